Background: an optimization exercise with open tools, aiming at small area. Do not read the settings as production practice. Only simulation tests tie the RTL to the original design; equivalence was not proved. Order is by start time. A run may have started before the one above it ended, and the first run may already hold edits. Not every run is shown, and edits may drop behaviour that the tests do not exercise. Power figures rest on the tool's default switching activity, not on a simulated workload.

==> flow/config.mk <==
export PLATFORM = sky130hd
export DESIGN_NAME = cardinal_router_four_way
export DESIGN_NICKNAME = cardinal_router_four_way
export VERILOG_FILES = /design/flow/design.v
export SDC_FILE = /design/flow/constraint.sdc
export NUM_CORES = 4
export LEC_CHECK = 0
export CAP_MARGIN = 20
export CORE_MARGIN = 2
export CORE_UTILIZATION = 30
export PLACE_DENSITY = 0.45
export SLEW_MARGIN = 20
==> flow/constraint.sdc <==
create_clock -name core_clock -period 6.0 [get_ports {clk}]
set_input_delay 1.2000 -clock core_clock [delete_from_list [all_inputs] [get_ports {clk}]]
set_output_delay 1.2000 -clock core_clock [all_outputs]
set_load 0.01 [all_outputs]
==> flow/design.v <==
`timescale 1ns/1ps
module input_ctrl (
	input  wire        clk,
	input  wire        reset,  
	input  wire        polarity,  
	input  wire        send_in,  
	output reg         ready_in,  
	input  wire [63:0] data_in,  
	input  wire        clear_even,
	input  wire        clear_odd,
	output reg         valid_even,
	output reg         valid_odd,
	output reg  [63:0] data_even,
	output reg  [63:0] data_odd
);
    wire ext_even =  polarity;   
    wire ext_odd  = ~polarity;   
    wire can_accept_even = ext_even && !valid_even;
    wire can_accept_odd  = ext_odd  && !valid_odd;
    always @(*) begin
        ready_in = ext_even ? ~valid_even : ~valid_odd;
    end
	always @(posedge clk) begin
		if (reset) begin
			valid_even <= 1'b0;
			valid_odd  <= 1'b0;
			data_even  <= 64'b0;
			data_odd   <= 64'b0;
		end
		else begin
            if (send_in && can_accept_even) begin
                data_even  <= data_in;
                valid_even <= 1'b1;
            end
            if (send_in && can_accept_odd) begin
                data_odd   <= data_in;
                valid_odd  <= 1'b1;
            end
			if (clear_even) valid_even <= 1'b0;
			if (clear_odd)  valid_odd  <= 1'b0;			
		end
	end
endmodule
`timescale 1ns/1ps
module output_ctrl (
	input  wire        clk,
	input  wire        reset,  
	input  wire        polarity,  
	input  wire        ready_out,  
	output reg         send_out,  
	output reg [63:0] data_out,  
	input  wire [63:0] data_even,
	input  wire        en_even,
	input  wire [63:0] data_odd,
	input  wire        en_odd,
	output reg         empty_even,
	output reg         empty_odd
);
	reg [63:0] output_buffer_data_even,  output_buffer_data_odd;
    reg        output_buffer_valid_even, output_buffer_valid_odd;
	always @(*) begin
		data_out = polarity ? output_buffer_data_even : output_buffer_data_odd;
		send_out = polarity ? (output_buffer_valid_even & ready_out) : (output_buffer_valid_odd & ready_out);
		empty_even = !output_buffer_valid_even;
		empty_odd  = !output_buffer_valid_odd;
	end
	always @(posedge clk) begin
		if (reset) begin
			output_buffer_data_even <= 64'b0;
			output_buffer_data_odd  <= 64'b0;
			output_buffer_valid_even <= 1'b0;
			output_buffer_valid_odd  <= 1'b0;
		end
		else begin
			if (polarity) begin
				if (en_odd && !output_buffer_valid_odd) begin
					output_buffer_data_odd <= data_odd;
					output_buffer_valid_odd <= en_odd;
				end
			end
			else begin
				if (en_even && !output_buffer_valid_even) begin
					output_buffer_data_even  <= data_even;
					output_buffer_valid_even <= en_even;
				end
			end
			if (!polarity && output_buffer_valid_odd  && ready_out) output_buffer_valid_odd  <= 1'b0;
            if (polarity  && output_buffer_valid_even && ready_out) output_buffer_valid_even <= 1'b0;
		end
	end
endmodule
`timescale 1ns/1ps
module round_robin_arbitrator5 (
	input  wire clk,
	input  wire reset,  
	input  wire en,  
	input  wire output_empty,
	input  wire [4:0] req,  
	output reg  [4:0] gnt  
);
	reg [4:0] prio;
	always @(posedge clk) begin
		if (reset) prio <= 5'b00001;
		else if (en && output_empty && (gnt != 5'b00000)) prio <= {gnt[3:0], gnt[4]};
	end
	always @(*) begin
		gnt = 5'b00000;
		if (output_empty && en) begin
			case (prio)
				5'b00001: begin
					if      (req[0]) gnt = 5'b00001;
					else if (req[1]) gnt = 5'b00010;
					else if (req[2]) gnt = 5'b00100;
					else if (req[3]) gnt = 5'b01000;
					else if (req[4]) gnt = 5'b10000;
				end
				5'b00010: begin
					if      (req[1]) gnt = 5'b00010;
					else if (req[2]) gnt = 5'b00100;
					else if (req[3]) gnt = 5'b01000;
					else if (req[4]) gnt = 5'b10000;
					else if (req[0]) gnt = 5'b00001;
				end
				5'b00100: begin
					if      (req[2]) gnt = 5'b00100;
					else if (req[3]) gnt = 5'b01000;
					else if (req[4]) gnt = 5'b10000;
					else if (req[0]) gnt = 5'b00001;
					else if (req[1]) gnt = 5'b00010;
				end
				5'b01000: begin
					if      (req[3]) gnt = 5'b01000;
					else if (req[4]) gnt = 5'b10000;
					else if (req[0]) gnt = 5'b00001;
					else if (req[1]) gnt = 5'b00010;
					else if (req[2]) gnt = 5'b00100;
				end
				5'b10000: begin
					if      (req[4]) gnt = 5'b10000;
					else if (req[0]) gnt = 5'b00001;
					else if (req[1]) gnt = 5'b00010;
					else if (req[2]) gnt = 5'b00100;
					else if (req[3]) gnt = 5'b01000;
				end
			endcase
		end
	end
endmodule
`timescale 1ns/1ps
module switch_arbiter_four_way (
	input  wire        clk,
	input  wire        reset,  
	input  wire        en,  
	input  wire        up_in_valid,
	input  wire        down_in_valid,
	input  wire        left_in_valid,
	input  wire        right_in_valid,
	input  wire        pe_in_valid,
	input  wire [63:0] up_in_data,
	input  wire [63:0] down_in_data,
	input  wire [63:0] left_in_data,
	input  wire [63:0] right_in_data,
	input  wire [63:0] pe_in_data,
	input  wire        up_out_empty,
	input  wire        down_out_empty,
	input  wire        left_out_empty,
	input  wire        right_out_empty,
	input  wire        pe_out_empty,
	output reg         up_in_clear,
	output reg         down_in_clear,
	output reg         left_in_clear,
	output reg         right_in_clear,
	output reg         pe_in_clear,
	output reg         up_out_enable,
	output reg         down_out_enable,
	output reg         left_out_enable,
	output reg         right_out_enable,
	output reg         pe_out_enable,
	output reg  [63:0] up_out_data,
	output reg  [63:0] down_out_data,
	output reg  [63:0] left_out_data,
	output reg  [63:0] right_out_data,
	output reg  [63:0] pe_out_data
);
	localparam VC_BIT     = 63;
    localparam DIR_X_BIT  = 62;
	localparam DIR_Y_BIT  = 61;
    localparam HOP_X_HI   = 55;  
	localparam HOP_X_LO   = 52;
	localparam HOP_Y_HI   = 51;  
    localparam HOP_Y_LO   = 48;
	wire        valid_in [0:4]; 
	wire [63:0] data_in  [0:4];
	assign data_in [0] = up_in_data;
	assign data_in [1] = down_in_data;
	assign data_in [2] = left_in_data;
	assign data_in [3] = right_in_data;
	assign data_in [4] = pe_in_data;
	assign valid_in [0] = up_in_valid;
	assign valid_in [1] = down_in_valid;
	assign valid_in [2] = left_in_valid;
	assign valid_in [3] = right_in_valid;
	assign valid_in [4] = pe_in_valid;
	reg        valid [0:4]; 
	reg [63:0] data  [0:4];
	integer i;
	localparam GOING_UP      = 5'b00001;
	localparam GOING_DOWN    = 5'b00010;
	localparam GOING_LEFT    = 5'b00100;
	localparam GOING_RIGHT   = 5'b01000;
	localparam GOING_PE      = 5'b10000;
	localparam GOING_NOWHERE = 5'b00000;
	reg [4:0] target [0:4];
	reg [3:0] x_offset, y_offset;
	reg       x_dir,    y_dir;
    always @(*) begin
        for (i = 0; i < 5; i = i + 1) begin
            valid[i] = valid_in[i];
            data[i] = data_in[i];
            target[i] = GOING_NOWHERE;
            x_dir = 1'b0;
            y_dir = 1'b0;
            x_offset = 4'd0;
            y_offset = 4'd0;
            if (valid[i]) begin
				x_dir = data[i][DIR_X_BIT];
				y_dir = data[i][DIR_Y_BIT];
                x_offset = data[i][HOP_X_HI:HOP_X_LO];
                y_offset = data[i][HOP_Y_HI:HOP_Y_LO];
                if     (x_offset != 0) begin
                    data[i][HOP_X_HI:HOP_X_LO] = x_offset - 4'd1;
                    target[i] = (x_dir ? GOING_LEFT : GOING_RIGHT);
                end
                else if (y_offset != 0) begin
                    data[i][HOP_Y_HI:HOP_Y_LO] = y_offset - 4'd1;
                    target[i] = (y_dir ? GOING_UP : GOING_DOWN);
                end
				else begin
                    target[i] = GOING_PE;  
                end
            end
        end
    end
	wire [4:0] req_up;
	wire [4:0] req_down;
	wire [4:0] req_left;
	wire [4:0] req_right;
	wire [4:0] req_pe;
	assign req_up = {
		((target[4] == GOING_UP)   & valid[4]),  
		((target[3] == GOING_UP)   & valid[3]),
		((target[2] == GOING_UP)   & valid[2]),
		((target[1] == GOING_UP)   & valid[1]),
		1'b0
	};
	assign req_down = {
		((target[4] == GOING_DOWN) & valid[4]),
		((target[3] == GOING_DOWN) & valid[3]),
		((target[2] == GOING_DOWN) & valid[2]),
		1'b0,
		((target[0] == GOING_DOWN) & valid[0])
	};
	assign req_left = {
		((target[4] == GOING_LEFT) & valid[4]),
		((target[3] == GOING_LEFT) & valid[3]),
		1'b0,
		((target[1] == GOING_LEFT) & valid[1]),
		((target[0] == GOING_LEFT) & valid[0])
	};
	assign req_right = {
		((target[4] == GOING_RIGHT) & valid[4]),
		1'b0,
		((target[2] == GOING_RIGHT) & valid[2]),
		((target[1] == GOING_RIGHT) & valid[1]),
		((target[0] == GOING_RIGHT) & valid[0])
	};
	assign req_pe = {
		((target[4] == GOING_PE) & valid[4]),
		((target[3] == GOING_PE) & valid[3]),
		((target[2] == GOING_PE) & valid[2]),
		((target[1] == GOING_PE) & valid[1]),
		((target[0] == GOING_PE) & valid[0])
	};
	wire [4:0] gnt_up;
	wire [4:0] gnt_down;
	wire [4:0] gnt_left;
	wire [4:0] gnt_right;
	wire [4:0] gnt_pe;
	round_robin_arbitrator5 RRARB_UP(
		.clk(clk), .reset(reset), .en(en),
		.output_empty(up_out_empty),
		.req(req_up),
		.gnt(gnt_up)
	);
	round_robin_arbitrator5 RRARB_DOWN(
		.clk(clk), .reset(reset), .en(en),
		.output_empty(down_out_empty),
		.req(req_down),
		.gnt(gnt_down)
	);
	round_robin_arbitrator5 RRARB_LEFT(
		.clk(clk), .reset(reset), .en(en),
		.output_empty(left_out_empty),
		.req(req_left),
		.gnt(gnt_left)
	);
	round_robin_arbitrator5 RRARB_RIGHT(
		.clk(clk), .reset(reset), .en(en),
		.output_empty(right_out_empty),
		.req(req_right),
		.gnt(gnt_right)
	);
	round_robin_arbitrator5 RRARB_PE(
		.clk(clk), .reset(reset), .en(en),
		.output_empty(pe_out_empty),
		.req(req_pe),
		.gnt(gnt_pe)
	);
	localparam UP_GRANTED      = 5'b00001;
	localparam DOWN_GRANTED    = 5'b00010;
	localparam LEFT_GRANTED    = 5'b00100;
	localparam RIGHT_GRANTED   = 5'b01000;
	localparam PE_GRANTED      = 5'b10000;
	localparam NONE_GRANTED    = 5'b00000;
	always @(*) begin
		up_in_clear    = 1'b0;
		down_in_clear  = 1'b0;
		left_in_clear  = 1'b0;
		right_in_clear = 1'b0;
		pe_in_clear    = 1'b0;
		up_out_enable    = 1'b0;
		down_out_enable  = 1'b0;
		left_out_enable  = 1'b0;
		right_out_enable = 1'b0;
		pe_out_enable    = 1'b0;
		up_out_data    = 64'b0;
		down_out_data  = 64'b0;
		left_out_data  = 64'b0;
		right_out_data = 64'b0;
		pe_out_data    = 64'b0;
		if (en) begin
			case (gnt_up)
				UP_GRANTED: begin
					up_out_data   = data[0];
					up_out_enable = 1'b1;
					up_in_clear   = 1'b1;
				end
				DOWN_GRANTED: begin
					up_out_data   = data[1];
					up_out_enable = 1'b1;
					down_in_clear   = 1'b1;
				end
				LEFT_GRANTED: begin
					up_out_data   = data[2];
					up_out_enable = 1'b1;
					left_in_clear   = 1'b1;
				end
				RIGHT_GRANTED: begin
					up_out_data   = data[3];
					up_out_enable = 1'b1;
					right_in_clear   = 1'b1;
				end
				PE_GRANTED: begin
					up_out_data   = data[4];
					up_out_enable = 1'b1;
					pe_in_clear   = 1'b1;
				end
				default: ;
			endcase
			case (gnt_down)
				UP_GRANTED: begin
					down_out_data   = data[0];
					down_out_enable = 1'b1;
					up_in_clear   = 1'b1;
				end
				DOWN_GRANTED: begin
					down_out_data   = data[1];
					down_out_enable = 1'b1;
					down_in_clear   = 1'b1;
				end
				LEFT_GRANTED: begin
					down_out_data   = data[2];
					down_out_enable = 1'b1;
					left_in_clear   = 1'b1;
				end
				RIGHT_GRANTED: begin
					down_out_data   = data[3];
					down_out_enable = 1'b1;
					right_in_clear   = 1'b1;
				end
				PE_GRANTED: begin
					down_out_data   = data[4];
					down_out_enable = 1'b1;
					pe_in_clear   = 1'b1;
				end
				default: ;
			endcase
			case (gnt_left)
				UP_GRANTED: begin
					left_out_data   = data[0];
					left_out_enable = 1'b1;
					up_in_clear   = 1'b1;
				end
				DOWN_GRANTED: begin
					left_out_data   = data[1];
					left_out_enable = 1'b1;
					down_in_clear   = 1'b1;
				end
				LEFT_GRANTED: begin
					left_out_data   = data[2];
					left_out_enable = 1'b1;
					left_in_clear   = 1'b1;
				end
				RIGHT_GRANTED: begin
					left_out_data   = data[3];
					left_out_enable = 1'b1;
					right_in_clear   = 1'b1;
				end
				PE_GRANTED: begin
					left_out_data   = data[4];
					left_out_enable = 1'b1;
					pe_in_clear   = 1'b1;
				end
				default: ;
			endcase
			case (gnt_right)
				UP_GRANTED: begin
					right_out_data   = data[0];
					right_out_enable = 1'b1;
					up_in_clear   = 1'b1;
				end
				DOWN_GRANTED: begin
					right_out_data   = data[1];
					right_out_enable = 1'b1;
					down_in_clear   = 1'b1;
				end
				LEFT_GRANTED: begin
					right_out_data   = data[2];
					right_out_enable = 1'b1;
					left_in_clear   = 1'b1;
				end
				RIGHT_GRANTED: begin
					right_out_data   = data[3];
					right_out_enable = 1'b1;
					right_in_clear   = 1'b1;
				end
				PE_GRANTED: begin
					right_out_data   = data[4];
					right_out_enable = 1'b1;
					pe_in_clear   = 1'b1;
				end
				default: ;
			endcase
			case (gnt_pe)
				UP_GRANTED: begin
					pe_out_data   = data[0];
					pe_out_enable = 1'b1;
					up_in_clear   = 1'b1;
				end
				DOWN_GRANTED: begin
					pe_out_data   = data[1];
					pe_out_enable = 1'b1;
					down_in_clear   = 1'b1;
				end
				LEFT_GRANTED: begin
					pe_out_data   = data[2];
					pe_out_enable = 1'b1;
					left_in_clear   = 1'b1;
				end
				RIGHT_GRANTED: begin
					pe_out_data   = data[3];
					pe_out_enable = 1'b1;
					right_in_clear   = 1'b1;
				end
				PE_GRANTED: begin
					pe_out_data   = data[4];
					pe_out_enable = 1'b1;
					pe_in_clear   = 1'b1;
				end
				default: ;
			endcase
		end
	end
endmodule
`timescale 1ns/1ps
module cardinal_router_four_way (
	input  wire        clk,
	input  wire        reset,  
	output reg         polarity,  
	input  wire        upsi,  
	output wire        upri,  
	input  wire [63:0] updi,  
	input  wire        downsi,  
	output wire        downri,  
	input  wire [63:0] downdi,  
	input  wire        leftsi,  
	output wire        leftri,  
	input  wire [63:0] leftdi,  
	input  wire        rightsi,  
	output wire        rightri,  
	input  wire [63:0] rightdi,  
	input  wire        pesi,  
	output wire        peri,  
	input  wire [63:0] pedi,  
	output wire        upso,  
	input  wire        upro,  
	output wire [63:0] updo,  
	output wire        downso,  
	input  wire        downro,  
	output wire [63:0] downdo,  
	output wire        leftso,  
	input  wire        leftro,  
	output wire [63:0] leftdo,  
	output wire        rightso,  
	input  wire        rightro,  
	output wire [63:0] rightdo,  
	output wire        peso,  
	input  wire        pero,  
	output wire [63:0] pedo   
);
	always @(posedge clk) begin
		if (reset) polarity <= 1'b0;
		else       polarity <= ~polarity;
	end
	wire        up_in_clear_even,  up_in_clear_odd;
	wire        up_in_valid_even,  up_in_valid_odd;
	wire [63:0] up_in_data_even,   up_in_data_odd;
	input_ctrl UP_INPUT_CTRL (
		.clk(clk), .reset(reset), .polarity(polarity),
		.send_in    (upsi),
		.ready_in   (upri),
		.data_in    (updi),
		.clear_even (up_in_clear_even),
		.clear_odd  (up_in_clear_odd),
		.valid_even (up_in_valid_even),
		.valid_odd  (up_in_valid_odd),
		.data_even  (up_in_data_even),
		.data_odd   (up_in_data_odd)
	);
	wire        down_in_clear_even,  down_in_clear_odd;
	wire        down_in_valid_even,  down_in_valid_odd;
	wire [63:0] down_in_data_even,   down_in_data_odd;
	input_ctrl DOWN_INPUT_CTRL (
		.clk(clk), .reset(reset), .polarity(polarity),
		.send_in    (downsi),
		.ready_in   (downri),
		.data_in    (downdi),
		.clear_even (down_in_clear_even),
		.clear_odd  (down_in_clear_odd),
		.valid_even (down_in_valid_even),
		.valid_odd  (down_in_valid_odd),
		.data_even  (down_in_data_even),
		.data_odd   (down_in_data_odd)
	);
	wire        left_in_clear_even,  left_in_clear_odd;
	wire        left_in_valid_even,  left_in_valid_odd;
	wire [63:0] left_in_data_even,   left_in_data_odd;
	input_ctrl LEFT_INPUT_CTRL (
		.clk(clk), .reset(reset), .polarity(polarity),
		.send_in    (leftsi),
		.ready_in   (leftri),
		.data_in    (leftdi),
		.clear_even (left_in_clear_even),
		.clear_odd  (left_in_clear_odd),
		.valid_even (left_in_valid_even),
		.valid_odd  (left_in_valid_odd),
		.data_even  (left_in_data_even),
		.data_odd   (left_in_data_odd)
	);
	wire        right_in_clear_even,  right_in_clear_odd;
	wire        right_in_valid_even,  right_in_valid_odd;
	wire [63:0] right_in_data_even,   right_in_data_odd;
	input_ctrl RIGHT_INPUT_CTRL (
		.clk(clk), .reset(reset), .polarity(polarity),
		.send_in    (rightsi),
		.ready_in   (rightri),
		.data_in    (rightdi),
		.clear_even (right_in_clear_even),
		.clear_odd  (right_in_clear_odd),
		.valid_even (right_in_valid_even),
		.valid_odd  (right_in_valid_odd),
		.data_even  (right_in_data_even),
		.data_odd   (right_in_data_odd)
	);
	wire        pe_in_clear_even,  pe_in_clear_odd;
	wire        pe_in_valid_even,  pe_in_valid_odd;
	wire [63:0] pe_in_data_even,   pe_in_data_odd;
	input_ctrl PE_INPUT_CTRL (
		.clk(clk), .reset(reset), .polarity(polarity),
		.send_in    (pesi),
		.ready_in   (peri),
		.data_in    (pedi),
		.clear_even (pe_in_clear_even),
		.clear_odd  (pe_in_clear_odd),
		.valid_even (pe_in_valid_even),
		.valid_odd  (pe_in_valid_odd),
		.data_even  (pe_in_data_even),
		.data_odd   (pe_in_data_odd)
	);
	wire        up_out_empty_even,  up_out_empty_odd;
	wire        up_out_en_even,  up_out_en_odd;
	wire [63:0] up_out_data_even,   up_out_data_odd;
	output_ctrl UP_OUTPUT_CTRL (
		.clk(clk), .reset(reset), .polarity(polarity),
		.ready_out  (upro),
		.send_out   (upso),
		.data_out   (updo),
		.empty_even (up_out_empty_even),
		.empty_odd  (up_out_empty_odd),
		.en_even    (up_out_en_even),
		.en_odd     (up_out_en_odd),
		.data_even  (up_out_data_even),
		.data_odd   (up_out_data_odd)
	);
	wire        down_out_empty_even,  down_out_empty_odd;
	wire        down_out_en_even,  down_out_en_odd;
	wire [63:0] down_out_data_even,   down_out_data_odd;
	output_ctrl DOWN_OUTPUT_CTRL (
		.clk(clk), .reset(reset), .polarity(polarity),
		.ready_out  (downro),
		.send_out   (downso),
		.data_out   (downdo),
		.empty_even (down_out_empty_even),
		.empty_odd  (down_out_empty_odd),
		.en_even    (down_out_en_even),
		.en_odd     (down_out_en_odd),
		.data_even  (down_out_data_even),
		.data_odd   (down_out_data_odd)
	);
	wire        left_out_empty_even,  left_out_empty_odd;
	wire        left_out_en_even,  left_out_en_odd;
	wire [63:0] left_out_data_even,   left_out_data_odd;
	output_ctrl LEFT_OUTPUT_CTRL (
		.clk(clk), .reset(reset), .polarity(polarity),
		.ready_out  (leftro),
		.send_out   (leftso),
		.data_out   (leftdo),
		.empty_even (left_out_empty_even),
		.empty_odd  (left_out_empty_odd),
		.en_even    (left_out_en_even),
		.en_odd     (left_out_en_odd),
		.data_even  (left_out_data_even),
		.data_odd   (left_out_data_odd)
	);
	wire        right_out_empty_even,  right_out_empty_odd;
	wire        right_out_en_even,  right_out_en_odd;
	wire [63:0] right_out_data_even,   right_out_data_odd;
	output_ctrl RIGHT_OUTPUT_CTRL (
		.clk(clk), .reset(reset), .polarity(polarity),
		.ready_out  (rightro),
		.send_out   (rightso),
		.data_out   (rightdo),
		.empty_even (right_out_empty_even),
		.empty_odd  (right_out_empty_odd),
		.en_even    (right_out_en_even),
		.en_odd     (right_out_en_odd),
		.data_even  (right_out_data_even),
		.data_odd   (right_out_data_odd)
	);
	wire        pe_out_empty_even,  pe_out_empty_odd;
	wire        pe_out_en_even,  pe_out_en_odd;
	wire [63:0] pe_out_data_even,   pe_out_data_odd;
	output_ctrl PE_OUTPUT_CTRL (
		.clk(clk), .reset(reset), .polarity(polarity),
		.ready_out  (pero),
		.send_out   (peso),
		.data_out   (pedo),
		.empty_even (pe_out_empty_even),
		.empty_odd  (pe_out_empty_odd),
		.en_even    (pe_out_en_even),
		.en_odd     (pe_out_en_odd),
		.data_even  (pe_out_data_even),
		.data_odd   (pe_out_data_odd)
	);
	switch_arbiter_four_way ARB_EVEN (
        .clk(clk), .reset(reset), .en(!polarity),
		.up_in_valid    (up_in_valid_even),
		.down_in_valid  (down_in_valid_even),
		.left_in_valid  (left_in_valid_even),
		.right_in_valid (right_in_valid_even),
		.pe_in_valid    (pe_in_valid_even),
		.up_in_data    (up_in_data_even),
		.down_in_data  (down_in_data_even),
		.left_in_data  (left_in_data_even),
		.right_in_data (right_in_data_even),
		.pe_in_data    (pe_in_data_even),
        .up_out_empty    (up_out_empty_even),
		.down_out_empty  (down_out_empty_even),
		.left_out_empty  (left_out_empty_even),
		.right_out_empty (right_out_empty_even),
        .pe_out_empty    (pe_out_empty_even),
		.up_in_clear    (up_in_clear_even),
		.down_in_clear  (down_in_clear_even),
		.left_in_clear  (left_in_clear_even),
		.right_in_clear (right_in_clear_even),
		.pe_in_clear    (pe_in_clear_even),
		.up_out_enable    (up_out_en_even),
		.down_out_enable  (down_out_en_even),
		.left_out_enable  (left_out_en_even),
		.right_out_enable (right_out_en_even),
		.pe_out_enable    (pe_out_en_even),
		.up_out_data    (up_out_data_even),
		.down_out_data  (down_out_data_even),
		.left_out_data  (left_out_data_even),
		.right_out_data (right_out_data_even),
		.pe_out_data     (pe_out_data_even)
    );
	switch_arbiter_four_way ARB_ODD (
        .clk(clk), .reset(reset), .en(polarity),
		.up_in_valid    (up_in_valid_odd),
		.down_in_valid  (down_in_valid_odd),
		.left_in_valid  (left_in_valid_odd),
		.right_in_valid (right_in_valid_odd),
		.pe_in_valid    (pe_in_valid_odd),
		.up_in_data    (up_in_data_odd),
		.down_in_data  (down_in_data_odd),
		.left_in_data  (left_in_data_odd),
		.right_in_data (right_in_data_odd),
		.pe_in_data    (pe_in_data_odd),
        .up_out_empty    (up_out_empty_odd),
		.down_out_empty  (down_out_empty_odd),
		.left_out_empty  (left_out_empty_odd),
		.right_out_empty (right_out_empty_odd),
        .pe_out_empty    (pe_out_empty_odd),
		.up_in_clear    (up_in_clear_odd),
		.down_in_clear  (down_in_clear_odd),
		.left_in_clear  (left_in_clear_odd),
		.right_in_clear (right_in_clear_odd),
		.pe_in_clear    (pe_in_clear_odd),
		.up_out_enable    (up_out_en_odd),
		.down_out_enable  (down_out_en_odd),
		.left_out_enable  (left_out_en_odd),
		.right_out_enable (right_out_en_odd),
		.pe_out_enable    (pe_out_en_odd),
		.up_out_data    (up_out_data_odd),
		.down_out_data  (down_out_data_odd),
		.left_out_data  (left_out_data_odd),
		.right_out_data (right_out_data_odd),
		.pe_out_data     (pe_out_data_odd)
    );
endmodule
==> flow/run.sh <==
#!/bin/bash
# synth_recipe.tcl (not shown) runs the flow's synth.tcl, then flattens the netlist and writes it again
# the make line also repeats each setting of config.mk as NAME=value (left out here)
make -C /OpenROAD-flow-scripts/flow DESIGN_CONFIG=/design/flow/config.mk WORK_HOME=/design/flow/orfs CLKGATE_MAP_FILE= SYNTH_SCRIPT=/design/flow/synth_recipe.tcl finish
==> results of run 1 <==
-- kinds of logic (layout without fill, tap and decap cells) --
logic type / after synthesis / after routing / synth area share, %
compound gates: 2934 / 2934 / 30.4
simple gates: 2619 / 2619 / 17.2
flops: 1343 / 1343 / 40.6
buf+inv: 898 / 1237 / 5.35
mux: 331 / 331 / 5.61
xor+xnor: 37 / 37 / 0.490
fa+ha+maj: 21 / 21 / 0.393
other cells: 0 / 15 / 0
-- layout make-up --
class | instances | share of cell area, %
Multi-Input combinational cell | 5942 | 45.0
Inverter | 91 | 0.431
Sequential cell | 1343 | 33.2
Timing Repair Buffer | 849 | 10.3
Antenna cell | 15 | 0.0464
Tap cell | 2871 | 4.44
Clock buffer | 248 | 6.04
Clock inverter | 49 | 0.541
-- sequential cells by signal, summed over array words and instances (netlist names), 5 cells and up --
register                                   flops
UP_OUTPUT_CTRL.output_buffer_data_odd         64
DOWN_INPUT_CTRL.data_even                     64
RIGHT_INPUT_CTRL.data_even                    64
UP_OUTPUT_CTRL.output_buffer_data_even        64
UP_INPUT_CTRL.data_odd                        64
RIGHT_INPUT_CTRL.data_odd                     64
DOWN_OUTPUT_CTRL.output_buffer_data_even      64
LEFT_OUTPUT_CTRL.output_buffer_data_even      64
RIGHT_OUTPUT_CTRL.output_buffer_data_even     64
LEFT_INPUT_CTRL.data_odd                      64
DOWN_INPUT_CTRL.data_odd                      64
ARB_ODD.RRARB_PE.prio                          5
LEFT_OUTPUT_CTRL.output_buffer_data_odd       64
PE_OUTPUT_CTRL.output_buffer_data_odd         64
LEFT_INPUT_CTRL.data_even                     64
PE_INPUT_CTRL.data_odd                        64
PE_INPUT_CTRL.data_even                       64
UP_INPUT_CTRL.data_even                       64
PE_OUTPUT_CTRL.output_buffer_data_even        64
ARB_EVEN.RRARB_PE.prio                         5
DOWN_OUTPUT_CTRL.output_buffer_data_odd       64
RIGHT_OUTPUT_CTRL.output_buffer_data_odd      64
-- stage by stage --
stage | total power (uW) | setup slack, ns | hold WS [ns]
floorplan | 12100 | 2.51 | 0.433
global placement | 14600 | 1.03 | 0.446
detailed placement | 14600 | 1.35 | 0.449
CTS | 24600 | 0.773 | 0.457
global route | 25300 | 0.715 | 0.485
finish | 24900 | 0.727 | 0.456
-- layout by cell type, fill, tap and decap left out, types with 102 or more instances in the layout --
cell type / instances
a211oi_1: 102
clkdlybuf4s50_1: 661
a21oi_1: 1021
a222oi_1: 433
mux2_2: 320
o31ai_1: 130
a22oi_1: 167
o21ai_0: 273
a31oi_1: 332
buf_4: 162
dfxtp_1: 1342
nand2_1: 1816
nor2_1: 241
clkbuf_16: 170
-- worst paths after layout --
check	endpoint	depth (start not counted)
setup / recovery	pedo[10]	4
hold / removal	DOWN_INPUT_CTRL.data_odd[52]	2
setup reg to reg	PE_OUTPUT_CTRL.output_buffer_data_odd[37]	9
hold reg to reg	DOWN_INPUT_CTRL.data_odd[52]	2
-- metal layers --
metal | share of wire, % | GRT usage (%) | vias to the layer above
li1 | - | - | 31000
met1 | 39 | 50.0 | 37300
met2 | 41 | 55.0 | 6418
met3 | 13 | 11.3 | 1389
met4 | 7.0 | 22.4 | 20
met5 | 0.038 | 0.173 | -
-- cells in the mapped netlist (all sizes together) (18+ instances only) --
master / count
a211oi: 108
a21oi: 1026
a221oi: 89
a222oi: 433
a22o: 34
a22oi: 167
a31oi: 332
and2: 38
and3: 59
buf: 129
clkbuf: 678
dfxtp: 1343
ha: 20
inv: 91
mux2: 320
nand2: 1824
nand2b: 30
nand3: 81
nand4: 49
nor2: 253
nor2b: 18
nor3: 86
nor3b: 30
o211a: 98
o211ai: 84
o21ai: 281
o31ai: 130
or3: 36
or3b: 20
xnor2: 29
-- report_power, final --
part           switching [uW]  internal, uW
Clock                    4420          5830
Sequential                687          9490
Combinational            3020          1430
-- worst max-delay path, delay by kind of cell (launching register included) --
kind                   cells  cell delay (ns)
flip-flops                 1             0.87
multiplexers               1             0.49
buffers and inverters      3             1.74
==> run notes, run 1 <==
During synthesis, Yosys emitted a total of 8 warnings. Averaged over all synthesized cells, the footprint is 8.08 um2. The count of antenna-violating nets left after detailed routing is 0. The post-detailed-placement cell area is 75,600 um2. Setup violations remaining at the end of the flow were counted as 0.

For this run, asynchronously set or reset flops after synthesis account for 0%. In this run, CTS created clock tree buffers numbering 166. In the final design database the tool counted 8,745 nets.

Traced cell by cell, the critical path runs through buf_4 -> buf_4 -> mux2_2 -> clkdlybuf4s50_1. The wire length per cell is 39.5 um. The number of levels in the clock H-tree is 4. The core outline area came out at 220,000 um2. Routability-driven placement finished with a final weighted congestion of 0.986. The number of antenna violations at the first check in global routing came out at 37.

The library cell occupying the most area in the post-synthesis netlist is dfxtp_1. In this run the critical register-to-register path is launched from LEFT_INPUT_CTRL.data_odd[52]. The register-to-register path setup slack came out at 1.11 ns. Sorting the synthesized cells by area gives the leading types as dfxtp_1 41%, nand2_1 10%, a21oi_1 7.7%.

Cells fill 36.9% of the core in the end. The horizontal extent of the die is 474 um. In this run the deepest clock path goes through 3 buffers. The layout has 22,600 filler cells.

In the final layout, the share of cells above drive strength 1 is 10.6%. The HPWL after detailed placement came out at 287 mm. In the routed design, unresolved DRC markers number 0. The count of TritonRoute iterations in the first routing pass is 14. The total overflow left after global routing is 0. The worst setup path is launched from a flop. The minimum period implied by the final worst setup slack came out at 5.27 ns.

The top-level I/O count came out at 663. The chip height is 474 um. The min-delay analysis places its worst path in the category flop to flop. The placed cell count came out at 11,100. Clock tree synthesis found a total of 1,343 sinks. The count of pins over their slew limit is 0. The pin count of the biggest net entering global routing is 169. The area of all placed cells without fillers came out at 80,900 um2. Dividing the detail-routed via count by the number of cells gives 6.67.

The worst voltage drop across the vdd grid came out at 310 uV. In this design, the critical path's most frequently occurring cell is buf_4. The top cell type by area accounts for 40.6% of the synthesized area.

For this run, the total global-route usage over all layers was measured as 38.1%. After detailed routing, the total wire length is 451 mm. The slowest stage of the critical path is the dfxtp_4 cell. The leakage power came out at 0.0278 uW. STA classifies the critical path endpoint as an output pin.

The count of placed standard cells in the final layout, fillers left out is 11,400. The total power divided by cell area is 307 nW/um2. In this run the worst setup path begins at polarity.

The maximum fanout along the worst path is 41. The register bit total from synthesis is 1,343. The cts-stage hold buffer count came out at 0.

For the pin with the worst max-slew slack, the measured transition is 1.24 ns. The delay of the slowest cell on the worst path came out at 0.87 ns. The multi-input gate area in the final layout came out at 36,400 um2. The register clock-pin slew on the reported worst setup and hold paths is 0.06 ns.

The cell area after synthesis came out at 66,200 um2. For this run, the leading register cell type out of synthesis is dfxtp_1. The sequential-to-total area share from yosys stat is 40.6%. The number of buffer cells added on primary ports came out at 662. The endpoint arrival time on the critical path came out at 4.07 ns. In this run the tightest slew margin relative to its limit is 17.2%.

The number of different library cells used by synthesis comes to 98. The worst hold path begins at DOWN_INPUT_CTRL.data_odd[52]. The cell count after synthesis came out at 8,183. The floorplan step defined a die boundary enclosing 224,000 um2. The synthesis-to-layout area growth is 22.3%. The portion of the clock cycle consumed by the worst path in the final layout came out at 87.9%.

The CTS tree is done. The number of failing hold endpoints at the final stage was 0. The initial utilization of the core area, before any placement, comes to 30.1%.

Post-CTS repair changed the size of 0 cells. The via count of the first global-routing pass is 69,400. Summing over every cut layer, the via total after detailed routing is 76,100. Across the whole layout, storage elements account for 26,900 um2.

The number of rows in the core area came out at 172. Setup repair after global routing left no endpoint under its margin. The DRC violation total after the first TritonRoute iteration is 15,200. The worst clock skew came out at 0.0507 ns. By startpoint and endpoint, the worst setup path is classified as flop to output pin. The clock reaches the later pin of the worst-skew pair after 0.89 ns. Adding up every negative setup slack in the final design gives 0 ns. In this run the post-CTS setup repair buffer count came out at 0. The flow ran to the end and the layout has no timing, DRC or antenna violations. The synthesized design contains 0 enable-type register cells.

The maximum clock frequency came out at 190 MHz. The first global-routing pass estimated 598 mm of wire. The root buffer cell chosen for the clock tree is clkbuf_16. The reported max-cap violation count is 0. Data on the critical path is required at its endpoint by 4.80 ns.
==> inputs of run 2 (changes only) <==
==> flow/design.v (replaced) <==
`timescale 1ns/1ps
module input_ctrl #(
	parameter W = 64
) (
	input  wire         clk,
	input  wire         reset,
	input  wire         send_in,
	output wire         ready_in,
	input  wire [W-1:0] data_in,
	input  wire         clear,      
	output reg          int_valid,
	output reg  [W-1:0] int_data
);
	reg         ext_valid;
	reg [W-1:0] ext_data;
	assign ready_in = ~ext_valid;
	always @(posedge clk) begin
		if (reset) begin
			ext_valid <= 1'b0;
			int_valid <= 1'b0;
		end else begin
			ext_valid <= int_valid & ~clear;
			int_valid <= ext_valid | send_in;
		end
	end
	always @(posedge clk) begin
		ext_data <= int_data;
		int_data <= ext_valid ? ext_data : data_in;
	end
endmodule
`timescale 1ns/1ps
module output_ctrl #(
	parameter W = 64
) (
	input  wire         clk,
	input  wire         reset,
	input  wire         ready_out,
	output wire         send_out,
	output reg  [W-1:0] data_out,
	input  wire         wr,         
	input  wire [W-1:0] wdata,      
	output wire         empty       
);
	reg         ext_valid, int_valid;
	reg [W-1:0] int_data;
	assign send_out = ext_valid & ready_out;
	assign empty    = ~int_valid;
	always @(posedge clk) begin
		if (reset) begin
			ext_valid <= 1'b0;
			int_valid <= 1'b0;
		end else begin
			ext_valid <= int_valid | wr;
			int_valid <= ext_valid & ~ready_out;
		end
	end
	always @(posedge clk) begin
		data_out <= (int_data & {W{~wr}}) | wdata;
		int_data <= data_out;
	end
endmodule
`timescale 1ns/1ps
module round_robin_arbitrator5 #(
	parameter N  = 5,
	parameter SW = 3
) (
	input  wire         clk,
	input  wire         reset,
	input  wire         output_empty,
	input  wire [N-1:0] req,
	output reg  [N-1:0] gnt
);
	reg [SW-1:0] int_ptr, ext_ptr;
	reg [SW-1:0] nxt;
	reg          found;
	integer i, idx;
	always @(*) begin
		gnt   = {N{1'b0}};
		nxt   = int_ptr;
		found = 1'b0;
		for (i = 0; i < N; i = i + 1) begin
			idx = int_ptr + i;
			if (idx >= N) idx = idx - N;
			if (!found && output_empty && req[idx]) begin
				found    = 1'b1;
				gnt[idx] = 1'b1;
				nxt      = (idx == N - 1) ? 0 : idx + 1;
			end
		end
	end
	always @(posedge clk) begin
		if (reset) begin
			int_ptr <= {SW{1'b0}};
			ext_ptr <= {SW{1'b0}};
		end else begin
			int_ptr <= ext_ptr;
			ext_ptr <= nxt;
		end
	end
endmodule
`timescale 1ns/1ps
module switch_arbiter_four_way (
	input  wire       valid,
	input  wire       xnz,       
	input  wire       ynz,       
	input  wire       x_dir,     
	input  wire       y_dir,     
	output wire       go_up,
	output wire       go_down,
	output wire       go_left,
	output wire       go_right,
	output wire       go_pe
);
	assign go_left  = valid &  xnz &  x_dir;
	assign go_right = valid &  xnz & ~x_dir;
	assign go_up    = valid & ~xnz &  ynz &  y_dir;
	assign go_down  = valid & ~xnz &  ynz & ~y_dir;
	assign go_pe    = valid & ~xnz & ~ynz;
endmodule
`timescale 1ns/1ps
module cardinal_router_four_way (
	input  wire        clk,
	input  wire        reset,  
	output reg         polarity,  
	input  wire        upsi,  
	output wire        upri,  
	input  wire [63:0] updi,  
	input  wire        downsi,  
	output wire        downri,  
	input  wire [63:0] downdi,  
	input  wire        leftsi,  
	output wire        leftri,  
	input  wire [63:0] leftdi,  
	input  wire        rightsi,  
	output wire        rightri,  
	input  wire [63:0] rightdi,  
	input  wire        pesi,  
	output wire        peri,  
	input  wire [63:0] pedi,  
	output wire        upso,  
	input  wire        upro,  
	output wire [63:0] updo,  
	output wire        downso,  
	input  wire        downro,  
	output wire [63:0] downdo,  
	output wire        leftso,  
	input  wire        leftro,  
	output wire [63:0] leftdo,  
	output wire        rightso,  
	input  wire        rightro,  
	output wire [63:0] rightdo,  
	output wire        peso,  
	input  wire        pero,  
	output wire [63:0] pedo   
);
	always @(posedge clk) begin
		if (reset) polarity <= 1'b0;
		else       polarity <= ~polarity;
	end
	wire [4:0] si = {pesi, rightsi, leftsi, downsi, upsi};
	wire [4:0] ri;
	assign {peri, rightri, leftri, downri, upri} = ri;
	wire [4:0] clr;
	wire [4:0] iv;
	wire [59:0] up_q, down_q;
	wire [63:0] left_q, right_q, pe_q;
	input_ctrl #(.W(60)) UP_IN (.clk(clk), .reset(reset), .send_in(si[0]), .ready_in(ri[0]),
		.data_in({updi[63:56], updi[51:0]}), .clear(clr[0]), .int_valid(iv[0]), .int_data(up_q));
	input_ctrl #(.W(60)) DOWN_IN (.clk(clk), .reset(reset), .send_in(si[1]), .ready_in(ri[1]),
		.data_in({downdi[63:56], downdi[51:0]}), .clear(clr[1]), .int_valid(iv[1]), .int_data(down_q));
	input_ctrl #(.W(64)) LEFT_IN (.clk(clk), .reset(reset), .send_in(si[2]), .ready_in(ri[2]),
		.data_in(leftdi), .clear(clr[2]), .int_valid(iv[2]), .int_data(left_q));
	input_ctrl #(.W(64)) RIGHT_IN (.clk(clk), .reset(reset), .send_in(si[3]), .ready_in(ri[3]),
		.data_in(rightdi), .clear(clr[3]), .int_valid(iv[3]), .int_data(right_q));
	input_ctrl #(.W(64)) PE_IN (.clk(clk), .reset(reset), .send_in(si[4]), .ready_in(ri[4]),
		.data_in(pedi), .clear(clr[4]), .int_valid(iv[4]), .int_data(pe_q));
	wire [63:0] pk [0:4];
	assign pk[0] = {up_q[59:52],   4'b0, up_q[51:0]};
	assign pk[1] = {down_q[59:52], 4'b0, down_q[51:0]};
	assign pk[2] = left_q;
	assign pk[3] = right_q;
	assign pk[4] = pe_q;
	wire [4:0] go_up, go_down, go_left, go_right, go_pe;
	wire [4:0] xd = {pe_q[62], 1'b1, 1'b0, 1'b0, 1'b0};
	wire [4:0] yd = {pe_q[61], right_q[61], left_q[61], 1'b1, 1'b0};
	genvar k;
	generate
		for (k = 0; k < 5; k = k + 1) begin : DEC
			switch_arbiter_four_way D (
				.valid(iv[k]),
				.xnz((k < 2) ? 1'b0 : (|pk[k][55:52])),
				.ynz(|pk[k][51:48]),
				.x_dir(xd[k]), .y_dir(yd[k]),
				.go_up(go_up[k]), .go_down(go_down[k]), .go_left(go_left[k]),
				.go_right(go_right[k]), .go_pe(go_pe[k]));
		end
	endgenerate
	wire [4:0] oe;    
	wire [3:0] g_up, g_down;
	wire [1:0] g_left, g_right;
	wire [4:0] g_pe;
	round_robin_arbitrator5 #(.N(4), .SW(2)) ARB_UP (.clk(clk), .reset(reset), .output_empty(oe[0]),
		.req({go_up[4], go_up[3], go_up[2], go_up[1]}), .gnt(g_up));
	round_robin_arbitrator5 #(.N(4), .SW(2)) ARB_DOWN (.clk(clk), .reset(reset), .output_empty(oe[1]),
		.req({go_down[4], go_down[3], go_down[2], go_down[0]}), .gnt(g_down));
	round_robin_arbitrator5 #(.N(2), .SW(1)) ARB_LEFT (.clk(clk), .reset(reset), .output_empty(oe[2]),
		.req({go_left[4], go_left[3]}), .gnt(g_left));
	round_robin_arbitrator5 #(.N(2), .SW(1)) ARB_RIGHT (.clk(clk), .reset(reset), .output_empty(oe[3]),
		.req({go_right[4], go_right[2]}), .gnt(g_right));
	round_robin_arbitrator5 #(.N(5), .SW(3)) ARB_PE (.clk(clk), .reset(reset), .output_empty(oe[4]),
		.req(go_pe), .gnt(g_pe));
	assign clr[0] = g_down[0] | g_pe[0];
	assign clr[1] = g_up[0]   | g_pe[1];
	assign clr[2] = g_up[1] | g_down[1] | g_right[0] | g_pe[2];
	assign clr[3] = g_up[2] | g_down[2] | g_left[0]  | g_pe[3];
	assign clr[4] = g_up[3] | g_down[3] | g_left[1] | g_right[1] | g_pe[4];
	function [58:0] f_ud; input [63:0] d; f_ud = {d[63:62], d[60:56], d[51:0]}; endfunction
	function [62:0] f_lr; input [63:0] d; f_lr = {d[63], d[61:0]}; endfunction
	function [55:0] f_pe; input [63:0] d; f_pe = {d[63:56], d[47:0]}; endfunction
	wire [58:0] w_up = ({59{g_up[0]}} & f_ud(pk[1])) | ({59{g_up[1]}} & f_ud(pk[2]))
	                 | ({59{g_up[2]}} & f_ud(pk[3])) | ({59{g_up[3]}} & f_ud(pk[4]));
	wire [58:0] w_down = ({59{g_down[0]}} & f_ud(pk[0])) | ({59{g_down[1]}} & f_ud(pk[2]))
	                   | ({59{g_down[2]}} & f_ud(pk[3])) | ({59{g_down[3]}} & f_ud(pk[4]));
	wire [62:0] w_left = ({63{g_left[0]}} & f_lr(pk[3])) | ({63{g_left[1]}} & f_lr(pk[4]));
	wire [62:0] w_right = ({63{g_right[0]}} & f_lr(pk[2])) | ({63{g_right[1]}} & f_lr(pk[4]));
	wire [55:0] w_pe = ({56{g_pe[0]}} & f_pe(pk[0])) | ({56{g_pe[1]}} & f_pe(pk[1]))
	                 | ({56{g_pe[2]}} & f_pe(pk[2])) | ({56{g_pe[3]}} & f_pe(pk[3]))
	                 | ({56{g_pe[4]}} & f_pe(pk[4]));
	wire [58:0] up_e, down_e;
	wire [62:0] left_e, right_e;
	wire [55:0] pe_e;
	output_ctrl #(.W(59)) UP_OUT (.clk(clk), .reset(reset), .ready_out(upro), .send_out(upso),
		.data_out(up_e), .wr(|g_up), .wdata(w_up), .empty(oe[0]));
	output_ctrl #(.W(59)) DOWN_OUT (.clk(clk), .reset(reset), .ready_out(downro), .send_out(downso),
		.data_out(down_e), .wr(|g_down), .wdata(w_down), .empty(oe[1]));
	output_ctrl #(.W(63)) LEFT_OUT (.clk(clk), .reset(reset), .ready_out(leftro), .send_out(leftso),
		.data_out(left_e), .wr(|g_left), .wdata(w_left), .empty(oe[2]));
	output_ctrl #(.W(63)) RIGHT_OUT (.clk(clk), .reset(reset), .ready_out(rightro), .send_out(rightso),
		.data_out(right_e), .wr(|g_right), .wdata(w_right), .empty(oe[3]));
	output_ctrl #(.W(56)) PE_OUT (.clk(clk), .reset(reset), .ready_out(pero), .send_out(peso),
		.data_out(pe_e), .wr(|g_pe), .wdata(w_pe), .empty(oe[4]));
	assign updo    = {up_e[58:57],   1'b1, up_e[56:52],   4'b0, up_e[51:48] - 4'd1,   up_e[47:0]};
	assign downdo  = {down_e[58:57], 1'b0, down_e[56:52], 4'b0, down_e[51:48] - 4'd1, down_e[47:0]};
	assign leftdo  = {left_e[62],  1'b1, left_e[61:56],  left_e[55:52] - 4'd1,  left_e[51:0]};
	assign rightdo = {right_e[62], 1'b0, right_e[61:56], right_e[55:52] - 4'd1, right_e[51:0]};
	assign pedo    = {pe_e[55:48], 8'b0, pe_e[47:0]};
endmodule
==> run 2 against run 1 <==
  * Still clean on timing, DRC and antenna
  * Core utilization is 1.8 points higher
  * Register-to-register slack got worse by 0.37 ns
  * Maximum frequency grew 0.22%
  * Final cell count decreased by 47%
  * Combinational power increased by 58%
  * Critical path depth up 13
  * Critical path type is now flop to flop
==> run notes, run 2 <==
The sum of met2 wire segment lengths after detailed routing is 76.4 mm (was 184 mm). The initial standard-cell utilization of the core is 30.3% (was 30.1%). Most used standard cells in the synthesized netlist: 1,263 x dfxtp_1, 315 x mux2_2, 294 x a22oi_1 (was 1,824 x nand2_1, 1,343 x dfxtp_1, 1,022 x a21oi_1). The cell count after synthesis is 3,649 (was 8,183). The data required time of the worst path came to 6.69 ns (was 4.80 ns). Setup repair after global routing missed its margin: no (unchanged).

The register cell area after layout came to 25,300 um2 (was 26,900 um2). The reported max-cap violation count was 0 (unchanged). The library cell occupying the most area in the post-synthesis netlist is dfxtp_1 (unchanged).

The DRC violation total after the first TritonRoute iteration came to 3,137 (was 15,200). The critical path endpoint is PE_OUT.data_out[48] (was pedo[10]). The count of placed standard cells in the final layout, fillers left out is 6,057 (was 11,400). The top layer used by detailed routing was met5 (unchanged). The chip height is 380 um (was 474 um). The count of antenna-violating nets left after detailed routing is 0 (unchanged). The global route total overflow is 0 (unchanged). The most common cell after layout, fill and taps aside was dfxtp_1 (was nand2_1). The weighted congestion reported at the end of routability-driven placement is 0.850 (was 0.986). The aggregate negative setup slack is 0 ns (unchanged). The root buffer selected by CTS was clkbuf_16 (unchanged). The worst hold-check path type was flop to flop (unchanged). The number of failing hold endpoints at the final stage came out at 0 (unchanged). The fill cell instance count of the final layout is 13,700 (was 22,600).

The register bit total from synthesis came out at 1,263 (was 1,343). The core outline area is 140,000 um2 (was 220,000 um2). The number of rows in the core area is 137 (was 172). The count of TritonRoute iterations in the first routing pass came out at 6 (was 14). The portion of the clock cycle consumed by the worst path in the final layout came to 87.7% (was 87.9%). The maximum clock frequency is 190 MHz (about the same). The worst clock skew came to 0.0425 ns (was 0.0507 ns).

The number of buffer cells added on primary ports is 634 (was 662). The number of antenna violations at the first check in global routing came out at 33 (was 37). The register clock-pin slew on the reported worst setup and hold paths came out at 0.06 ns (about the same). The maximum fanout along the worst path came out at 21 (was 41). The number of levels in the clock H-tree is 4 (unchanged). The endpoint arrival time on the critical path was 5.95 ns (was 4.07 ns). The ratio of cells with drive above 1 in the final layout is 16.5% (was 10.6%). The total CTS buffers is 139 (was 166).

The launching instance or port of the critical path was ARB_PE.int_ptr[0] (was polarity). The number of sinks on the clock net came out at 1,263 (was 1,343). The slowest library cell on the worst path is nor3_1 (was dfxtp_4).

The worst voltage drop across the vdd grid is 421 uV (was 310 uV). The total wire length is 166 mm (was 451 mm). The register-to-register path setup slack is 0.74 ns (was 1.11 ns). Commonest cells after routing, fill and taps aside: 1,258 x dfxtp_1, 633 x clkdlybuf4s50_1, 315 x mux2_2 (was 1,816 x nand2_1, 1,342 x dfxtp_1, 1,021 x a21oi_1).

Status: no timing/DRC/antenna violations (unchanged). The number of gates given a new drive strength after cts was 0 (unchanged). The final setup violation count is 0 (unchanged). The via count of the first global-routing pass came to 30,100 (was 69,400). The most instantiated library cell after synthesis is dfxtp_1 (was nand2_1). Ordered cell list for the critical path: buf_4 -> ha_1 -> nor2b_1 -> o31ai_1 -> xnor2_1 -> inv_1 -> ha_1 -> o2111ai_1 -> a21boi_0 -> o2111ai_1 -> nor3_1 -> nand3_1 -> or3_1 -> o2111ai_4 -> buf_4 -> a222oi_1 -> o211ai_1 (was buf_4 -> buf_4 -> mux2_2 -> clkdlybuf4s50_1).

The number of warnings reported in the yosys synthesis log is 9 (was 8). The detailed-route via count is 30,400 (was 76,100). The post-layout net count was 4,460 (was 8,745).

The distinct cell type count after synthesis is 86 (was 98). The count of pins over their slew limit was 0 (unchanged). The leakage power is 0.0218 uW (was 0.0278 uW). The number of DRC violations after detailed routing is 0 (unchanged). The number of cell instances on the worst register-to-register path came out at 17 (was 9).

The HPWL after detailed placement was 104 mm (was 287 mm). The vias per cell is 5.02 (was 6.67). The amount of wire on met3 after detailed routing is 13.7 mm (was 58.5 mm). The average cell area after synthesis is 11.6 um2 (was 8.08 um2). The horizontal extent of the die was 380 um (was 474 um). The area of all placed cells without fillers came to 54,100 um2 (was 80,900 um2). The type of the setup path with the least slack is flop to flop (was flop to output pin). The sequential-to-total area share from yosys stat came to 59.7% (was 40.6%).

The post-detailed-placement cell area was 49,400 um2 (was 75,600 um2). The top-level I/O count is 663 (unchanged). The number of enable flip-flop cells after synthesis was 0 (unchanged).

The endpoint of the worst-slack reg-to-reg timing path is PE_OUT.data_out[48] (was PE_OUTPUT_CTRL.output_buffer_data_odd[37]). The placed cell count is 5,803 (was 11,100). The CTS tree is done (unchanged). The minimum period implied by the final worst setup slack is 5.26 ns (was 5.27 ns).

The fraction of synthesis flops using an asynchronous set or reset pin is 0% (unchanged). The share of Yosys cell area claimed by the top area cell type came out at 59.7% (was 40.6%). The cts-stage hold buffer count is 0 (unchanged). The max-slew headroom at the worst pin came out at 27.9% (was 17.2%).

The cell area after synthesis is 42,400 um2 (was 66,200 um2). The delay of the slowest cell on the worst path came to 0.68 ns (was 0.87 ns). The sum of routed wire segments on met1 is 70.1 mm (was 177 mm). The synthesis-to-layout area growth came to 27.6% (was 22.3%). The clock latency on the worst-skew pair came out at 0.79 ns (was 0.89 ns). The dominant register cell in the synthesized netlist is dfxtp_1 (unchanged). The buffer depth of the longest clock path came out at 3 (unchanged). The multi-input gate area in the final layout is 13,800 um2 (was 36,400 um2). The pin count of the biggest net entering global routing is 65 (was 169).

Cell types with the largest area share after synthesis: dfxtp_1 60%, mux2_2 8.4%, a22oi_1 5.2% (was dfxtp_1 41%, nand2_1 10%, a21oi_1 7.7%). The count of buffers added by post-CTS timing repair for setup was 0 (unchanged). The wire length per cell is 27.3 um (was 39.5 um). The slew of the pin with the lowest slew margin was 1.08 ns (was 1.24 ns). The wire length of the first global-routing pass is 230 mm (was 598 mm).

The total routing usage reported by global routing came out at 22.2% (was 38.1%). The area enclosed by the die boundary is 144,000 um2 (was 224,000 um2). The total power divided by cell area is 505 nW/um2 (was 307 nW/um2).

The launch instance of the worst register-to-register path is ARB_PE.int_ptr[0] (was LEFT_INPUT_CTRL.data_odd[52]). The category of the worst setup path launch point is a flop (unchanged). The endpoint class of the critical path was a flop (was output pin).
==> run 2: cell types whose count changed in the layout (fill, tap and decap cells not counted), moves of 186 or more <==
cell / previous run / this run
nand2_1: 1816 / 164
o21ai_0: 273 / 30
a31oi_1: 332 / 9
a222oi_1: 433 / 184
a21oi_1: 1021 / 41
nor2_1: 241 / 55
==> run 2: cell type report <==
class | instances | area share (%)
Tap cell | 1876 | 4.34
Timing Repair Buffer | 703 | 13.0
Clock inverter | 40 | 0.985
Antenna cell | 10 | 0.0463
Inverter | 246 | 1.71
Clock buffer | 204 | 7.68
Multi-Input combinational cell | 1715 | 25.5
Sequential cell | 1263 | 46.8
==> run 2: through the flow <==
step | utilization [%] | total power, uW | hold slack (ns) | setup slack (ns)
finish | 38.7 | 27300 | 0.336 | 0.738
global route | 38.7 | 28500 | 0.352 | 0.368
CTS | 38.7 | 27600 | 0.342 | 0.802
detailed placement | 35.3 | 18700 | 0.335 | 0.827
global placement | 35.3 | 18700 | 0.332 | 0.812
floorplan | - | 15500 | 0.331 | 1.33
==> run 2: metal layers <==
layer / GRT usage, % / vias to the layer above
met3: 6.82 / 304
met2: 35.8 / 1302
li1: - / 13700
met5: 0 / -
met4: 7.44 / 40
met1: 28.1 / 15000
==> run 2: report_power, final <==
part / internal (uW) / total, uW / switching [uW]
sequential: 10500 / 11600 / 1100
combinational: 3190 / 7050 / 3860
clock: 5160 / 8710 / 3540
total: 18800 / 27300 / 8500
==> run 2: cell families after synthesis <==
| kind of cell | Yosys count | share of synthesized area, % |
|---|---|---|
| flops | 1263 | 59.7 |
| compound gates | 720 | 14.0 |
| buf+inv | 697 | 8.60 |
| simple gates | 551 | 6.61 |
| mux | 334 | 8.85 |
| fa+ha+maj | 60 | 1.79 |
| xor+xnor | 22 | 0.472 |
| other cells | 2 | 0.0177 |
==> run 2: worst min path at each step <==
stage                               start  slack, ns               endpoint  cells past startpoint
finish              DOWN_OUT.data_out[34]       0.34  DOWN_OUT.int_data[34]                      0
global placement      PE_OUT.data_out[24]       0.33    PE_OUT.int_data[24]                      0
CTS                 DOWN_OUT.data_out[34]       0.34  DOWN_OUT.int_data[34]                      0
floorplan            DOWN_IN.int_data[57]       0.33   DOWN_IN.ext_data[57]                      0
global route          PE_OUT.data_out[24]       0.35    PE_OUT.int_data[24]                      0
detailed placement  DOWN_OUT.data_out[28]       0.33  DOWN_OUT.int_data[28]                      0
==> run 2: worst max-delay path: cells and delay by family, from the launching register on <==
| kind | cells | cell delay (ns) |
|---|---|---|
| fa+ha+maj | 2 | 0.83 |
| buf+inv | 3 | 0.78 |
| xor+xnor | 1 | 0.23 |
| compound gates | 7 | 1.37 |
| simple gates | 4 | 1.42 |
| flops | 1 | 0.46 |
==> inputs of run 3 (changes only) <==
--- a/flow/design.v
+++ b/flow/design.v
@@ -29,20 +29,15 @@
 	end
 endmodule
 `timescale 1ns/1ps
-module output_ctrl #(
-	parameter W = 64
-) (
-	input  wire         clk,
-	input  wire         reset,
-	input  wire         ready_out,
-	output wire         send_out,
-	output reg  [W-1:0] data_out,
-	input  wire         wr,         
-	input  wire [W-1:0] wdata,      
-	output wire         empty       
-);
-	reg         ext_valid, int_valid;
-	reg [W-1:0] int_data;
+module output_ctrl (
+	input  wire clk,
+	input  wire reset,
+	input  wire ready_out,
+	output wire send_out,
+	input  wire wr,         
+	output wire empty       
+);
+	reg ext_valid, int_valid;
 	assign send_out = ext_valid & ready_out;
 	assign empty    = ~int_valid;
 	always @(posedge clk) begin
@@ -54,47 +49,62 @@
 			int_valid <= ext_valid & ~ready_out;
 		end
 	end
-	always @(posedge clk) begin
-		data_out <= (int_data & {W{~wr}}) | wdata;
-		int_data <= data_out;
-	end
 endmodule
 `timescale 1ns/1ps
 module round_robin_arbitrator5 #(
-	parameter N  = 5,
-	parameter SW = 3
+	parameter N = 5
 ) (
 	input  wire         clk,
 	input  wire         reset,
 	input  wire         output_empty,
 	input  wire [N-1:0] req,
-	output reg  [N-1:0] gnt
-);
-	reg [SW-1:0] int_ptr, ext_ptr;
+	output wire [N-1:0] gnt
+);
+	localparam SW = (N > 4) ? 3 : (N > 2) ? 2 : 1;
+	reg [SW-1:0] int_idx, ext_idx;
+	wire [N-1:0] int_ptr;
+	genvar d;
+	generate
+		for (d = 0; d < N; d = d + 1) begin : DECODE
+			assign int_ptr[d] = (int_idx == d);
+		end
+	endgenerate
 	reg [SW-1:0] nxt;
-	reg          found;
-	integer i, idx;
+	integer e;
 	always @(*) begin
-		gnt   = {N{1'b0}};
-		nxt   = int_ptr;
-		found = 1'b0;
-		for (i = 0; i < N; i = i + 1) begin
-			idx = int_ptr + i;
-			if (idx >= N) idx = idx - N;
-			if (!found && output_empty && req[idx]) begin
-				found    = 1'b1;
-				gnt[idx] = 1'b1;
-				nxt      = (idx == N - 1) ? 0 : idx + 1;
+		nxt = {SW{1'b0}};
+		for (e = 0; e < N - 1; e = e + 1)
+			if (gnt[e]) nxt = nxt | (e + 1);
+	end
+	genvar i, j, s;
+	generate
+		for (i = 0; i < N; i = i + 1) begin : G
+			wire [N-1:0] block;
+			for (j = 0; j < N; j = j + 1) begin : B
+				if (j == i) begin : SELF
+					assign block[j] = 1'b0;
+				end else begin : OTHER
+					wire [N-1:0] rng;
+					for (s = 0; s < N; s = s + 1) begin : S
+						if ((j > i && s > i && s <= j) || (j < i && (s > i || s <= j))) begin : IN
+							assign rng[s] = int_ptr[s];
+						end else begin : OUT
+							assign rng[s] = 1'b0;
+						end
+					end
+					assign block[j] = req[j] & (|rng);
+				end
 			end
-		end
-	end
+			assign gnt[i] = output_empty & req[i] & ~(|block);
+		end
+	endgenerate
 	always @(posedge clk) begin
 		if (reset) begin
-			int_ptr <= {SW{1'b0}};
-			ext_ptr <= {SW{1'b0}};
+			int_idx <= {SW{1'b0}};
+			ext_idx <= {SW{1'b0}};
 		end else begin
-			int_ptr <= ext_ptr;
-			ext_ptr <= nxt;
+			int_idx <= ext_idx;
+			ext_idx <= (|gnt) ? nxt : int_idx;
 		end
 	end
 endmodule
@@ -139,19 +149,19 @@
 	input  wire [63:0] pedi,  
 	output wire        upso,  
 	input  wire        upro,  
-	output wire [63:0] updo,  
+	output reg  [63:0] updo,  
 	output wire        downso,  
 	input  wire        downro,  
-	output wire [63:0] downdo,  
+	output reg  [63:0] downdo,  
 	output wire        leftso,  
 	input  wire        leftro,  
-	output wire [63:0] leftdo,  
+	output reg  [63:0] leftdo,  
 	output wire        rightso,  
 	input  wire        rightro,  
-	output wire [63:0] rightdo,  
+	output reg  [63:0] rightdo,  
 	output wire        peso,  
 	input  wire        pero,  
-	output wire [63:0] pedo   
+	output reg  [63:0] pedo   
 );
 	always @(posedge clk) begin
 		if (reset) polarity <= 1'b0;
@@ -199,15 +209,15 @@
 	wire [3:0] g_up, g_down;
 	wire [1:0] g_left, g_right;
 	wire [4:0] g_pe;
-	round_robin_arbitrator5 #(.N(4), .SW(2)) ARB_UP (.clk(clk), .reset(reset), .output_empty(oe[0]),
+	round_robin_arbitrator5 #(.N(4)) ARB_UP (.clk(clk), .reset(reset), .output_empty(oe[0]),
 		.req({go_up[4], go_up[3], go_up[2], go_up[1]}), .gnt(g_up));
-	round_robin_arbitrator5 #(.N(4), .SW(2)) ARB_DOWN (.clk(clk), .reset(reset), .output_empty(oe[1]),
+	round_robin_arbitrator5 #(.N(4)) ARB_DOWN (.clk(clk), .reset(reset), .output_empty(oe[1]),
 		.req({go_down[4], go_down[3], go_down[2], go_down[0]}), .gnt(g_down));
-	round_robin_arbitrator5 #(.N(2), .SW(1)) ARB_LEFT (.clk(clk), .reset(reset), .output_empty(oe[2]),
+	round_robin_arbitrator5 #(.N(2)) ARB_LEFT (.clk(clk), .reset(reset), .output_empty(oe[2]),
 		.req({go_left[4], go_left[3]}), .gnt(g_left));
-	round_robin_arbitrator5 #(.N(2), .SW(1)) ARB_RIGHT (.clk(clk), .reset(reset), .output_empty(oe[3]),
+	round_robin_arbitrator5 #(.N(2)) ARB_RIGHT (.clk(clk), .reset(reset), .output_empty(oe[3]),
 		.req({go_right[4], go_right[2]}), .gnt(g_right));
-	round_robin_arbitrator5 #(.N(5), .SW(3)) ARB_PE (.clk(clk), .reset(reset), .output_empty(oe[4]),
+	round_robin_arbitrator5 #(.N(5)) ARB_PE (.clk(clk), .reset(reset), .output_empty(oe[4]),
 		.req(go_pe), .gnt(g_pe));
 	assign clr[0] = g_down[0] | g_pe[0];
 	assign clr[1] = g_up[0]   | g_pe[1];
@@ -226,22 +236,40 @@
 	wire [55:0] w_pe = ({56{g_pe[0]}} & f_pe(pk[0])) | ({56{g_pe[1]}} & f_pe(pk[1]))
 	                 | ({56{g_pe[2]}} & f_pe(pk[2])) | ({56{g_pe[3]}} & f_pe(pk[3]))
 	                 | ({56{g_pe[4]}} & f_pe(pk[4]));
-	wire [58:0] up_e, down_e;
-	wire [62:0] left_e, right_e;
-	wire [55:0] pe_e;
-	output_ctrl #(.W(59)) UP_OUT (.clk(clk), .reset(reset), .ready_out(upro), .send_out(upso),
-		.data_out(up_e), .wr(|g_up), .wdata(w_up), .empty(oe[0]));
-	output_ctrl #(.W(59)) DOWN_OUT (.clk(clk), .reset(reset), .ready_out(downro), .send_out(downso),
-		.data_out(down_e), .wr(|g_down), .wdata(w_down), .empty(oe[1]));
-	output_ctrl #(.W(63)) LEFT_OUT (.clk(clk), .reset(reset), .ready_out(leftro), .send_out(leftso),
-		.data_out(left_e), .wr(|g_left), .wdata(w_left), .empty(oe[2]));
-	output_ctrl #(.W(63)) RIGHT_OUT (.clk(clk), .reset(reset), .ready_out(rightro), .send_out(rightso),
-		.data_out(right_e), .wr(|g_right), .wdata(w_right), .empty(oe[3]));
-	output_ctrl #(.W(56)) PE_OUT (.clk(clk), .reset(reset), .ready_out(pero), .send_out(peso),
-		.data_out(pe_e), .wr(|g_pe), .wdata(w_pe), .empty(oe[4]));
-	assign updo    = {up_e[58:57],   1'b1, up_e[56:52],   4'b0, up_e[51:48] - 4'd1,   up_e[47:0]};
-	assign downdo  = {down_e[58:57], 1'b0, down_e[56:52], 4'b0, down_e[51:48] - 4'd1, down_e[47:0]};
-	assign leftdo  = {left_e[62],  1'b1, left_e[61:56],  left_e[55:52] - 4'd1,  left_e[51:0]};
-	assign rightdo = {right_e[62], 1'b0, right_e[61:56], right_e[55:52] - 4'd1, right_e[51:0]};
-	assign pedo    = {pe_e[55:48], 8'b0, pe_e[47:0]};
-endmodule
+	wire [4:0] wr = {|g_pe, |g_right, |g_left, |g_down, |g_up};
+	output_ctrl UP_OUT    (.clk(clk), .reset(reset), .ready_out(upro),    .send_out(upso),    .wr(wr[0]), .empty(oe[0]));
+	output_ctrl DOWN_OUT  (.clk(clk), .reset(reset), .ready_out(downro),  .send_out(downso),  .wr(wr[1]), .empty(oe[1]));
+	output_ctrl LEFT_OUT  (.clk(clk), .reset(reset), .ready_out(leftro),  .send_out(leftso),  .wr(wr[2]), .empty(oe[2]));
+	output_ctrl RIGHT_OUT (.clk(clk), .reset(reset), .ready_out(rightro), .send_out(rightso), .wr(wr[3]), .empty(oe[3]));
+	output_ctrl PE_OUT    (.clk(clk), .reset(reset), .ready_out(pero),    .send_out(peso),    .wr(wr[4]), .empty(oe[4]));
+	reg [58:0] up_i, down_i;
+	reg [62:0] left_i, right_i;
+	reg [55:0] pe_i;
+	wire [58:0] up_x    = {updo[63:62], updo[60:56], updo[51:0]};
+	wire [58:0] down_x  = {downdo[63:62], downdo[60:56], downdo[51:0]};
+	wire [62:0] left_x  = {leftdo[63], leftdo[61:0]};
+	wire [62:0] right_x = {rightdo[63], rightdo[61:0]};
+	wire [55:0] pe_x    = {pedo[63:56], pedo[47:0]};
+	wire [58:0] up_n    = (up_i    & {59{~wr[0]}}) | {w_up[58:52],    w_up[51:48]    - {3'b0, wr[0]}, w_up[47:0]};
+	wire [58:0] down_n  = (down_i  & {59{~wr[1]}}) | {w_down[58:52],  w_down[51:48]  - {3'b0, wr[1]}, w_down[47:0]};
+	wire [62:0] left_n  = (left_i  & {63{~wr[2]}}) | {w_left[62:56],  w_left[55:52]  - {3'b0, wr[2]}, w_left[51:0]};
+	wire [62:0] right_n = (right_i & {63{~wr[3]}}) | {w_right[62:56], w_right[55:52] - {3'b0, wr[3]}, w_right[51:0]};
+	wire [55:0] pe_n    = (pe_i    & {56{~wr[4]}}) | w_pe;
+	always @(posedge clk) begin
+		up_i    <= up_x;
+		down_i  <= down_x;
+		left_i  <= left_x;
+		right_i <= right_x;
+		pe_i    <= pe_x;
+		{updo[63:62], updo[60:56], updo[51:0]} <= up_n;
+		{updo[61], updo[55:52]}                <= 5'b10000;
+		{downdo[63:62], downdo[60:56], downdo[51:0]} <= down_n;
+		{downdo[61], downdo[55:52]}                  <= 5'b00000;
+		{leftdo[63], leftdo[61:0]} <= left_n;
+		leftdo[62]                 <= 1'b1;
+		{rightdo[63], rightdo[61:0]} <= right_n;
+		rightdo[62]                  <= 1'b0;
+		{pedo[63:56], pedo[47:0]} <= pe_n;
+		pedo[55:48]               <= 8'b0;
+	end
+endmodule
==> flow/flow/run.sh (new file) <==
#!/bin/bash
# Standard ORFS layout (standard.sh) with three changes:
#  - synthesis is the standard script, except that ABC maps the logic
#    with an area-oriented script (flow/abc_area.script); registers are
#    mapped before ABC runs, so they are the standard synthesis's;
#  - the port buffers use the smallest buffer cell;
#  - clock tree synthesis uses clkbuf_8 with sink clusters of 15 and no
#    dummy loads.
set -euo pipefail
WD=$PWD
{
  echo "proc abc {args} {"
  echo "  set i [lsearch -exact \$args -script]"
  echo "  set args [lreplace \$args \$i [expr {\$i+1}] -script $WD/flow/abc_area.script]"
  echo "  puts \"flow: abc with $WD/flow/abc_area.script\""
  echo "  yosys abc {*}\$args"
  echo "}"
  cat synth_recipe.tcl
} > flow_synth.tcl
bash standard.sh \
  "SYNTH_SCRIPT=$WD/flow_synth.tcl" \
  "BUFFER_PORTS_ARGS=-buffer_cell sky130_fd_sc_hd__buf_1" \
  "CTS_ARGS=-sink_clustering_enable -repair_clock_nets -dont_use_dummy_load -buf_list sky130_fd_sc_hd__clkbuf_8 -sink_clustering_size 15 -sink_clustering_max_diameter 50" \
  finish > standard_flow.log 2>&1
==> flow/flow/abc_area.script (new file) <==
strash
dc2
dch -f
amap
==> flow/standard.sh (new file) <==
#!/bin/bash
# synth_recipe.tcl (not shown) runs the flow's synth.tcl, then flattens the netlist and writes it again
# the make line also repeats each setting of config.mk as NAME=value (left out here)
make -C /OpenROAD-flow-scripts/flow DESIGN_CONFIG=/design/flow/config.mk WORK_HOME=/design/flow/orfs CLKGATE_MAP_FILE= SYNTH_SCRIPT=/design/flow/synth_recipe.tcl "${@:-finish}"
--- a/flow/config.mk
+++ b/flow/config.mk
@@ -7,6 +7,6 @@
 export LEC_CHECK = 0
 export CAP_MARGIN = 20
 export CORE_MARGIN = 2
-export CORE_UTILIZATION = 30
-export PLACE_DENSITY = 0.45
+export CORE_UTILIZATION = 60
+export PLACE_DENSITY = 0.7
 export SLEW_MARGIN = 20
removed: flow/run.sh
==> run 3 against run 2 <==
  * Hold slack worse by 0.015 ns
  * Largest cell class unchanged
  * Design area is 24% lower
  * Synthesized cell count is 23% lower
  * Still clean on timing, DRC and antenna
  * Critical path type unchanged
  * Sequential share of layout area is 15 points higher
  * Critical endpoint is now downdo[50]
  * Highest routed layer unchanged
  * Routed wire length is 18% lower
  * Largest power group unchanged
==> run notes, run 3 <==
The top-level I/O count is 663 (unchanged). The number of antenna violations at the first check in global routing is 42 (was 33). The sequential power share is 62.4% (was 42.3%). The leakage power came out at 0.0165 uW (was 0.0218 uW).

The HPWL after detailed placement came out at 81.1 mm (was 104 mm). The most instantiated library cell after synthesis was dfxtp_1 (unchanged). The type of the setup path with the least slack is flop to flop (unchanged).

The reported max-cap violation count came out at 0 (unchanged). The library cell occupying the most area in the post-synthesis netlist was dfxtp_1 (unchanged). The number of warnings reported in the yosys synthesis log came to 7 (was 9). The fraction of synthesized cell area in xor and xnor cells is 0.0490% (was 0.472%). The worst voltage drop across the vdd grid is 262 uV (was 421 uV).

The count of antenna-violating nets left after detailed routing came to 0 (unchanged). The number of cell instances on the worst register-to-register path is 11 (was 17). The wire length per cell came out at 31.0 um (was 27.3 um). The worst hold-check path type is flop to flop (unchanged). The number of gates given a new drive strength after cts was 0 (unchanged). The register-to-register path setup slack is 1.47 ns (was 0.74 ns).

The worst clock skew came out at 0.0589 ns (was 0.0425 ns). Ordered cell list for the critical path: nor4_2 -> nand3b_1 -> nor2_1 -> clkinv_1 -> o2111ai_2 -> clkinv_4 -> nor4_2 -> clkinv_1 -> ha_2 -> ha_4 -> a221o_1 (was buf_4 -> ha_1 -> nor2b_1 -> o31ai_1 -> xnor2_1 -> inv_1 -> ha_1 -> o2111ai_1 -> a21boi_0 -> o2111ai_1 -> nor3_1 -> nand3_1 -> or3_1 -> o2111ai_4 -> buf_4 -> a222oi_1 -> o211ai_1). The area of all placed cells without fillers came out at 41,200 um2 (was 54,100 um2).

The cell count after synthesis came out at 2,801 (was 3,649). The buffer depth of the longest clock path came out at 3 (unchanged). The number of failing hold endpoints at the final stage is 0 (unchanged). The ratio of cells with drive above 1 in the final layout was 5.85% (was 16.5%). The count of placed standard cells in the final layout, fillers left out came to 4,398 (was 6,057). The net switching power came out at 4790 uW (was 8500 uW). Commonest cells after routing, fill and taps aside: 1,257 x dfxtp_1, 633 x buf_1, 312 x a22o_1 (was 1,258 x dfxtp_1, 633 x clkdlybuf4s50_1, 315 x mux2_2). The number of DRC violations after detailed routing is 0 (unchanged).

The cell area after synthesis came out at 35,700 um2 (was 42,400 um2). The total wire length came out at 136 mm (was 166 mm). The post-detailed-placement cell area is 39,700 um2 (was 49,400 um2).

Cell types with the largest area share after synthesis: dfxtp_1 71%, a22o_1 7.6%, o221ai_1 4.6% (was dfxtp_1 60%, mux2_2 8.4%, a22oi_1 5.2%). The hold path endpoint was right_i[47] (was DOWN_OUT.int_data[34]). The number of levels in the clock H-tree is 3 (was 4). The category of the worst setup path launch point is a flop (unchanged). The largest family of logic cells by synthesized area is compound AO/OA/AOI/OAI gates (unchanged). The most common cell after layout, fill and taps aside is dfxtp_1 (unchanged). The final setup violation count was 0 (unchanged). The fraction of synthesis flops using an asynchronous set or reset pin is 0% (unchanged). The number of sinks on the clock net is 1,263 (unchanged). The placed cell count is 4,260 (was 5,803).

The dominant register cell in the synthesized netlist is dfxtp_1 (unchanged). Setup repair after global routing missed its margin: no (unchanged). The average cell area after synthesis came out at 12.8 um2 (was 11.6 um2). The endpoint class of the critical path is a flop (unchanged). The global route total overflow came out at 0 (unchanged).

The CTS tree is done (unchanged). The total routing usage reported by global routing is 43.0% (was 22.2%). The launch instance of the worst register-to-register path is PE_IN.int_data[52] (was ARB_PE.int_ptr[0]). The vias per cell is 6.58 (was 5.02). The slew of the pin with the lowest slew margin came out at 1.18 ns (was 1.08 ns).

The launch point of the worst hold path is rightdo[47] (was DOWN_OUT.data_out[34]). The wire length of the first global-routing pass came out at 190 mm (was 230 mm). The total power divided by cell area is 411 nW/um2 (was 505 nW/um2). The maximum clock frequency came out at 221 MHz (was 190 MHz). The detailed-route via count is 28,900 (was 30,400). The DRC violation total after the first TritonRoute iteration was 3,503 (was 3,137). The share of Yosys cell area claimed by the top area cell type is 70.8% (was 59.7%).

The maximum fanout along the worst path is 28 (was 21). The via count of the first global-routing pass is 28,000 (was 30,100). The sequential-to-total area share from yosys stat is 70.8% (was 59.7%). The number of rows in the core area is 89 (was 137).

The kind of cell adding the most delay to the critical path was simple AND/OR/NAND/NOR gates (unchanged). The switching part of the total power is 28.3% (was 31.1%). The chip height is 248 um (was 380 um). The slowest library cell on the worst path is o2111ai_2 (was nor3_1).

The post-synthesis mux area share is 0% (was 8.85%). The register clock-pin slew on the reported worst setup and hold paths came out at 0.10 ns (was 0.06 ns). The share of the synthesized area in compound gates (AO/OA/AOI/OAI) came to 20.9% (was 14.0%). The post-layout net count is 3,943 (was 4,460). The core outline area came out at 58,900 um2 (was 140,000 um2). The portion of the clock cycle consumed by the worst path in the final layout came out at 75.4% (was 87.7%). The pin count of the biggest net entering global routing is 50 (was 65).

The count of pins over their slew limit came out at 0 (unchanged). The number of buffer cells added on primary ports is 634 (unchanged). The horizontal extent of the die is 248 um (was 380 um). The synthesis-to-layout area growth came out at 15.3% (was 27.6%). The cts-stage hold buffer count came out at 0 (unchanged).

The weighted congestion reported at the end of routability-driven placement was 0.912 (was 0.850). The max-slew headroom at the worst pin came to 21.6% (was 27.9%). The count of buffers added by post-CTS timing repair for setup came out at 0 (unchanged).

The share of synthesized cell area in and, or, nand and nor gates came out at 4.14% (was 6.61%). The count of buffering cells on the critical path with inverters included came to 3 (unchanged). The delay of the slowest cell on the worst path is 0.70 ns (was 0.68 ns).

The initial standard-cell utilization of the core came out at 60.7% (was 30.3%). The endpoint of the worst-slack reg-to-reg timing path is downdo[50] (was PE_OUT.data_out[48]). The cell depth of the worst hold path came out at 0 (unchanged). Most used standard cells in the synthesized netlist: 1,263 x dfxtp_1, 312 x a22o_1, 282 x clkinv_1 (was 1,263 x dfxtp_1, 315 x mux2_2, 294 x a22oi_1). The part of the total power dissipated in combinational logic came out at 13.4% (was 25.8%). The data required time of the worst path is 6.58 ns (was 6.69 ns).

The area enclosed by the die boundary came out at 61,500 um2 (was 144,000 um2). The total CTS buffers came out at 102 (was 139). The internal power component is 12,100 uW (was 18,800 uW). The clock latency on the worst-skew pair is 0.74 ns (was 0.79 ns). The register bit total from synthesis is 1,263 (unchanged). Status: no timing/DRC/antenna violations (unchanged). The count of TritonRoute iterations in the first routing pass came out at 9 (was 6). The clock power share came out at 24.2% (was 31.9%). The endpoint arrival time on the critical path was 5.11 ns (was 5.95 ns). The root buffer selected by CTS is clkbuf_8 (was clkbuf_16).

The adder and majority gate portion of the synthesized area is 0.700% (was 1.79%). The minimum period implied by the final worst setup slack is 4.53 ns (was 5.26 ns). The number of enable flip-flop cells after synthesis came out at 0 (unchanged). The distinct cell type count after synthesis is 36 (was 86).
[run 3: cell families after synthesis]
group,Yosys count
AOI/OAI and AO/OA,865
xor gates and xnor gates,2
adders and majority gates,20
buffers and inverters,302
DFF,1263
other,2
and+or+nand+nor,347
[run 3: cell type report]
| class | instances | area (um2) |
|---|---|---|
| diodes | 36 | 90.1 |
| multi-input cells | 1254 | 9590 |
| clock buffers | 102 | 1400 |
| fillers | 4499 | 17700 |
| well taps | 773 | 967 |
| inverters | 282 | 1070 |
| repair buffers | 688 | 2790 |
| flip-flops and latches | 1263 | 25300 |
[run 3: how the worst max path moves through the flow]
stage | from | end | slack [ns] | cells past startpoint
6_report | PE_IN.int_data[52] | downdo[50] | 1.47 | 11
5_1_grt | PE_IN.int_data[52] | downdo[50] | 1.37 | 11
3_5_place_dp | PE_IN.int_data[52] | downdo[50] | 1.57 | 11
4_1_cts | PE_IN.int_data[52] | downdo[50] | 1.55 | 11
3_3_place_gp | PE_IN.int_data[52] | downdo[50] | 1.64 | 11
2_1_floorplan | RIGHT_IN.int_data[52] | downdo[50] | -1.81 | 11
[run 3: power groups by stage]
stage	Combinational, uW	Clock, uW	Sequential (uW)
after CTS	2220	4070	10500
after floorplan	914	0	10700
after global placement	2170	0	10700
final	2270	4090	10600
after global routing	2410	4390	10700
after detailed placement	2210	0	10700
[run 3: layer usage]
layer  wire (um)  share of wire, %  vias to the layer above  track usage, %
met3       17700                13                      543            13.9
met1       50100                37                    14100            54.5
met2       60000                44                     2102            64.9
met4        8340               6.1                       22            24.1
met5         143              0.10                        -               0
li1            -                 -                    12200               -
[run 3: through the flow]
stage | worst slack, ns | hold WS, ns | TNS (ns) | total power [uW] | util (%)
floorplan | -1.81 | 0.331 | -38.48 | 11700 | -
global placement | 1.64 | 0.333 | 0 | 12800 | 67.4
detailed placement | 1.57 | 0.334 | 0 | 12900 | 67.4
CTS | 1.55 | 0.325 | 0 | 16800 | 69.8
global route | 1.37 | 0.327 | 0 | 17500 | 69.9
finish | 1.47 | 0.321 | 0 | 16900 | 70.0
[run 3: worst reg2reg max path: cells and delay by family (launching register included)]
| kind | cells | cell delay [ns] |
|---|---|---|
| AO/OA/AOI/OAI | 2 | 1.02 |
| flip-flops | 1 | 0.36 |
| buffers and inverters | 3 | 1.00 |
| adder cells (fa/ha/maj) | 2 | 0.43 |
| AND/OR/NAND/NOR | 4 | 1.61 |
==> inputs of run 4 (changes only) <==
--- a/flow/config.mk
+++ b/flow/config.mk
@@ -7,6 +7,6 @@
 export LEC_CHECK = 0
 export CAP_MARGIN = 20
 export CORE_MARGIN = 2
-export CORE_UTILIZATION = 60
-export PLACE_DENSITY = 0.7
+export CORE_UTILIZATION = 45
+export PLACE_DENSITY = 0.6
 export SLEW_MARGIN = 20
==> run 4 against run 3 <==
  * Register-to-register slack is essentially flat
  * Clock skew shrank 0.0042 ns
  * Routed wire length grew 5.8%
==> run notes, run 4 <==
The total wire length is 144 mm (was 136 mm). The switching part of the total power came out at 28.4% (was 28.3%). The minimum period implied by the final worst setup slack is 4.52 ns (was 4.53 ns). The category of the worst setup path launch point was a flop (unchanged).

The number of sinks on the clock net came to 1,263 (unchanged). The part of the total power dissipated in combinational logic came to 13.3% (was 13.4%). The area of all placed cells without fillers is 41,600 um2 (was 41,200 um2).

The number of warnings reported in the yosys synthesis log came out at 7 (unchanged). The number of enable flip-flop cells after synthesis came out at 0 (unchanged). The leakage power came out at 0.0165 uW (about the same). The dominant register cell in the synthesized netlist is dfxtp_1 (unchanged). The number of levels in the clock H-tree is 3 (unchanged).

The total routing usage reported by global routing was 34.2% (was 43.0%). The count of TritonRoute iterations in the first routing pass is 10 (was 9). The count of buffers added by post-CTS timing repair for setup is 0 (unchanged). The worst voltage drop across the vdd grid came out at 228 uV (was 262 uV). The initial standard-cell utilization of the core came out at 45.4% (was 60.7%). The count of antenna-violating nets left after detailed routing is 0 (unchanged).

The fraction of synthesis flops using an asynchronous set or reset pin came out at 0% (unchanged). The global route total overflow came out at 0 (unchanged). The clock latency on the worst-skew pair came to 0.76 ns (was 0.74 ns). The data required time of the worst path is 6.62 ns (was 6.58 ns).

The net switching power is 4860 uW (was 4790 uW). The number of DRC violations after detailed routing came out at 0 (unchanged). The average cell area after synthesis came to 12.8 um2 (unchanged). The vias per cell is 6.14 (was 6.58). The most instantiated library cell after synthesis is dfxtp_1 (unchanged). The sequential power share came out at 61.7% (was 62.4%). The HPWL after detailed placement came out at 84.4 mm (was 81.1 mm).

The distinct cell type count after synthesis was 36 (unchanged). The maximum clock frequency is 221 MHz (about the same). The register clock-pin slew on the reported worst setup and hold paths is 0.10 ns (about the same). The number of antenna violations at the first check in global routing is 40 (was 42). Commonest cells after routing, fill and taps aside: 1,257 x dfxtp_1, 633 x buf_1, 312 x a22o_1 (unchanged). The wire length per cell is 30.9 um (was 31.0 um). The reported max-cap violation count came to 0 (unchanged). The detailed-route via count came out at 28,600 (was 28,900). The core outline area is 78,700 um2 (was 58,900 um2). The endpoint class of the critical path is a flop (unchanged). The worst hold-check path type is flop to flop (unchanged). The final worst setup slack was 1.48 ns (was 1.47 ns). The total power divided by cell area is 411 nW/um2 (about the same). The synthesis-to-layout area growth was 16.4% (was 15.3%). The buffer depth of the longest clock path came to 3 (unchanged). The share of Yosys cell area claimed by the top area cell type came out at 70.8% (unchanged).

Most used standard cells in the synthesized netlist: 1,263 x dfxtp_1, 312 x a22o_1, 282 x clkinv_1 (unchanged). The cts-stage hold buffer count is 0 (unchanged). The type of the setup path with the least slack is flop to flop (unchanged). The ratio of cells with drive above 1 in the final layout came out at 6.01% (was 5.85%). The top-level I/O count came out at 663 (unchanged).

The wire length of the first global-routing pass came out at 203 mm (was 190 mm). The worst setup timing slack at the placement stage came out at 1.61 ns (was 1.57 ns). The internal power component is 12,200 uW (was 12,100 uW).

The endpoint arrival time on the critical path came to 5.14 ns (was 5.11 ns). The horizontal extent of the die is 286 um (was 248 um). Status: no timing/DRC/antenna violations (unchanged). The final setup violation count came to 0 (unchanged). The clock power share came out at 25.1% (was 24.2%). The cell count after synthesis came to 2,801 (unchanged).

Setup repair after global routing missed its margin: no (unchanged). The placed cell count came out at 4,534 (was 4,260). The root buffer selected by CTS is clkbuf_8 (unchanged). The pin count of the biggest net entering global routing came out at 55 (was 50). The overall power is 17,100 uW (was 16,900 uW). The chip height is 286 um (was 248 um). The maximum fanout along the worst path was 48 (was 28). The post-detailed-placement cell area is 40,000 um2 (was 39,700 um2). The DRC violation total after the first TritonRoute iteration came out at 3,240 (was 3,503). The number of gates given a new drive strength after cts is 0 (unchanged). The total CTS buffers is 110 (was 102). The number of failing hold endpoints at the final stage is 0 (unchanged). The count of pins over their slew limit came out at 0 (unchanged). The area enclosed by the die boundary came to 81,700 um2 (was 61,500 um2).

The cell area after synthesis is 35,700 um2 (unchanged). The number of buffer cells added on primary ports came out at 634 (unchanged). Cell types with the largest area share after synthesis: dfxtp_1 71%, a22o_1 7.6%, o221ai_1 4.6% (unchanged).

The library cell occupying the most area in the post-synthesis netlist is dfxtp_1 (unchanged). The count of placed standard cells in the final layout, fillers left out is 4,663 (was 4,398). The number of rows in the core area came to 103 (was 89). The slew of the pin with the lowest slew margin came to 1.19 ns (was 1.18 ns). The weighted congestion reported at the end of routability-driven placement came out at 0.882 (was 0.912). The portion of the clock cycle consumed by the worst path in the final layout came to 75.4% (about the same). The worst clock skew came out at 0.0548 ns (was 0.0589 ns). The most common cell after layout, fill and taps aside is dfxtp_1 (unchanged).

The sequential-to-total area share from yosys stat is 70.8% (unchanged). The CTS tree is done (unchanged). The via count of the first global-routing pass is 28,800 (was 28,000). The max-slew headroom at the worst pin is 20.4% (was 21.6%). The post-layout net count was 3,948 (was 3,943). The register bit total from synthesis came out at 1,263 (unchanged).
## run 4: cell counts after synthesis
Identical to the previous run, type by type.
## run 4: worst paths after layout
check	from	to	slack (ns)	depth (start not counted)
max	UP_IN.int_data[48]	pedo[19]	1.48	11
min	updo[49]	up_i[49]	0.32	0
max reg2reg	UP_IN.int_data[48]	pedo[19]	1.48	11
min reg2reg	updo[49]	up_i[49]	0.32	0
## run 4: routing by layer
metal	vias up	global-route usage, %	wire (um)
met3	431	9.35	16200
met1	14100	43.5	55900
met2	1866	53.6	64900
met5	-	0	229
li1	12200	-	-
met4	36	16.9	6880
## run 4: cell type report
class | count | area, um2
clock buffer | 110 | 1510
fill | 6967 | 37100
inverter | 282 | 1080
antenna | 19 | 47.5
multi-input combinational | 1254 | 9590
tap | 1050 | 1310
sequential | 1263 | 25300
timing repair buffer | 685 | 2760
## run 4: metrics by stage
step	utilization, %	hold WS (ns)	setup TNS (ns)
floorplan	-	0.331	-38.48
global placement	50.9	0.334	0
detailed placement	50.9	0.334	0
CTS	52.8	0.319	0
global route	52.8	0.318	0
finish	52.8	0.319	0
## run 4: power by group through the flow
stage / clock, uW / sequential, uW / combinational, uW
2_1_floorplan: 0 / 10700 / 914
3_3_place_gp: 0 / 10700 / 2200
3_5_place_dp: 0 / 10700 / 2230
4_1_cts: 4310 / 10500 / 2250
5_1_grt: 4640 / 10700 / 2410
6_report: 4290 / 10500 / 2270
## run 4: logic make-up after synthesis
family | share of synthesized area (%)
other | 0.0210
xor gates and xnor gates | 0.0490
adders and majority gates | 0.700
buffers and inverters | 3.38
AOI/OAI and AO/OA | 20.9
DFF | 70.8
and+or+nand+nor | 4.14
## run 4: critical path: stages, from the launching register on
cell and delay (ns):
dfxtp_1 0.34, nor4_1 0.69, nand2_1 0.23, a221oi_1 0.51, nor2_1 0.18, o21ai_4 0.57
buf_4 0.38, nand4_1 0.20, nor2_4 0.15, buf_4 0.79, a221oi_1 0.17, o221ai_1 0.12
==> inputs of run 5 (changes only) <==
==> flow/run.sh (new file) <==
#!/bin/bash
# synth_recipe.tcl (not shown) runs the flow's synth.tcl, then flattens the netlist and writes it again
# the make line also repeats each setting of config.mk as NAME=value (left out here)
make -C /OpenROAD-flow-scripts/flow DESIGN_CONFIG=/design/flow/config.mk WORK_HOME=/design/flow/orfs CLKGATE_MAP_FILE= SYNTH_SCRIPT=/design/flow/synth_recipe.tcl finish
--- a/flow/config.mk
+++ b/flow/config.mk
@@ -8,5 +8,8 @@
 export CAP_MARGIN = 20
 export CORE_MARGIN = 2
 export CORE_UTILIZATION = 45
+export CTS_BUF_LIST = sky130_fd_sc_hd__clkbuf_8
+export CTS_CLUSTER_DIAMETER = 50
+export CTS_CLUSTER_SIZE = 15
 export PLACE_DENSITY = 0.6
 export SLEW_MARGIN = 20
removed: flow/flow/run.sh
removed: flow/flow/abc_area.script
removed: flow/standard.sh
==> run 5 against run 4 <==
  * Maximum frequency shrank 4.7%
  * Synthesized area grew 5.2%
  * Clock power grew 36%
  * Critical path depth shrank 3
  * First-iteration DRC count shrank 2.4%
  * Worst setup slack lost 0.22 ns
  * Critical path type unchanged
  * Critical endpoint is now pedo[37]
  * Highest routed layer unchanged
==> run notes, run 5 <==
The average cell area after synthesis came out at 12.1 um2 (was 12.8 um2). The reported max-cap violation count is 0 (unchanged). The top-level I/O count is 663 (unchanged). The buffer depth of the longest clock path is 3 (unchanged).

The wire length of the first global-routing pass came to 193 mm (was 203 mm). The minimum period implied by the final worst setup slack came out at 4.75 ns (was 4.52 ns). The launch instance of the worst register-to-register path is RIGHT_IN.int_data[55] (was UP_IN.int_data[48]).

The fill cell instance count of the final layout was 7,012 (was 6,967). The register-to-register path setup slack is 1.25 ns (was 1.48 ns). The maximum clock frequency came out at 211 MHz (was 221 MHz). The area enclosed by the die boundary was 85,900 um2 (was 81,700 um2). The worst voltage drop across the vdd grid came out at 204 uV (was 228 uV). The share of Yosys cell area claimed by the top area cell type came out at 67.3% (was 70.8%). The number of sinks on the clock net is 1,263 (unchanged). The slowest library cell on the worst path is buf_4 (unchanged). The number of rows in the core area is 106 (was 103). The slew of the pin with the lowest slew margin came out at 1.18 ns (was 1.19 ns).

The vias per cell came out at 5.66 (was 6.14). The core outline area was 83,200 um2 (was 78,700 um2). Status: no timing/DRC/antenna violations (unchanged). The dominant register cell in the synthesized netlist is dfxtp_1 (unchanged). The hold path endpoint is right_i[15] (was up_i[49]). The via count of the first global-routing pass was 28,300 (was 28,800). The number of warnings reported in the yosys synthesis log is 7 (unchanged).

The distinct cell type count after synthesis is 58 (was 36). The number of enable flip-flop cells after synthesis came out at 0 (unchanged). The endpoint class of the critical path is a flop (unchanged). The weighted congestion reported at the end of routability-driven placement came out at 0.867 (was 0.882). The launch point of the worst hold path is rightdo[15] (was updo[49]).

In this design, the critical path's most frequently occurring cell is buf_4. The clock power share is 30.3% (was 25.1%). The part of the total power dissipated in combinational logic was 14.8% (was 13.3%). The count of buffers added by post-CTS timing repair for setup is 0 (unchanged).

The number of DRC violations after detailed routing is 0 (unchanged). The clock latency on the worst-skew pair came out at 0.76 ns (about the same). The number of failing hold endpoints at the final stage came to 0 (unchanged).

The total wire length came out at 136 mm (was 144 mm). The HPWL after detailed placement is 83.5 mm (was 84.4 mm). The pin count of the biggest net entering global routing is 60 (was 55). The worst hold-check path type was flop to flop (unchanged). The total routing usage reported by global routing came out at 30.6% (was 34.2%). The maximum fanout along the worst path came out at 56 (was 48).

The chip height is 293 um (was 286 um). The horizontal extent of the die came out at 293 um (was 286 um). The placed cell count came out at 4,687 (was 4,534).

The sequential-to-total area share from yosys stat is 67.3% (was 70.8%). The worst clock skew came out at 0.0366 ns (was 0.0548 ns). The multi-input gate area in the final layout came out at 11,400 um2 (was 9590 um2). The count of antenna-violating nets left after detailed routing came out at 0 (unchanged).

The library cell occupying the most area in the post-synthesis netlist is dfxtp_1 (unchanged). The register bit total from synthesis is 1,263 (unchanged). Most used standard cells in the synthesized netlist: 1,263 x dfxtp_1, 493 x nand2_1, 312 x mux2_2 (was 1,263 x dfxtp_1, 312 x a22o_1, 282 x clkinv_1). The count of TritonRoute iterations in the first routing pass is 10 (unchanged).

The leakage power came out at 0.0192 uW (was 0.0165 uW). The cts-stage hold buffer count came out at 0 (unchanged). The wire length per cell came to 27.7 um (was 30.9 um).

The total CTS buffers is 115 (was 110). The switching part of the total power came out at 26.7% (was 28.4%). The CTS tree is done (unchanged). The sequential power share came out at 54.9% (was 61.7%). The initial standard-cell utilization of the core is 45.2% (was 45.4%). The endpoint arrival time on the critical path came out at 5.33 ns (was 5.14 ns). The register cell area after layout was 25,300 um2 (about the same). The most common cell after layout, fill and taps aside was dfxtp_1 (unchanged). The register clock-pin slew on the reported worst setup and hold paths is 0.09 ns (was 0.10 ns). The portion of the clock cycle consumed by the worst path in the final layout came out at 79.1% (was 75.4%). The ratio of cells with drive above 1 in the final layout came to 15.3% (was 6.01%). Ordered cell list for the critical path: or4_1 -> nor4_1 -> o311ai_0 -> nor2_4 -> buf_4 -> or3_4 -> buf_4 -> o211ai_1 (was nor4_1 -> nand2_1 -> a221oi_1 -> nor2_1 -> o21ai_4 -> buf_4 -> nand4_1 -> nor2_4 -> buf_4 -> a221oi_1 -> o221ai_1). The aggregate negative setup slack came to 0 ns (unchanged).

The synthesis-to-layout area growth is 27.1% (was 16.4%). The cell area after synthesis is 37,600 um2 (was 35,700 um2). The total power divided by cell area is 402 nW/um2 (was 411 nW/um2). The type of the setup path with the least slack was flop to flop (unchanged). The number of levels in the clock H-tree is 3 (unchanged). The category of the worst setup path launch point is a flop (unchanged).

Commonest cells after routing, fill and taps aside: 1,258 x dfxtp_1, 634 x clkdlybuf4s50_1, 493 x nand2_1 (was 1,257 x dfxtp_1, 633 x buf_1, 312 x a22o_1). The detailed-route via count came to 27,800 (was 28,600). The number of antenna violations at the first check in global routing came out at 32 (was 40). The DRC violation total after the first TritonRoute iteration came out at 3,163 (was 3,240).

The number of buffer cells added on primary ports is 634 (unchanged). The delay of the slowest cell on the worst path is 0.88 ns (was 0.79 ns). The root buffer selected by CTS is clkbuf_8 (unchanged). The final worst hold slack came out at 0.336 ns (was 0.319 ns).

Setup repair after global routing missed its margin: no (unchanged). The post-detailed-placement cell area is 45,000 um2 (was 40,000 um2). Cell types with the largest area share after synthesis: dfxtp_1 67%, mux2_2 9.3%, nand2_1 4.9% (was dfxtp_1 71%, a22o_1 7.6%, o221ai_1 4.6%). The count of placed standard cells in the final layout, fillers left out came to 4,908 (was 4,663). The endpoint of the worst-slack reg-to-reg timing path is pedo[37] (was pedo[19]). The area of all placed cells without fillers came out at 47,800 um2 (was 41,600 um2). The final setup violation count is 0 (unchanged). The net switching power came out at 5130 uW (was 4860 uW). The count of pins over their slew limit is 0 (unchanged). The fraction of synthesis flops using an asynchronous set or reset pin is 0% (unchanged). The most instantiated library cell after synthesis is dfxtp_1 (unchanged). The number of cell instances on the worst register-to-register path came out at 8 (was 11). The max-slew headroom at the worst pin is 21.3% (was 20.4%). The global route total overflow came out at 0 (unchanged). The number of gates given a new drive strength after cts came out at 0 (unchanged). The cell depth of the worst hold path came to 0 (unchanged). The data required time of the worst path came to 6.59 ns (was 6.62 ns). The internal power component is 14,100 uW (was 12,200 uW). The cell count after synthesis came out at 3,114 (was 2,801). The post-layout net count came to 4,076 (was 3,948).
## run 5: worst max-delay path by stage
stage | from | cells past startpoint | end
after global placement | RIGHT_IN.int_data[55] | 8 | pedo[38]
after CTS | RIGHT_IN.int_data[55] | 8 | pedo[18]
after global routing | RIGHT_IN.int_data[55] | 8 | pedo[16]
after detailed placement | RIGHT_IN.int_data[55] | 8 | pedo[18]
after floorplan | LEFT_IN.int_data[55] | 12 | downdo[51]
final | RIGHT_IN.int_data[55] | 8 | pedo[37]
## run 5: per-stage QoR
step           power [uW]  setup WS, ns  utilization (%)
2_1_floorplan       11500          2.57                -
3_3_place_gp        13500          1.47             54.1
3_5_place_dp        13500          1.41             54.1
4_1_cts             19300          1.40             57.4
5_1_grt             19900          1.20             57.4
6_report            19200          1.25             57.4
## run 5: layout make-up
| cell class | instances | share of cell area [%] |
|---|---|---|
| Inverter | 80 | 0.629 |
| Antenna cell | 20 | 0.105 |
| Tap cell | 1080 | 2.83 |
| Sequential cell | 1263 | 53.0 |
| Clock inverter | 70 | 1.88 |
| Clock buffer | 131 | 3.77 |
| Timing Repair Buffer | 681 | 14.0 |
| Multi-Input combinational cell | 1583 | 23.8 |
## run 5: layer usage
metal / share of wire (%) / global-route usage [%]
met1: 38 / 37.1
met2: 48 / 50.7
met3: 9.3 / 7.15
met4: 4.6 / 15.7
met5: 0.12 / 0
## run 5: kinds of logic (layout without fill, tap and decap cells)
family                   Yosys count  in the layout  share of synthesized area, %
flip-flops                      1263           1263                          67.3
AND/OR/NAND/NOR                  744            744                          8.74
AO/OA/AOI/OAI                    480            480                          10.7
multiplexers                     315            315                          9.42
buffers and inverters            286            962                          3.13
adder cells (fa/ha/maj)           20             20                         0.666
XOR/XNOR                           4              4                        0.0932
other                              2             40                        0.0200
## run 5: power by group through the flow
stage	sequential, uW	clock, uW	combinational, uW
floorplan	10700	0	854
global placement	10700	0	2810
detailed placement	10700	0	2830
CTS	10500	5890	2850
global route	10700	6220	3000
finish	10600	5820	2840
## run 5: worst max-delay path: cells and delay by family, from the launching register on
| kind | cells | cell delay (ns) |
|---|---|---|
| buf+inv | 2 | 1.69 |
| flops | 1 | 0.35 |
| compound gates | 2 | 0.47 |
| simple gates | 4 | 2.00 |
==> inputs of run 6 (changes only) <==
==> flow/flow/run.sh (new file) <==
#!/bin/bash
# Standard ORFS layout (standard.sh) with three changes:
#  - synthesis is the standard script, except that ABC maps the logic
#    with an area-oriented script (flow/abc_area.script); registers are
#    mapped before ABC runs, so they are the standard synthesis's;
#  - the port buffers use the smallest buffer cell;
#  - clock tree synthesis uses clkbuf_4 with sink clusters of 10 and no
#    dummy loads.
set -euo pipefail
WD=$PWD
{
  echo "proc abc {args} {"
  echo "  set i [lsearch -exact \$args -script]"
  echo "  set args [lreplace \$args \$i [expr {\$i+1}] -script $WD/flow/abc_area.script]"
  echo "  puts \"flow: abc with $WD/flow/abc_area.script\""
  echo "  yosys abc {*}\$args"
  echo "}"
  cat synth_recipe.tcl
} > flow_synth.tcl
bash standard.sh \
  "SYNTH_SCRIPT=$WD/flow_synth.tcl" \
  "BUFFER_PORTS_ARGS=-buffer_cell sky130_fd_sc_hd__buf_1" \
  "CTS_ARGS=-sink_clustering_enable -repair_clock_nets -dont_use_dummy_load -buf_list sky130_fd_sc_hd__clkbuf_4 -sink_clustering_size 10 -sink_clustering_max_diameter 40" \
  finish > standard_flow.log 2>&1
==> flow/flow/abc_area.script (new file) <==
strash
dc2
dch -f
amap
==> flow/standard.sh (new file) <==
#!/bin/bash
# synth_recipe.tcl (not shown) runs the flow's synth.tcl, then flattens the netlist and writes it again
# the make line also repeats each setting of config.mk as NAME=value (left out here)
make -C /OpenROAD-flow-scripts/flow DESIGN_CONFIG=/design/flow/config.mk WORK_HOME=/design/flow/orfs CLKGATE_MAP_FILE= SYNTH_SCRIPT=/design/flow/synth_recipe.tcl "${@:-finish}"
==> flow/config.mk (replaced) <==
export PLATFORM = sky130hd
export DESIGN_NAME = cardinal_router_four_way
export DESIGN_NICKNAME = cardinal_router_four_way
export VERILOG_FILES = /design/flow/design.v
export SDC_FILE = /design/flow/constraint.sdc
export NUM_CORES = 4
export LEC_CHECK = 0
export CAP_MARGIN = 20
export CORE_MARGIN = 2
export CORE_UTILIZATION = 60
export PLACE_DENSITY = 0.7
export SLEW_MARGIN = 20
removed: flow/run.sh
==> run 6 against run 5 <==
  * Critical endpoint is now downdo[14]
  * Sequential power is essentially flat
  * Still clean
  * Clock skew grew 0.079 ns
  * Maximum frequency grew 5.6%
==> run notes, run 6 <==
The total power divided by cell area was 406 nW/um2 (was 402 nW/um2). The cell count after synthesis came to 2,801 (was 3,114). The count of pins over their slew limit is 0 (unchanged). The wire length of the first global-routing pass is 192 mm (was 193 mm). The total wire length is 137 mm (was 136 mm).

The cts-stage hold buffer count is 0 (unchanged). The most repeated library cell on the critical path is nor4_2 (was buf_4). The share of Yosys cell area claimed by the top area cell type is 70.8% (was 67.3%). The chip height is 248 um (was 293 um). Setup repair after global routing missed its margin: no (unchanged).

The number of antenna violations at the first check in global routing came out at 39 (was 32). The clock latency on the worst-skew pair was 1.04 ns (was 0.76 ns). The most common cell after layout, fill and taps aside is dfxtp_1 (unchanged). The distinct cell type count after synthesis came to 36 (was 58). The slew of the pin with the lowest slew margin came out at 1.15 ns (was 1.18 ns). The sequential power share is 63.6% (was 54.9%). The net switching power is 4830 uW (was 5130 uW). Ordered cell list for the critical path: nor4_2 -> nand3b_1 -> nor2_1 -> clkinv_1 -> o2111ai_2 -> clkinv_4 -> nor4_2 -> buf_4 -> a222oi_1 -> o211ai_1 (was or4_1 -> nor4_1 -> o311ai_0 -> nor2_4 -> buf_4 -> or3_4 -> buf_4 -> o211ai_1).

The delay of the slowest cell on the worst path is 0.71 ns (was 0.88 ns). The most instantiated library cell after synthesis is dfxtp_1 (unchanged). The fraction of synthesis flops using an asynchronous set or reset pin came out at 0% (unchanged). The final core utilization came out at 69.5% (was 57.4%). Cell types with the largest area share after synthesis: dfxtp_1 71%, a22o_1 7.6%, o221ai_1 4.6% (was dfxtp_1 67%, mux2_2 9.3%, nand2_1 4.9%). The worst voltage drop across the vdd grid came out at 277 uV (was 204 uV). The endpoint class of the critical path was a flop (unchanged). The data required time of the worst path is 6.88 ns (was 6.59 ns).

The number of rows in the core area came out at 89 (was 106). The leakage power came out at 0.0165 uW (was 0.0192 uW). The total routing usage reported by global routing came out at 43.4% (was 30.6%). Commonest cells after routing, fill and taps aside: 1,257 x dfxtp_1, 633 x buf_1, 312 x a22o_1 (was 1,258 x dfxtp_1, 634 x clkdlybuf4s50_1, 493 x nand2_1). The internal power component came to 11,800 uW (was 14,100 uW). The initial standard-cell utilization of the core came out at 60.7% (was 45.2%).

The number of sinks on the clock net came out at 1,263 (unchanged). The pin count of the biggest net entering global routing came out at 50 (was 60). The synthesis-to-layout area growth came to 14.6% (was 27.1%).

The vias per cell came out at 6.59 (was 5.66). Most used standard cells in the synthesized netlist: 1,263 x dfxtp_1, 312 x a22o_1, 282 x clkinv_1 (was 1,263 x dfxtp_1, 493 x nand2_1, 312 x mux2_2). The worst hold-check path type is flop to flop (unchanged). The area enclosed by the die boundary is 61,500 um2 (was 85,900 um2). The category of the worst setup path launch point is a flop (unchanged). The core outline area came to 58,900 um2 (was 83,200 um2). The post-detailed-placement cell area came out at 39,700 um2 (was 45,000 um2). The maximum clock frequency came out at 223 MHz (was 211 MHz). The count of TritonRoute iterations in the first routing pass is 10 (unchanged). The ratio of cells with drive above 1 in the final layout was 7.14% (was 15.3%). The HPWL after detailed placement is 81.1 mm (was 83.5 mm). The final worst hold slack is 0.288 ns (was 0.336 ns).

The total CTS buffers came out at 152 (was 115). The number of levels in the clock H-tree is 4 (was 3). The weighted congestion reported at the end of routability-driven placement came out at 0.912 (was 0.867). The reported max-cap violation count is 0 (unchanged). The horizontal extent of the die came out at 248 um (was 293 um).

The via count of the first global-routing pass is 28,500 (was 28,300). The wire length per cell came out at 30.8 um (was 27.7 um). The register clock-pin slew on the reported worst setup and hold paths is 0.11 ns (was 0.09 ns). The number of DRC violations after detailed routing is 0 (unchanged).

The clock power share is 22.7% (was 30.3%). The slowest library cell on the worst path was o2111ai_2 (was buf_4). The number of gates given a new drive strength after cts is 0 (unchanged).

The buffer depth of the longest clock path came out at 3 (unchanged). The number of enable flip-flop cells after synthesis is 0 (unchanged). The endpoint arrival time on the critical path came out at 5.37 ns (was 5.33 ns).

The library cell occupying the most area in the post-synthesis netlist is dfxtp_1 (unchanged). The register bit total from synthesis was 1,263 (unchanged). The average cell area after synthesis came to 12.8 um2 (was 12.1 um2).

The final setup violation count came to 0 (unchanged). The post-layout net count is 3,993 (was 4,076). The switching part of the total power is 29.1% (was 26.7%).

The count of buffers added by post-CTS timing repair for setup is 0 (unchanged). The placed cell count is 4,260 (was 4,687). The cell area after synthesis is 35,700 um2 (was 37,600 um2).

The count of antenna-violating nets left after detailed routing is 0 (unchanged). The DRC violation total after the first TritonRoute iteration came out at 3,641 (was 3,163). The type of the setup path with the least slack is flop to flop (unchanged). The count of placed standard cells in the final layout, fillers left out was 4,449 (was 4,908).

The top-level I/O count came to 663 (unchanged). The maximum fanout along the worst path was 36 (was 56). The area of all placed cells without fillers came out at 41,000 um2 (was 47,800 um2). The worst clock skew is 0.115 ns (was 0.0366 ns). The global route total overflow came out at 0 (unchanged). The number of warnings reported in the yosys synthesis log is 7 (unchanged). The detailed-route via count is 29,300 (was 27,800). The sequential-to-total area share from yosys stat came out at 70.8% (was 67.3%). The number of buffer cells added on primary ports came out at 634 (unchanged). The minimum period implied by the final worst setup slack came out at 4.49 ns (was 4.75 ns). The CTS tree is done (unchanged).

The aggregate negative setup slack is 0 ns (unchanged). Status: no timing/DRC/antenna violations (unchanged). The portion of the clock cycle consumed by the worst path in the final layout was 74.9% (was 79.1%). The number of failing hold endpoints at the final stage is 0 (unchanged). The max-slew headroom at the worst pin is 23.0% (was 21.3%).

The root buffer selected by CTS is clkbuf_4 (was clkbuf_8). The part of the total power dissipated in combinational logic is 13.7% (was 14.8%). The dominant register cell in the synthesized netlist is dfxtp_1 (unchanged).
==> run 6: changes by cell type after synthesis, moves of 21 or more <==
| cell | change |
|---|---|
| mux2_2 | -312 |
| a22o_1 | +308 |
| nand2_1 | -285 |
| clkinv_1 | +281 |
| o221ai_1 | +189 |
| a22oi_1 | -156 |
| clkbuf_1 | -150 |
| nand3_1 | -102 |
| inv_1 | -77 |
| o211ai_1 | -29 |
| o22ai_1 | +28 |
| o2111ai_1 | +21 |
==> run 6: path summary, 6_finish.rpt <==
| kind | start | to | slack, ns | cells after the start |
|---|---|---|---|---|
| worst min register to register | leftdo[51] | left_i[51] | 0.29 | 0 |
| worst max-delay path | PE_IN.int_data[52] | downdo[14] | 1.51 | 10 |
| worst max register to register | PE_IN.int_data[52] | downdo[14] | 1.51 | 10 |
| worst min-delay path | leftdo[51] | left_i[51] | 0.29 | 0 |
==> run 6: per-stage QoR <==
stage          power [uW]  worst slack [ns]
3_3_place_gp        12800              1.64
5_1_grt             17200              1.28
4_1_cts             16500              1.56
3_5_place_dp        12900              1.57
6_report            16600              1.51
2_1_floorplan       11700             -1.81
==> run 6: critical path, delay by kind of cell, from the launching register on <==
kind | cells | cell delay, ns
and+or+nand+nor | 4 | 1.58
buffers and inverters | 3 | 1.39
AOI/OAI and AO/OA | 3 | 1.01
DFF | 1 | 0.36
==> run 6: cell type report <==
cell class	instances	area, um2
Inverter	282	1070
Fill cell	4520	18000
Sequential cell	1263	25300
Multi-Input combinational cell	1254	9590
Tap cell	773	967
Antenna cell	37	92.6
Timing Repair Buffer	688	2790
Clock buffer	152	1140
==> run 6: per-layer routing <==
metal	vias up	track usage [%]	share of wire (%)
met5	-	0	0.10
met4	20	25.5	6.2
met3	568	15.9	14
met2	2282	64.8	44
met1	14100	54.2	36
li1	12300	-	-
==> run 6: power by group through the flow <==
stage | registers [uW] | logic [uW] | clock network [uW]
3_5_place_dp | 10700 | 2210 | 0
4_1_cts | 10500 | 2220 | 3760
2_1_floorplan | 10700 | 914 | 0
6_report | 10600 | 2280 | 3770
5_1_grt | 10700 | 2410 | 4100
3_3_place_gp | 10700 | 2170 | 0
==> run 6: logic make-up (layout without fill, tap and decap cells) <==
family                   Yosys count  after routing  share of synthesized area (%)
buffers and inverters            302           1122                           3.38
AND/OR/NAND/NOR                  347            347                           4.14
adder cells (fa/ha/maj)           20             20                          0.700
other                              2             57                         0.0210
flip-flops                      1263           1263                           70.8
AO/OA/AOI/OAI                    865            865                           20.9
XOR/XNOR                           2              2                         0.0490

## afterwards: timing with drivers on the ports
No port has a modelled driver above. Below, the same layouts with a new extraction and two added sets of constraints.
Step 1: set_driving_cell puts a clkbuf_16 on clk and a buf_2 on each other input, an assumption about the parent block.
Step 2 also shifts input and output timing later by t, the mid clock arrival at the registers, as if the neighbouring blocks saw the same clock.
a / b / c = no drivers / after step 1 / after step 2; a / b = the first two.
run	t (ns)	slack for setup (ns)	worst setup path at the end	worst register clock-pin slew, ns	pins driven straight from the clock port
run 1	0.966	0.727 / 0.623 / 1.106	register to register	0.07 / 0.07	1
run 2	0.845	0.738 / 0.738 / 0.738	register to register	0.06 / 0.06	1
run 3	0.774	1.473 / 1.473 / 1.473	register to register	0.10 / 0.10	1
run 4	0.806	1.475 / 1.475 / 1.475	register to register	0.10 / 0.10	1
run 5	0.804	1.254 / 1.254 / 1.254	register to register	0.10 / 0.10	1
run 6	1.048	1.506 / 1.506 / 1.506	register to register	0.12 / 0.12	1
After both steps every run listed still meets setup and hold.
